Context: an optimization exercise on an open-source flow, tuned for small area, a short achievable clock period and few clock cycles. The choices shown serve that exercise and are no tape-out recipe. Where RTL was checked, it was by simulation tests only, not by an equivalence proof against the original. The runs stand in the order in which they began. Some may have run side by side, so a run need not build on the results above it, and the first need not be the original design. Some runs may be left out. An edit can pass the tests and still lose a function that they never use. The RTL of runs 2 to 5 was laid out without a check of its function. No activity file was given, so power comes from the tool's default toggle rates.

`design/flow/run.sh`:
```
#!/bin/bash
# synth_recipe.tcl (not shown) runs the flow's synth.tcl, then flattens the netlist and writes it again
# the make line also repeats each setting of config.mk as NAME=value (left out here)
make -C /OpenROAD-flow-scripts/flow DESIGN_CONFIG=/design/flow/config.mk WORK_HOME=/design/flow/orfs CLKGATE_MAP_FILE= SYNTH_SCRIPT=/design/flow/synth_recipe.tcl finish
```
`design/flow/config.mk`:
```
export PLATFORM = sky130hd
export DESIGN_NAME = cpu
export DESIGN_NICKNAME = cpu
export VERILOG_FILES = /design/flow/design.v
export SDC_FILE = /design/flow/constraint.sdc
export NUM_CORES = 4
export LEC_CHECK = 0
export CAP_MARGIN = 20
export CORE_MARGIN = 2
export CORE_UTILIZATION = 40
export SLEW_MARGIN = 20
```
`design/flow/constraint.sdc`:
```
create_clock -name core_clock -period 10.0 [get_ports {clk}]
set_input_delay 2.0000 -clock core_clock [delete_from_list [all_inputs] [get_ports {clk}]]
set_output_delay 2.0000 -clock core_clock [all_outputs]
set_load 0.01 [all_outputs]
```
`design/flow/design.v`:
```
`timescale 1ns / 1ps
module Accum(
        input clk, rst,
        input load_ac,
        input [7:0] accm_din,
        output [7:0] accum_dout
    );
logic [7:0] accum_reg;
always_ff @(posedge clk or negedge rst) begin 
    if(~rst) 
            accum_reg <= 8'h0;
    else begin
        if(load_ac) accum_reg <= accm_din;
    end
end
assign accum_dout = accum_reg;
endmodule
`timescale 1ns / 1ps
module Alu(
    input [7:0] accum, data,
    input [2:0] opcode,
    output logic [7:0] out,
    output  zero 
    );
localparam [2:0] HLT = 3'd0, SKZ = 3'd1, ADD = 3'd2, AND = 3'd3,
                 XOR = 3'd4, LDA = 3'd5, STO = 3'd6, JMP = 3'd7;
  always_comb begin 
    case(opcode) 
        HLT : out = accum;
        SKZ : out = accum;
        ADD : out = data + accum;
        AND : out = data & accum;
        XOR : out = data ^ accum;
        LDA : out = data;
        STO : out = accum;
        JMP : out = accum;
        default : out = accum;
      endcase 
  end
  assign zero = (accum == 8'h0) ? 1 : 0 ;
endmodule
`timescale 1ns / 1ps
module Instruction_reg(
    input clk, rst,
    input load_ir,
    input [7:0] mdata_in,
    output logic [2:0] op_out,
    output logic [4:0] ir_addr
    );
    always_ff @(posedge clk or negedge rst) begin 
        if(~rst) begin 
                op_out <= 3'b0; ir_addr <= 5'b0;
        end        
        else begin
            if(load_ir) begin 
                op_out <= mdata_in[7:5] ;
                ir_addr <= mdata_in[4:0] ;
            end
        end
    end
endmodule
`timescale 1ns / 1ps
module Memory(
    input logic clk,
    input logic mem_rd, mem_wr,
    input logic [7:0] mem_din,
    input logic [4:0] mem_add,
    input logic prog_we,
    input logic [4:0] prog_addr,
    input logic [7:0] prog_data,
    input logic [4:0] dbg_addr,
    output logic [7:0] dbg_data,
    output logic [7:0] mem_dout
    );
logic [7:0] memory [31:0];
always_ff @(posedge clk) begin 
         if(prog_we) memory[prog_addr] <= prog_data;
         else if(mem_wr && !mem_rd) memory[mem_add] <= mem_din;
         if(mem_rd && !mem_wr ) mem_dout <= memory[mem_add];
         dbg_data <= memory[dbg_addr];
end
endmodule
`timescale 1ns / 1ps
module Progam_counter(
    input clk, rst,
    input load_pc, inc_pc,
    input [4:0] pc_addin,
    output logic [4:0] pc_addout
    );
logic [4:0] pc_reg;
always_ff @(posedge clk or negedge rst) begin 
    if(!rst) begin 
            pc_reg <= 5'h0;
    end
    else begin 
        if(load_pc) pc_reg <= pc_addin;
        else if(inc_pc)  pc_reg <= pc_reg + 1;
    end
end
assign pc_addout = pc_reg;
endmodule
`timescale 1ns / 1ps
module Controller(
        input [2:0] opcode,
        input zero, clk, rst, 
        output logic mem_rd, load_ir, halt, inc_pc, load_ac, load_pc, mem_wr,
        output logic [2:0] cs 
        );
localparam [2:0] HLT = 3'd0, SKZ = 3'd1, ADD = 3'd2, AND = 3'd3,
                 XOR = 3'd4, LDA = 3'd5, STO = 3'd6, JMP = 3'd7;
localparam [2:0] inst_addr = 3'd0, inst_fetch = 3'd1, inst_load = 3'd2, idle = 3'd3,
                 op_addr = 3'd4, op_fetch = 3'd5, alu_op = 3'd6, store = 3'd7;
logic [2:0] cur_st;
logic halted;
logic aluop;
assign aluop = (opcode == ADD || opcode == AND || opcode == XOR || opcode == LDA);
always_ff @(posedge clk, negedge rst) begin
    if(!rst) begin
        cur_st <= inst_addr;
        halted <= 1'b0;
    end
    else if(!halted) begin
        if(cur_st == op_addr && opcode == HLT)
            halted <= 1'b1;
        else
            cur_st <= cur_st + 1;
    end
end
assign halt = halted;
assign cs = cur_st;
always_comb begin 
    mem_rd = 0; load_ir = 0; inc_pc = 0; load_ac = 0; load_pc = 0; mem_wr = 0;
    if(!halted) begin
        case (cur_st)
            inst_addr : ;
            inst_fetch : mem_rd = 1;
            inst_load : begin mem_rd = 1; load_ir = 1; end
            idle      : begin mem_rd = 1; load_ir = 1; end
            op_addr   : if(opcode != HLT) inc_pc = 1;
            op_fetch  : if(aluop) mem_rd = 1;
            alu_op    : begin
                            if(aluop) mem_rd = 1;
                            else if(opcode == SKZ && zero) inc_pc = 1;
                            else if(opcode == JMP) load_pc = 1;
                        end
            store     : begin
                            if(aluop) begin mem_rd = 1; load_ac = 1; end
                            else if(opcode == JMP) begin inc_pc = 1; load_pc = 1; end
                            else if(opcode == STO) mem_wr = 1;
                        end
            default   : ;
        endcase
    end
end
endmodule
`timescale 1ns / 1ps
module cpu(
    input clk, rst,
    input prog_we,
    input [4:0] prog_addr,
    input [7:0] prog_data,
    input [4:0] dbg_addr,
    output halt,
    output [7:0] acc,
    output [7:0] dbg_data
    );
logic load_pc, inc_pc, load_ir, mem_rd, mem_wr, load_ac, zero, fetch;
logic [4:0] ir_addr, pc_addr, mxMem_addr;
logic [2:0] opcode , curren_state;
logic [7:0] alu_out, acc_out, mem_dout;
Progam_counter pc  (.clk(clk), .rst(rst), .load_pc(load_pc), .inc_pc(inc_pc), .pc_addin(ir_addr), .pc_addout(pc_addr));
Instruction_reg ir (.clk(clk), .rst(rst), .load_ir(load_ir), .mdata_in(mem_dout), .ir_addr (ir_addr), .op_out  (opcode));
Memory mem         (.clk(clk), .mem_rd(mem_rd), .mem_wr(mem_wr), .mem_add(mxMem_addr), .mem_din(alu_out), .mem_dout(mem_dout),
                    .prog_we(prog_we), .prog_addr(prog_addr), .prog_data(prog_data), .dbg_addr(dbg_addr), .dbg_data(dbg_data));
Accum acc_r        (.clk(clk), .rst(rst), .load_ac(load_ac), .accm_din(alu_out), .accum_dout(acc_out));
Alu   alu          (.opcode(opcode), .accum(acc_out), .data(mem_dout), .out(alu_out), .zero(zero));
Controller con     (.clk(clk), .rst(rst), .opcode(opcode), .zero(zero), .mem_rd (mem_rd), .mem_wr (mem_wr), .load_ir(load_ir), .load_ac(load_ac), 
                                                                        .load_pc(load_pc), .inc_pc (inc_pc), .halt(halt), .cs(curren_state));
assign fetch = (load_ir) ? 1'b1 : 1'b0 ;
assign mxMem_addr = (fetch) ? pc_addr : ir_addr; 
assign acc = acc_out;
endmodule
```
==> key figures, run 1 <==
Flow run
  – Max cap viols: 0

Route
  – Vias: 9891
  – Routed wire length: 44400 um
  – DR iter-0 viols: 1417
  – DRC Markers: 0
  – DRT Pass-1 Iters: 5
  – Routed vias/inst: 6.31
  – Antenna-violating nets left: 0
  – Per-cell routed wire length: 28.3 um

STA
  – RSZ-0062 raised after global routing: no
  – # setup viols final: 0
  – Max_slew headroom: 29.5%
  – Final count of pins violating max slew: 0
  – Final Hold Viols: 0
  – Crit path time final: 5.15 ns
  – Final period util: 51.5%
  – Fmax: 194 MHz
  – Final clock skew: 0.0217 ns
  – Setup Total Neg Slack: 0 ns
  – Worst slew pin tran: 1.06 ns

Worst setup path
  – Crit path required time: 10.16 ns
  – Crit path DAT: 5.32 ns
  – CP cell instances: clkdlybuf4s50_1 > nor4b_1 > nand3_2 > nor2_1 > a21oi_1 > a32oi_2 > nor2_1
  – CP Launch Type: input pin
  – Crit-path max cell delay: 0.86 ns
  – Type of the worst setup path: input pin to flip-flop
  – Worst Setup End Kind: flip-flop
  – Worst-path maximum fanout: 23
  – Worst path slowest cell: a32oi_2
  – R2R cell count: 8
  – Crit-path most repeated cell: nor2_1

CTS
  – CTS tree: yes
  – Post-CTS setup buffer count: 0
  – Worst-Skew Late Latency: 0.52 ns
  – CTS resizes: 0
  – Root Buffer: clkbuf_16
  – H-tree levels: 2
  – CTS sink count: 297
  – CTS buffer count: 34
  – # hold bufs at CTS: 0
  – Clk pin slew, worst setup/hold paths: 0.06 ns
  – Clock Path Buffers: 3

Yosys
  – Seq/Total Area, Yosys: 58.3%
  – YS warnings: 6
  – Number of flops mapped to enable cells by yosys: 264
  – Post-Syn Area: 14900 um2
  – Number of distinct library cells after synthesis: 62
  – Register bit total from synthesis: 297
  – Syn Area/Cell: 14.2 um2
  – Async SR Flop Fraction: 8.42%
  – Net count after synthesis: 1091
  – Syn Inst Count: 1055
  – Top FF cell, synth: edfxtp_1

Layout
  – Final Instance Area: 16900 um2
  – P&R area growth vs syn: 12.9%
  – Final net count: 1111
  – Most common cell after layout, fill and taps aside: edfxtp_1
  – Largest register FFs: 256
  – Diode count: 0
  – Top reg by flops: mem.memory
  – Layout cells sized above 1: 20.2%
  – Fillers: 3138
  – Most frequent cells in the layout: edfxtp_1 (264), nand2_1 (149), mux4_2 (96)

Place
  – Port Buf Inserts: 37
  – Half-perimeter wire length after placement: 29900 um
  – Area post-placement: 15700 um2
  – Gpl congestion: 0.959

Global route
  – Grt ovf: 0
  – Largest net degree at the start of global routing: 65
  – First-pass GRT wire length: 65500 um
  – Total track usage: 23.3%
  – Initial antenna violation count: 0
  – Vias in the first global route: 9546

Run status
  – Outcome: timing/DRC/antenna clean

Die
  – Core Box Area: 36700 um2
  – Chip width: 197 um
  – Die Ht: 197 um
  – Die area: 38900 um2
  – Initial core utilization: 40.7%
  – Rows: 70
  – Io pins: 38

Hold path
  – WHS Path Cells: 2
  – Worst Hold Class: flip-flop to flip-flop

Power
  – Worst vdd ir: 0.153 mV
  – PD cells: 258 nW/um2
  – Leak pwr: 5.62 nW
==> cell usage after synthesis, drive strengths merged (5+ instances only) <==
| master | count | share of area, % |
|---|---|---|
| o21ai | 32 | 1.1 |
| mux2i | 50 | 3.4 |
| and2 | 13 | 0.54 |
| mux2 | 30 | 2.3 |
| buf | 44 | 1.8 |
| nand3 | 40 | 1.3 |
| dfrtp | 25 | 4.2 |
| o22ai | 13 | 0.54 |
| a311oi | 9 | 0.69 |
| dfxtp | 8 | 1.1 |
| a211o | 6 | 0.35 |
| a211oi | 13 | 0.65 |
| nand2 | 151 | 3.8 |
| nor2b | 6 | 0.25 |
| edfxtp | 264 | 53 |
| ha | 14 | 1.2 |
| o221ai | 5 | 0.29 |
| xnor2 | 7 | 0.41 |
| nor2 | 66 | 1.7 |
| nor3 | 17 | 0.57 |
| nor4 | 6 | 0.25 |
| a21oi | 26 | 0.87 |
| nor3b | 5 | 0.25 |
| a31oi | 10 | 0.42 |
| clkbuf | 26 | 0.65 |
| o211ai | 7 | 0.35 |
| inv | 15 | 0.38 |
| mux4 | 98 | 15 |
| a21boi | 6 | 0.30 |
==> worst max-delay path, delay by kind of cell <==
family,cells,cell delay [ns]
buf+inv,1,0.53
simple gates,4,1.79
compound gates,2,0.98
==> area by class of cell <==
type | instances | area (um2) | share of cell area, %
clock buffer | 42 | 922 | 5.46
timing repair buffer | 54 | 490 | 2.91
clock inverter | 18 | 230 | 1.36
multi-input combinational | 673 | 5880 | 34.8
tap | 468 | 586 | 3.47
sequential | 297 | 8710 | 51.6
inverter | 15 | 56.3 | 0.334
==> power breakdown <==
| group | switching [mW] | internal (mW) |
|---|---|---|
| combinational | 0.903 | 0.579 |
| sequential | 0.152 | 1.45 |
| clock | 0.507 | 0.766 |
| total | 1.56 | 2.79 |
==> stage by stage <==
stage	instances	hold slack, ns	power, mW	utilization, %	setup slack [ns]
global route	1567	0.589	4.53	46.0	4.63
detailed placement	1507	0.537	3.07	42.8	4.06
floorplan	1055	0.469	2.61	-	5.37
finish	1567	0.552	4.35	46.0	4.85
CTS	1567	0.549	4.35	46.0	4.58
global placement	1507	0.517	3.06	42.8	4.23
==> per-layer routing <==
layer | global-route usage (%) | share of wire, % | vias to the layer above
met4 | 9.08 | 3.8 | 0
met2 | 35.2 | 45 | 574
met3 | 4.05 | 9.1 | 92
met5 | 0 | 0 | -
met1 | 33.6 | 42 | 5054
li1 | - | - | 4171
==> path summary, 6_finish.rpt <==
path                       slack (ns)            start            endpoint
setup / recovery                 4.85          prog_we   mem.memory[13][5]
hold / removal                   0.55  mem.mem_dout[0]       ir.ir_addr[0]
setup reg to reg                 5.81       con.halted     mem.mem_dout[2]
hold reg to reg                  0.55  mem.mem_dout[0]       ir.ir_addr[0]
max in group asynchronous        7.86              rst  acc_r.accum_reg[3]
min in group asynchronous        1.86              rst       con.cur_st[0]
==> logic make-up (layout without fill, tap and decap cells) <==
group                    Yosys count  in the layout  synth area share [%]
buffers and inverters             85            129                  2.79
AND/OR/NAND/NOR                  325            325                  9.75
multiplexers                     178            178                  20.5
XOR/XNOR                           9              9                 0.527
AO/OA/AOI/OAI                    146            146                  6.80
adder cells (fa/ha/maj)           15             15                  1.31
flip-flops                       297            297                  58.3
Testbench counts, summed over its fixed seeds: cycles 82,768.
==> run 2: changes to the inputs <==
==> design/flow/design.v (replaced) <==
`timescale 1ns / 1ps
module cpu(
    input clk, rst,
    input prog_we,
    input [4:0] prog_addr,
    input [7:0] prog_data,
    input [4:0] dbg_addr,
    output halt,
    output [7:0] acc,
    output [7:0] dbg_data
    );
localparam [2:0] HLT = 3'd0, SKZ = 3'd1, ADD = 3'd2, AND = 3'd3,
                 XOR = 3'd4, LDA = 3'd5, STO = 3'd6, JMP = 3'd7;
logic [7:0] mem [0:31];
logic [7:0] ir;
logic [4:0] pc;
logic [7:0] ac;
logic       halted;
wire [2:0] op = ir[7:5];
wire [4:0] a  = ir[4:0];
wire       zero = (ac == 8'h00);
wire [4:0] pc1 = pc + 5'd1;
wire [4:0] pc2 = pc + 5'd2;
logic [4:0] pc_next;
always_comb begin
    if (op == JMP)               pc_next = a;
    else if (op == SKZ && zero)  pc_next = pc2;
    else                         pc_next = pc1;
end
logic [4:0] fa;
always_comb begin
    if (!rst)                        fa = 5'd0;
    else if (halted || op == HLT)    fa = dbg_addr;
    else                             fa = pc_next;
end
wire [31:0] fdec = 32'd1 << fa;
wire [31:0] adec = 32'd1 << a;
logic [7:0] fdata, odata;
always_comb begin
    fdata = 8'h00;
    odata = 8'h00;
    for (int i = 0; i < 32; i++) begin
        fdata = fdata | ({8{fdec[i]}} & mem[i]);
        odata = odata | ({8{adec[i]}} & mem[i]);
    end
end
wire sto = rst && !halted && op == STO;
wire [7:0] wdata = prog_we ? prog_data : ac;
always_ff @(posedge clk) begin
    for (int i = 0; i < 32; i++)
        if (prog_we ? (prog_addr == i[4:0]) : (sto && adec[i]))
            mem[i] <= wdata;
end
always_ff @(posedge clk) begin
    if (prog_we && prog_addr == 5'd0)  ir <= prog_data;
    else if (sto && a == pc1)          ir <= ac;
    else                               ir <= fdata;
end
logic [7:0] ac_next;
always_comb begin
    case (op)
        ADD:     ac_next = ac + odata;
        AND:     ac_next = ac & odata;
        XOR:     ac_next = ac ^ odata;
        LDA:     ac_next = odata;
        default: ac_next = ac;
    endcase
end
always_ff @(posedge clk or negedge rst) begin
    if (!rst) begin
        pc     <= 5'd0;
        ac     <= 8'h00;
        halted <= 1'b0;
    end else if (!halted) begin
        if (op == HLT) halted <= 1'b1;
        else begin
            pc <= pc_next;
            ac <= ac_next;
        end
    end
end
assign halt     = halted;
assign acc      = ac;
assign dbg_data = ir;
endmodule
==> run 2 against run 1 <==
- sequential power is 15% lower
- worst hold slack improved by 0.069 ns
- sequential cell count is 19 lower
- utilization rose by 2.3 points
- via count grew 34%
- synthesized cell count grew 11%
- global-route usage rose by 21 points
- total power shrank 27%
- clock skew increased by 0.016 ns
- clock power fell by 12%
- worst setup slack got worse by 0.22 ns
- cell area down 1.0%
==> key figures, run 2 <==
Global route
  – Vias in the first global route: 12432 (+30%)
  – Largest net degree at the start of global routing: 34 (-48%)
  – Grt ovf: 0 (unchanged)
  – Total track usage: 43.9% (+21 points)
  – First-pass GRT wire length: 107000 um (+63%)
  – Initial antenna violation count: 1 (+1)

CTS
  – CTS resizes: 0 (unchanged)
  – Post-CTS setup buffer count: 0 (unchanged)
  – H-tree levels: 1 (-1)
  – Worst-Skew Late Latency: 0.60 ns (+0.08 ns)
  – # hold bufs at CTS: 0 (unchanged)
  – CTS tree: yes
  – Clock Path Buffers: 3 (unchanged)
  – CTS buffer count: 30 (-12%)
  – CTS sink count: 278 (-6.4%)
  – Root Buffer: clkbuf_16
  – Clk pin slew, worst setup/hold paths: 0.07 ns (about the same)

Yosys
  – Syn Area/Cell: 12.0 um2 (-15%)
  – Register bit total from synthesis: 278 (-6.4%)
  – Top post-synthesis cells by area: edfxtp_1 (54%), a22oi_1 (7.4%), dfrtp_1 (2.5%), nor2_1 (2.2%), nand2_1 (2.0%)
  – Post-Syn Area: 14100 um2 (-5.6%)
  – Syn Inst Count: 1174 (+11%)
  – YS warnings: 2 (-4)
  – Number of distinct library cells after synthesis: 83 (+34%)
  – Commonest cells in the netlist: edfxtp_1 (256), a22oi_1 (140), nor2_1 (83), nand2_1 (77), nand3_1 (45)
  – Top FF cell, synth: edfxtp_1
  – Post-synth top area cell: edfxtp_1
  – Seq/Total Area, Yosys: 58.1% (-0.20 points)
  – Number of flops mapped to enable cells by yosys: 256 (-3.0%)
  – Yosys top cell area share: 54.5% (+1.4 points)
  – Net count after synthesis: 1206 (+11%)
  – Async SR Flop Fraction: 5.04% (-3.4 points)
  – Cell with the most instances after synthesis: edfxtp_1

Layout
  – Largest registers: mem x256, ac x8, ir x8
  – Most common cell after layout, fill and taps aside: edfxtp_1
  – Fillers: 3148 (+0.32%)
  – Top reg by flops: mem
  – Most frequent cells in the layout: edfxtp_1 (256), a22oi_1 (140), buf_4 (85)
  – Largest register FFs: 256 (unchanged)
  – Layout cells sized above 1: 16.9% (-3.3 points)
  – P&R area growth vs syn: 18.4%
  – Final net count: 1305 (+17%)
  – Final Core Density: 48.2% (+2.3 points)

Worst setup path
  – CP Launch Type: flip-flop
  – R2r setup slk: 4.62 ns (-1.19 ns)
  – Worst Setup End Kind: flip-flop
  – Type of the worst setup path: flip-flop to flip-flop
  – Crit path required time: 10.46 ns (+0.30 ns)
  – Crit path DAT: 5.84 ns (+0.52 ns)
  – Worst-path maximum fanout: 19 (-17%)

Hold path
  – Worst Hold Class: flip-flop to flip-flop

Power
  – Clock Power Share: 35.3% (+6.1 points)
  – Switching Fraction: 31.9% (-4.0 points)
  – Logic gate share of total power: 22.0% (-12 points)
  – Power Internal: 2.17 mW (-22%)
  – Worst vdd ir: 0.127 mV (-17%)
  – Psw: 1.02 mW (-35%)
  – Seq pwr share: 42.7% (+6.0 points)
  – PD cells: 191 nW/um2 (-26%)
  – Leak pwr: 5.41 nW (-3.9%)
  – Power, Total: 3.19 mW (-27%)

Die
  – Initial core utilization: 40.7% (about the same)
  – Rows: 68 (-2.9%)
  – Die area: 36800 um2 (-5.5%)
  – Chip width: 192 um (-2.8%)
  – Io pins: 38 (unchanged)
  – Die Ht: 192 um (-2.8%)
  – Core Box Area: 34600 um2 (-5.6%)

STA
  – Final clock skew: 0.0373 ns (+0.0156 ns)
  – Final period util: 53.8% (+2.2 points)
  – RSZ-0062 raised after global routing: no
  – Worst slew pin tran: 1.25 ns (+0.196 ns)
  – Crit path time final: 5.38 ns (+0.223 ns)
  – Setup Total Neg Slack: 0 ns (unchanged)
  – Final count of pins violating max slew: 0 (unchanged)
  – Final Hold Viols: 0 (unchanged)
  – Max_slew headroom: 16.4% (-13 points)
  – # setup viols final: 0 (unchanged)
  – Fmax: 186 MHz (-4.2%)

Route
  – DRC Markers: 0 (unchanged)
  – Routed vias/inst: 7.58 (+20%)
  – Antenna-violating nets left: 0 (unchanged)
  – DRT Pass-1 Iters: 7 (+2)
  – Vias: 13276 (+34%)
  – DR iter-0 viols: 2195 (+55%)
  – Routed wire length: 80500 um (+81%)
  – Per-cell routed wire length: 46.0 um (+62%)

Run status
  – Outcome: timing/DRC/antenna clean

Flow run
  – Max cap viols: 0 (unchanged)

Place
  – Gpl congestion: 1.11 (+16%)
  – Half-perimeter wire length after placement: 55100 um (+85%)
  – Port Buf Inserts: 37 (unchanged)
==> run 2: changes by cell type in the layout (fill, tap and decap cells not counted), moves of 12 or more <==
cell,delta
nand4_1,+37
or3_1,+12
mux4_2,-96
a22oi_1,+138
nor2_2,+15
mux2i_1,-38
o32ai_1,+24
buf_4,+67
a22o_1,+18
a32oi_1,+27
a221oi_1,+18
nand2_1,-72
nor3_2,+12
==> run 2: layer usage <==
layer	up-vias	GRT usage (%)	part of all wire (%)
li1	5104	-	-
met1	6625	56.0	37
met2	1232	61.5	41
met3	313	15.0	14
met4	2	32.7	8.9
met5	-	0	0.014
==> run 2: area by class of cell <==
type | instances | area, um2 | area share (%)
clock buffer | 36 | 795 | 4.76
sequential | 278 | 8200 | 49.1
tap | 455 | 569 | 3.41
clock inverter | 17 | 178 | 1.06
inverter | 20 | 75.1 | 0.449
timing repair buffer | 122 | 1010 | 6.04
antenna | 2 | 5.00 | 0.0300
multi-input combinational | 821 | 5870 | 35.2
==> run 2: power by group through the flow <==
stage	logic (mW)	clock network (mW)	registers (mW)
final	0.703	1.12	1.36
after detailed placement	0.668	0	1.38
after global placement	0.662	0	1.38
after floorplan	0.379	0	1.37
after global routing	0.728	1.17	1.36
after CTS	0.671	1.13	1.36
==> run 2: metrics by stage <==
stage / hold slack (ns) / setup slack, ns / std cells / cell area [um2]
detailed placement: 0.607 / 4.28 / 1696 / 15700
global placement: 0.604 / 4.26 / 1696 / 15700
global route: 0.639 / 4.48 / 1749 / 16700
finish: 0.621 / 4.62 / 1751 / 16700
CTS: 0.616 / 4.75 / 1749 / 16700
floorplan: 0.531 / 5.54 / 1174 / 14100
==> run 2: worst max-delay path, stage by stage (launching register included) <==
cell      delay, ns
dfxtp_1        0.33
buf_4          0.26
nand2b_1       0.83
nor2_1         0.12
buf_4          0.25
a22o_1         0.25
a221oi_1       0.36
nand4_1        0.17
or4_1          0.75
ha_1           0.37
a21o_1         0.19
a21oi_1        0.24
o21bai_1       0.10
a21oi_1        0.26
o21bai_1       0.11
a21oi_1        0.18
xnor2_1        0.13
nor2_1         0.06
o31ai_1        0.26
==> run 2: cells by family (layout without fill, tap and decap cells) <==
logic type                 count (synthesis)  count (layout)  synth area share, %
AOI/OAI and AO/OA                        380             380                 20.8
xor gates and xnor gates                  15              15                0.931
adders and majority gates                 11              11                 1.03
buffers and inverters                     75             195                 2.10
DFF                                      278             278                 58.1
muxes                                     29              29                 2.25
other                                      0               2                    0
and+or+nand+nor                          386             386                 14.7
==> run 2: path summary, 6_finish.rpt <==
path | startpoint | cells past startpoint | to
max | ir[1] | 18 | ac[7]
min | pc[4] | 2 | pc[4]
max reg2reg | ir[1] | 18 | ac[7]
min reg2reg | pc[4] | 2 | pc[4]
max in group asynchronous | rst | 2 | ac[7]
min in group asynchronous | rst | 2 | pc[3]
==> run 3: changes to the inputs <==
--- a/design/flow/config.mk
+++ b/design/flow/config.mk
@@ -9,3 +9,4 @@
 export CORE_MARGIN = 2
 export CORE_UTILIZATION = 40
+export SETUP_SLACK_MARGIN = 5
 export SLEW_MARGIN = 20
==> run 3 against run 2 <==
- worst hold slack gained 0.0099 ns
- utilization grew 1.1 points
- worst setup slack gained 0.31 ns
- cell area grew 2.3%
- clock-buffer cell count is the same
- clock skew shrank 0.0033 ns
- register-to-register slack gained 0.40 ns
- fmax grew 6.2%
- still clean
- final cell count grew 1.5%
- clock power is essentially flat
- routed wire length grew 0.33%
- critical endpoint is now ir[4]
==> key figures, run 3 <==
STA
  – Final clock skew: 0.0340 ns (-0.00328 ns)
  – Crit path time final: 5.06 ns (-0.315 ns)
  – Max_slew headroom: 22.1% (+5.7 points)
  – Setup Total Neg Slack: 0 ns (unchanged)
  – Final period util: 50.6% (-3.1 points)
  – RSZ-0062 raised after global routing: yes
  – Fmax: 198 MHz (+6.2%)
  – Worst slew pin tran: 1.16 ns (-0.0912 ns)
  – Worst hold margin: 0.631 ns (+0.00986 ns)
  – # setup viols final: 0 (unchanged)
  – Final count of pins violating max slew: 0 (unchanged)
  – Final Hold Viols: 0 (unchanged)

Yosys
  – Syn Inst Count: 1174 (unchanged)
  – Async SR Flop Fraction: 5.04% (unchanged)
  – Number of flops mapped to enable cells by yosys: 256 (unchanged)
  – Mux cell area share after synthesis: 2.25% (unchanged)
  – Top post-synthesis cells by area: edfxtp_1 (54%), a22oi_1 (7.4%), dfrtp_1 (2.5%), nor2_1 (2.2%), nand2_1 (2.0%)
  – Post-Synth XOR/XNOR Area: 0.931% (unchanged)
  – Post-synthesis simple-gate area fraction: 14.7% (unchanged)
  – Syn Area/Cell: 12.0 um2 (unchanged)
  – Compound-gate portion of the synthesized area: 20.8% (unchanged)
  – Post-synth top area cell: edfxtp_1
  – Yosys top cell area share: 54.5% (unchanged)
  – Synth Area in Adders: 1.03% (unchanged)
  – Net count after synthesis: 1206 (unchanged)
  – Number of distinct library cells after synthesis: 83 (unchanged)
  – Cell with the most instances after synthesis: edfxtp_1
  – Top FF cell, synth: edfxtp_1
  – Register bit total from synthesis: 278 (unchanged)
  – Commonest cells in the netlist: edfxtp_1 (256), a22oi_1 (140), nor2_1 (83), nand2_1 (77), nand3_1 (45)
  – YS warnings: 2 (unchanged)
  – Seq/Total Area, Yosys: 58.1% (unchanged)
  – Post-Syn Area: 14100 um2 (unchanged)
  – Largest family of logic cells by synthesized area: compound AO/OA/AOI/OAI gates

Global route
  – Total track usage: 43.9% (about the same)
  – Initial antenna violation count: 3 (+2)
  – Grt ovf: 0 (unchanged)
  – Largest net degree at the start of global routing: 34 (unchanged)
  – Vias in the first global route: 12391 (-0.33%)
  – First-pass GRT wire length: 107000 um (about the same)
  – GRT met2 Usage: 61.7% (+0.24 points)
  – GRT met1 Usage: 56.4% (+0.37 points)
  – Global route hottest layer: met2
  – Met3 Use GR: 14.8% (-0.18 points)

Die
  – Die area: 36800 um2 (unchanged)
  – Core Box Area: 34600 um2 (unchanged)
  – Chip width: 192 um (unchanged)
  – Rows: 68 (unchanged)
  – Initial core utilization: 40.7% (unchanged)
  – Die Ht: 192 um (unchanged)
  – Io pins: 38 (unchanged)

Layout
  – Largest registers: mem x256, ac x8, ir x8
  – Largest register FFs: 256 (unchanged)
  – Final Instance Area: 17100 um2 (+2.3%)
  – P&R area growth vs syn: 21.1%
  – Most common cell after layout, fill and taps aside: edfxtp_1
  – Final Core Density: 49.3% (+1.1 points)
  – Most frequent cells in the layout: edfxtp_1 (256), a22oi_1 (140), buf_4 (107)
  – Layout cells sized above 1: 19.7% (+2.7 points)
  – Final net count: 1333 (+2.1%)
  – Top reg by flops: mem

Route
  – Routed vias/inst: 7.47 (-1.5%)
  – Routed wire length: 80800 um (+0.33%)
  – DRC Markers: 0 (unchanged)
  – DRT Pass-1 Iters: 7 (unchanged)
  – Vias: 13273 (-0.023%)
  – Antenna-violating nets left: 0 (unchanged)
  – Per-cell routed wire length: 45.4 um (-1.2%)
  – DR iter-0 viols: 2249 (+2.5%)

Flow run
  – Max cap viols: 0 (unchanged)

CTS
  – H-tree levels: 1 (unchanged)
  – Root Buffer: clkbuf_16
  – Clock Path Buffers: 3 (unchanged)
  – Clk pin slew, worst setup/hold paths: 0.07 ns (about the same)
  – CTS buffer count: 30 (unchanged)
  – CTS tree: yes
  – CTS sink count: 278 (unchanged)
  – Worst-Skew Late Latency: 0.59 ns (about the same)

Power
  – Worst vdd ir: 0.126 mV (-0.43%)
  – PD cells: 188 nW/um2 (-1.4%)
  – Power, Total: 3.21 mW (+0.82%)
  – Leak pwr: 5.59 nW (+3.5%)

Worst setup path
  – Worst-path maximum fanout: 15 (-4)
  – Type of the worst setup path: input pin to flip-flop
  – CP Launch Type: input pin
  – Crit path required time: 10.50 ns (+0.04 ns)
  – Crit path DAT: 5.56 ns (-0.28 ns)
  – Worst Setup End Kind: flip-flop

Place
  – Gpl congestion: 1.11 (unchanged)
  – Half-perimeter wire length after placement: 55100 um (unchanged)
  – Port Buf Inserts: 37 (unchanged)
  – Area post-placement: 15700 um2 (unchanged)

Hold path
  – Worst Hold Class: flip-flop to flip-flop

Run status
  – Outcome: timing/DRC/antenna clean
==> run 3: cell counts after synthesis <==
No cell type changed its count.
==> run 3: per-stage QoR <==
stage / std cells / worst slack, ns
floorplan: 1174 / 5.54
global placement: 1696 / 4.26
detailed placement: 1696 / 4.28
CTS: 1751 / 4.92
global route: 1777 / 4.93
finish: 1778 / 4.94
==> run 3: area by class of cell <==
cell class / count / area (um2)
Fill cell: 3120 / 17500
Clock buffer: 36 / 795
Multi-Input combinational cell: 821 / 5980
Timing Repair Buffer: 150 / 1280
Sequential cell: 278 / 8200
Antenna cell: 1 / 2.50
Inverter: 20 / 75.1
Tap cell: 455 / 569
Clock inverter: 17 / 178
==> run 3: routing by layer <==
layer  up-vias  wire length [um]
li1       5161                 -
met1      6631             29500
met2      1170             32900
met3       307             11400
met4         4              7010
met5         -                27
==> run 3: worst max-delay path, stage by stage <==
cell             delay, ns
clkdlybuf4s50_1       0.43
a22oi_1               0.73
nand2_1               0.50
buf_4                 0.39
nor4_4                0.93
a32oi_1               0.21
nand3_1               0.17
nor4_1                0.06
a21oi_1               0.13
==> run 3: report_power, final <==
part	internal, mW	switching, mW	leakage [nW]	total, mW
logic	0.228	0.502	2.54	0.730
registers	1.32	0.0420	2.59	1.36
clock network	0.641	0.481	0.462	1.12
total	2.19	1.03	5.59	3.21
==> run 3: cells by family after synthesis <==
family                     count (synthesis)
xor gates and xnor gates                  15
and+or+nand+nor                          386
AOI/OAI and AO/OA                        380
buffers and inverters                     75
muxes                                     29
adders and majority gates                 11
DFF                                      278
==> run 3: what timing repair did <==
action,in CTS,in global routing
buffers inserted,2,26
hold endpoints to repair,0,0
pin swaps,1,8
gates resized for setup,6,20
hold buffers,0,0
endpoints found under the setup margin,8,41
==> run 3: path summary, 6_finish.rpt <==
check	from	to	slack, ns	depth (start not counted)
worst max-delay path	dbg_addr[4]	ir[4]	4.94	9
min in group asynchronous	rst	pc[3]	1.87	2
worst max register to register	ir[2]	ac[7]	5.02	17
worst min register to register	pc[4]	pc[4]	0.63	2
max in group asynchronous	rst	ac[5]	7.70	2
worst min-delay path	pc[4]	pc[4]	0.63	2
==> run 4: changes to the inputs <==
--- a/design/flow/design.v
+++ b/design/flow/design.v
@@ -28,15 +28,18 @@
     else                         pc_next = pc1;
 end
-logic [4:0] fa;
+wire [4:0]  fa    = (halted || op == HLT) ? dbg_addr : pc_next;
+wire [31:0] fonehot = 32'd1 << fa;
+wire fwd_p = !rst && prog_we && prog_addr == 5'd0;
+wire fwd_s = !halted && op == STO && a == pc1;
+logic [31:0] fdec;
 always_comb begin
-    if (!rst)                        fa = 5'd0;
-    else if (halted || op == HLT)    fa = dbg_addr;
-    else                             fa = pc_next;
+    for (int i = 0; i < 32; i++)
+        fdec[i] = rst ? (fonehot[i] && !fwd_s) : (i == 0 && !fwd_p);
 end
-wire [31:0] fdec = 32'd1 << fa;
-wire [31:0] adec = 32'd1 << a;
+wire [4:0]  wa   = rst ? a : prog_addr;
+wire [31:0] adec = 32'd1 << wa;
 logic [7:0] fdata, odata;
 always_comb begin
-    fdata = 8'h00;
+    fdata = ({8{fwd_p}} & prog_data) | ({8{rst && fwd_s}} & ac);
     odata = 8'h00;
     for (int i = 0; i < 32; i++) begin
@@ -46,15 +49,13 @@
 end
 wire sto = rst && !halted && op == STO;
-wire [7:0] wdata = prog_we ? prog_data : ac;
+wire we  = prog_we || sto;
+wire [7:0] wdata = rst ? ac : prog_data;
 always_ff @(posedge clk) begin
     for (int i = 0; i < 32; i++)
-        if (prog_we ? (prog_addr == i[4:0]) : (sto && adec[i]))
+        if (we && adec[i])
             mem[i] <= wdata;
 end
-always_ff @(posedge clk) begin
-    if (prog_we && prog_addr == 5'd0)  ir <= prog_data;
-    else if (sto && a == pc1)          ir <= ac;
-    else                               ir <= fdata;
-end
+always_ff @(posedge clk)
+    ir <= fdata;
 logic [7:0] ac_next;
 always_comb begin
==> design/flow/flow/run.sh (new file) <==
#!/bin/bash
# Layout flow: the standard ORFS flow, with two changes:
#  - synthesis maps logic with flow/abc.script instead of ORFS's abc_speed.script
#    (same synth -nofsm -noshare, flatten and renaming as synth_recipe.tcl);
#  - optional extra environment settings from flow/env.sh (repair targets etc).
# Every tool's output is in orfs/logs/...; make's own output goes to flow_make.log.
set -euo pipefail
here=$(pwd)
# synthesis script: synth_recipe.tcl with our copy of ORFS synth.tcl
sed "s#log_cmd abc {\*}\$abc_args#set abc_args [lreplace \$abc_args 1 1 $here/flow/abc.script]\n  log_cmd abc {*}\$abc_args#" \
    "$FLOW_HOME/scripts/synth.tcl" > "$here/synth_custom.tcl"
grep -q "flow/abc.script" "$here/synth_custom.tcl"
sed "s#source \$::env(SCRIPTS_DIR)/synth.tcl#source $here/synth_custom.tcl#" synth_recipe.tcl > synth_recipe_custom.tcl
grep -q "synth_custom.tcl" synth_recipe_custom.tcl
sed "s#SYNTH_SCRIPT=[^ ]*#SYNTH_SCRIPT=$here/synth_recipe_custom.tcl#" standard.sh > standard_custom.sh
grep -q "synth_recipe_custom.tcl" standard_custom.sh
if [[ -f flow/env.sh ]]; then source flow/env.sh; fi
bash standard_custom.sh > flow_make.log 2>&1
==> design/flow/flow/abc.script (new file) <==
&get -n
&st
&dch
&nf -p -R 1000
&st
&dch
&nf -p -R 1000
&st
&dch
&nf -p -R 1000
&put
buffer -c
topo
stime -c
upsize -c
dnsize -c
==> design/flow/standard.sh (new file) <==
#!/bin/bash
# synth_recipe.tcl (not shown) runs the flow's synth.tcl, then flattens the netlist and writes it again
# the make line also repeats each setting of config.mk as NAME=value (left out here)
make -C /OpenROAD-flow-scripts/flow DESIGN_CONFIG=/design/flow/config.mk WORK_HOME=/design/flow/orfs CLKGATE_MAP_FILE= SYNTH_SCRIPT=/design/flow/synth_recipe.tcl "${@:-finish}"
--- a/design/flow/config.mk
+++ b/design/flow/config.mk
@@ -9,4 +9,3 @@
 export CORE_MARGIN = 2
 export CORE_UTILIZATION = 40
-export SETUP_SLACK_MARGIN = 5
 export SLEW_MARGIN = 20
removed: design/flow/run.sh
==> run 4 against run 3 <==
- register-to-register slack lost 0.33 ns
- combinational power is 54% lower
- final cell count decreased by 17%
- sequential cell count is the same
- cell area down 11%
- total power down 11%
- die area is 9.8% lower
- routed wire length shrank 11%
- first-iteration DRC count grew 27%
- critical path type unchanged
==> key figures, run 4 <==
Worst setup path
  – Crit-path max cell delay: 1.12 ns (+0.19 ns)
  – Crit path required time: 10.43 ns (-0.07 ns)
  – Worst-path maximum fanout: 32 (+17)
  – Worst path slowest cell: a221oi_1
  – Worst Setup End Kind: flip-flop
  – Type of the worst setup path: input pin to flip-flop
  – R2r setup slk: 4.69 ns (-0.33 ns)
  – Crit path DAT: 7.14 ns (+1.58 ns)
  – CP cell instances: clkdlybuf4s50_1 > mux2_2 > nor2_1 > buf_4 > a221oi_1 > nand3_1 > nor2_1 > nand4_1 > ha_1 > a221o_1 > a211oi_1 > a21oi_1
  – Crit-path most repeated cell: nor2_1
  – CP Launch Type: input pin

Route
  – Met2 WL: 29800 um (-9.5%)
  – DR top layer: met5
  – Routed wire length: 72200 um (-11%)
  – M1 WL: 25400 um (-14%)
  – Vias: 11321 (-15%)
  – DRT Pass-1 Iters: 10 (+3)
  – DR iter-0 viols: 2858 (+27%)
  – Per-cell routed wire length: 49.0 um (+7.9%)
  – DR WL met3: 10700 um (-6.2%)
  – Antenna-violating nets left: 0 (unchanged)
  – DRC Markers: 0 (unchanged)
  – Routed vias/inst: 7.69 (+3.0%)

Global route
  – Initial antenna violation count: 8 (+5)
  – Vias in the first global route: 10648 (-14%)
  – Total track usage: 43.3% (-0.62 points)
  – First-pass GRT wire length: 95500 um (-11%)
  – Grt ovf: 0 (unchanged)
  – Largest net degree at the start of global routing: 33 (-2.9%)

Yosys
  – Syn Inst Count: 929 (-21%)
  – Post-synth top area cell: edfxtp_1
  – Post-Syn Area: 12700 um2 (-10%)
  – Number of flops mapped to enable cells by yosys: 256 (unchanged)
  – Syn Area/Cell: 13.7 um2 (+14%)
  – Top FF cell, synth: edfxtp_1
  – Commonest cells in the netlist: edfxtp_1 (256), nand2_1 (93), a222oi_1 (71), a221oi_1 (56), nor2_1 (55)
  – Async SR Flop Fraction: 5.04% (unchanged)
  – Register bit total from synthesis: 278 (unchanged)
  – Number of distinct library cells after synthesis: 57 (-31%)
  – Seq/Total Area, Yosys: 64.5% (+6.4 points)
  – Top post-synthesis cells by area: edfxtp_1 (61%), a222oi_1 (5.6%), a221oi_1 (3.9%), a22o_1 (3.3%), dfrtp_1 (2.8%)
  – Yosys top cell area share: 60.5% (+6.0 points)
  – Net count after synthesis: 962 (-20%)
  – YS warnings: 2 (unchanged)
  – Cell with the most instances after synthesis: edfxtp_1

Place
  – Half-perimeter wire length after placement: 51400 um (-6.7%)
  – Gpl congestion: 1.14 (+2.7%)
  – Place WS: 2.97 ns (-1.31 ns)
  – Port Buf Inserts: 37 (unchanged)

Layout
  – Final net count: 1080 (-19%)
  – Largest registers: mem x256, ac x8, ir x8
  – Diode count: 0 (-1)
  – Top reg by flops: mem
  – Final Core Density: 48.6% (-0.75 points)
  – Layout cells sized above 1: 19.3% (-0.41 points)
  – Most common cell after layout, fill and taps aside: edfxtp_1
  – P&R area growth vs syn: 20.1%
  – Largest register FFs: 256 (unchanged)
  – Fillers: 2759 (-12%)
  – Most frequent cells in the layout: edfxtp_1 (256), nand2_1 (93), a222oi_1 (71), buf_4 (71), a221oi_1 (56)

STA
  – PnR worst setup slack: 3.29 ns (-1.65 ns)
  – Setup Total Neg Slack: 0 ns (unchanged)
  – Final Hold Viols: 0 (unchanged)
  – Worst hold margin: 0.590 ns (-0.0414 ns)
  – Final clock skew: 0.0175 ns (-0.0166 ns)
  – # setup viols final: 0 (unchanged)
  – Fmax: 149 MHz (-25%)
  – Worst slew pin tran: 1.32 ns (+0.160 ns)
  – Max_slew headroom: 11.8% (-10 points)
  – Final count of pins violating max slew: 0 (unchanged)
  – Final period util: 67.1% (+16 points)
  – Crit path time final: 6.71 ns (+1.65 ns)
  – RSZ-0062 raised after global routing: no

CTS
  – CTS tree: yes
  – # hold bufs at CTS: 0 (unchanged)
  – Worst-Skew Late Latency: 0.57 ns (-0.02 ns)
  – Post-CTS setup buffer count: 0 (-2)
  – Clock Path Buffers: 3 (unchanged)
  – H-tree levels: 1 (unchanged)
  – CTS sink count: 278 (unchanged)
  – CTS buffer count: 31 (+3.3%)
  – Clk pin slew, worst setup/hold paths: 0.06 ns (about the same)
  – CTS resizes: 0 (-6)
  – Root Buffer: clkbuf_16

Die
  – Io pins: 38 (unchanged)
  – Rows: 65 (-4.4%)
  – Chip width: 182 um (-5.0%)
  – Die Ht: 182 um (-5.0%)
  – Initial core utilization: 40.5% (-0.29 points)
  – Die area: 33200 um2 (-9.8%)
  – Core Box Area: 31400 um2 (-9.3%)

Flow run
  – Max cap viols: 0 (unchanged)

Power
  – Leak pwr: 5.18 nW (-7.4%)
  – Worst vdd ir: 0.131 mV (+3.5%)
  – PD cells: 188 nW/um2 (+0.17%)

Run status
  – Outcome: timing/DRC/antenna clean

Hold path
  – Worst Hold Class: flip-flop to flip-flop
==> run 4: cell types whose count changed after synthesis, moves of 27 or more <==
| cell | before | now |
|---|---|---|
| a22o_1 | 18 | 48 |
| a222oi_1 | 2 | 71 |
| nor2_1 | 83 | 55 |
| a32oi_1 | 27 | 0 |
| o32ai_1 | 31 | 0 |
| a22oi_1 | 140 | 42 |
| clkbuf_1 | 42 | 9 |
| a221oi_1 | 20 | 56 |
==> run 4: final cells by class <==
cell class	count	area [um2]	share of cell area, %
inverters	7	26.3	0.172
repair buffers	108	898	5.89
clock buffers	35	801	5.25
clock inverters	21	272	1.78
multi-input cells	621	4550	29.8
flip-flops and latches	278	8200	53.8
well taps	402	503	3.30
==> run 4: critical path: cells and delay by family <==
| family | cells | cell delay [ns] |
|---|---|---|
| compound gates | 4 | 1.70 |
| fa+ha+maj | 1 | 0.42 |
| buf+inv | 2 | 0.87 |
| mux | 1 | 0.80 |
| simple gates | 4 | 1.33 |
==> run 4: layer usage <==
metal	up-vias	GRT usage [%]
li1	4227	-
met1	5563	54.5
met2	1213	62.3
met3	310	16.3
met4	8	28.7
met5	-	1.19
==> run 4: worst paths after layout <==
check | end | from | cells after the start
setup / recovery | ac[7] | prog_addr[4] | 12
hold / removal | pc[4] | pc[4] | 2
setup reg to reg | ac[7] | ir[4] | 11
hold reg to reg | pc[4] | pc[4] | 2
max in group asynchronous | ac[7] | rst | 2
min in group asynchronous | pc[3] | rst | 2
==> run 4: metrics by stage <==
stage | cell area [um2] | power [mW] | instances
2_1_floorplan | 12700 | 1.51 | 929
3_3_place_gp | 14100 | 1.66 | 1415
3_5_place_dp | 14200 | 1.66 | 1416
4_1_cts | 15200 | 2.86 | 1472
5_1_grt | 15200 | 2.94 | 1472
6_report | 15200 | 2.87 | 1472
==> run 4: where the power goes <==
group | switching (mW) | total (mW) | internal, mW
Sequential | 0.0295 | 1.33 | 1.30
Clock | 0.503 | 1.21 | 0.711
Combinational | 0.233 | 0.333 | 0.0998
==> run 4: cell families (layout without fill, tap and decap cells) <==
logic type / after synthesis / count (layout) / share of synthesized area [%]
multiplexers: 14 / 14 / 1.19
adder cells (fa/ha/maj): 12 / 12 / 1.24
flip-flops: 278 / 278 / 64.5
buffers and inverters: 30 / 171 / 1.34
AND/OR/NAND/NOR: 312 / 312 / 12.5
AO/OA/AOI/OAI: 269 / 269 / 18.2
XOR/XNOR: 14 / 14 / 0.965
==> run 5: changes to the inputs <==
==> design/flow/flow/env.sh (new file) <==
export SETUP_SLACK_MARGIN=6.5; export TNS_END_PERCENT=20
==> run 5 against run 4 <==
- still clean on timing, DRC and antenna
- total power up 3.2%
- first-iteration DRC count up 2.3%
- worst hold slack worse by 0.0025 ns
- fmax up 25%
- clock-buffer cell count down 4
- area after synthesis unchanged
- synthesized cell count unchanged
- register-to-register slack better by 1.2 ns
- sequential power about the same
- routed wire length down 1.1%
- worst setup slack better by 1.3 ns
- cell area up 18%
- largest cell class unchanged
==> key figures, run 5 <==
Run status
  – Outcome: timing/DRC/antenna clean

Hold path
  – Worst Hold Class: flip-flop to flip-flop
  – Hold Startpoint: pc[1]

STA
  – Setup Total Neg Slack: 0 ns (unchanged)
  – Worst slew pin tran: 1.03 ns (-0.290 ns)
  – Final count of pins violating max slew: 0 (unchanged)
  – # setup viols final: 0 (unchanged)
  – Fmax: 186 MHz (+25%)
  – Final clock skew: 0.0174 ns (-0.0000158 ns)
  – RSZ-0062 raised after global routing: yes
  – Crit path time final: 5.36 ns (-1.35 ns)
  – Max_slew headroom: 31.0% (+19 points)
  – Final Hold Viols: 0 (unchanged)
  – Final period util: 53.6% (-13 points)

Yosys
  – Async SR Flop Fraction: 5.04% (unchanged)
  – Post-Syn Area: 12700 um2 (unchanged)
  – Yosys top cell area share: 60.5% (unchanged)
  – Number of flops mapped to enable cells by yosys: 256 (unchanged)
  – Cell with the most instances after synthesis: edfxtp_1
  – Number of distinct library cells after synthesis: 57 (unchanged)
  – Post-synth top area cell: edfxtp_1
  – Syn Area/Cell: 13.7 um2 (unchanged)
  – Seq/Total Area, Yosys: 64.5% (unchanged)
  – Net count after synthesis: 962 (unchanged)
  – Top post-synthesis cells by area: edfxtp_1 (61%), a222oi_1 (5.6%), a221oi_1 (3.9%), a22o_1 (3.3%), dfrtp_1 (2.8%)
  – YS warnings: 2 (unchanged)
  – Register bit total from synthesis: 278 (unchanged)
  – Syn Inst Count: 929 (unchanged)
  – Commonest cells in the netlist: edfxtp_1 (256), nand2_1 (93), a222oi_1 (71), a221oi_1 (56), nor2_1 (55)
  – Top FF cell, synth: edfxtp_1

CTS
  – CTS tree: yes
  – Clk pin slew, worst setup/hold paths: 0.07 ns (about the same)
  – CTS sink count: 278 (unchanged)
  – Worst-Skew Late Latency: 0.60 ns (+0.03 ns)
  – Root Buffer: clkbuf_16
  – Clock Path Buffers: 3 (unchanged)
  – # hold bufs at CTS: 0 (unchanged)
  – CTS buffer count: 30 (-3.2%)
  – H-tree levels: 1 (unchanged)

Flow run
  – Max cap viols: 0 (unchanged)

Route
  – DRT Pass-1 Iters: 10 (unchanged)
  – DRC Markers: 0 (unchanged)
  – Vias: 12296 (+8.6%)
  – Routed wire length: 71400 um (-1.1%)
  – DR iter-0 viols: 2924 (+2.3%)
  – Per-cell routed wire length: 43.4 um (-11%)
  – Routed vias/inst: 7.48 (-2.8%)
  – Antenna-violating nets left: 0 (unchanged)

Layout
  – Final net count: 1251 (+16%)
  – Most frequent cells in the layout: edfxtp_1 (256), buf_4 (177), a222oi_1 (71)
  – P&R area growth vs syn: 41.9%
  – Layout cells sized above 1: 41.0% (+22 points)
  – Most common cell after layout, fill and taps aside: edfxtp_1
  – Largest register FFs: 256 (unchanged)
  – Largest registers: mem x256, ac x8, ir x8
  – Top reg by flops: mem
  – Final cell count without fillers: 1644 (+12%)
  – Final Instance Area: 18000 um2 (+18%)

Worst setup path
  – Crit-path max cell delay: 0.66 ns (-0.46 ns)
  – Crit path DAT: 5.81 ns (-1.33 ns)
  – CP Launch Type: input pin
  – R2r setup slk: 5.88 ns (+1.19 ns)
  – Crit. Startpoint: rst
  – RR Startpoint: ir[3]
  – CP cell instances: buf_16 > buf_16 > buf_4 > a21oi_4 > buf_4 > nor2_2 > nand2_2 > nor2_4 > a222oi_1 > nand4_1 > or4_4 > ha_1 > a21o_1 > o21ai_1 > a21oi_1 > a211oi_1 > a21oi_1
  – Worst Setup End Kind: flip-flop
  – Worst-path maximum fanout: 8 (-75%)
  – Type of the worst setup path: input pin to flip-flop
  – Worst path slowest cell: a222oi_1
  – Crit path required time: 10.45 ns (+0.02 ns)

Place
  – Gpl congestion: 1.05 (-7.8%)
  – Area post-placement: 14300 um2 (+1.1%)
  – Half-perimeter wire length after placement: 46900 um (-8.8%)
  – Cells after DPL: 1410 (-0.42%)
  – Port Buf Inserts: 37 (unchanged)

Die
  – Core Box Area: 31400 um2 (unchanged)
  – Rows: 65 (unchanged)
  – Io pins: 38 (unchanged)
  – Die area: 33200 um2 (unchanged)
  – Initial core utilization: 40.5% (unchanged)
  – Chip width: 182 um (unchanged)
  – Die Ht: 182 um (unchanged)

Power
  – Switching Fraction: 27.7% (+1.1 points)
  – PD cells: 165 nW/um2 (-13%)
  – Leak pwr: 6.41 nW (+24%)
  – Power Internal: 2.14 mW (+1.6%)
  – Logic gate share of total power: 16.4% (+4.8 points)
  – Psw: 822 uW (+7.5%)
  – Clock Power Share: 38.9% (-3.3 points)
  – Worst vdd ir: 0.139 mV (+6.6%)
  – Seq pwr share: 44.7% (-1.5 points)

Global route
  – Initial antenna violation count: 3 (-5)
  – Total track usage: 41.9% (-1.5 points)
  – First-pass GRT wire length: 94300 um (-1.2%)
  – Grt ovf: 0 (unchanged)
  – Vias in the first global route: 11226 (+5.4%)
  – Largest net degree at the start of global routing: 33 (unchanged)
## run 5: cell counts after synthesis
Identical to the previous run, type by type.
## run 5: area by class of cell
class | count | area [um2]
Antenna cell | 2 | 5.00
Inverter | 7 | 30.0
Multi-Input combinational cell | 625 | 5670
Clock buffer | 31 | 754
Fill cell | 2480 | 13400
Tap cell | 402 | 503
Timing Repair Buffer | 276 | 2620
Clock inverter | 23 | 243
Sequential cell | 278 | 8210
## run 5: cell families after synthesis
kind of cell | count (synthesis) | synth area share (%)
and+or+nand+nor | 312 | 12.5
AOI/OAI and AO/OA | 269 | 18.2
DFF | 278 | 64.5
adders and majority gates | 12 | 1.24
muxes | 14 | 1.19
buffers and inverters | 30 | 1.34
xor gates and xnor gates | 14 | 0.965
## run 5: repair_timing
action / in CTS / in global routing
endpoints found under the hold margin: 0 / 0
gates resized for setup: 230 / 49
setup buffers: 122 / 49
setup endpoints to repair: 289 / 157
pin swaps: 90 / 61
cloned: 7 / 0
## run 5: power groups by stage
stage	logic, mW	clock network (mW)	registers [mW]
after floorplan	0.200	0	1.34
after global placement	0.331	0	1.35
after detailed placement	0.331	0	1.35
after CTS	0.428	1.15	1.33
after global routing	0.501	1.20	1.33
final	0.488	1.15	1.33
## run 5: path summary, 6_finish.rpt
path                       endpoint  cells past startpoint
min in group asynchronous     ac[1]                      1
max in group asynchronous     pc[0]                      5
max reg2reg                   ac[7]                     12
min                           pc[1]                      2
min reg2reg                   pc[1]                      2
max                           ac[7]                     17
## run 5: layer usage
| layer | up-vias | wire [um] | track usage (%) |
|---|---|---|---|
| li1 | 4592 | - | - |
| met1 | 6035 | 26400 | 56.6 |
| met2 | 1337 | 27700 | 56.6 |
| met3 | 330 | 12100 | 18.8 |
| met4 | 2 | 5160 | 21.0 |
| met5 | - | 11 | 0 |
## run 5: through the flow
stage	hold WS, ns	power, mW	worst slack (ns)	utilization [%]
4_1_cts	0.584	2.90	4.81	55.4
2_1_floorplan	0.471	1.54	4.70	-
3_5_place_dp	0.556	1.68	2.83	45.6
5_1_grt	0.620	3.03	4.55	57.4
6_report	0.587	2.97	4.64	57.4
3_3_place_gp	0.538	1.68	2.92	45.5
## run 5: critical path, delay by kind of cell
| family | cells | cell delay, ns |
|---|---|---|
| AO/OA/AOI/OAI | 7 | 1.52 |
| adder cells (fa/ha/maj) | 1 | 0.36 |
| buffers and inverters | 4 | 0.54 |
| AND/OR/NAND/NOR | 5 | 1.39 |
==> run 6: changes to the inputs <==
--- a/design/flow/design.v
+++ b/design/flow/design.v
@@ -37,6 +37,6 @@
         fdec[i] = rst ? (fonehot[i] && !fwd_s) : (i == 0 && !fwd_p);
 end
-wire [4:0]  wa   = rst ? a : prog_addr;
-wire [31:0] adec = 32'd1 << wa;
+wire [31:0] adec = 32'd1 << a;
+wire [31:0] pdec = 32'd1 << prog_addr;
 logic [7:0] fdata, odata;
 always_comb begin
@@ -49,9 +49,8 @@
 end
 wire sto = rst && !halted && op == STO;
-wire we  = prog_we || sto;
 wire [7:0] wdata = rst ? ac : prog_data;
 always_ff @(posedge clk) begin
     for (int i = 0; i < 32; i++)
-        if (we && adec[i])
+        if ((prog_we && pdec[i]) || (sto && adec[i]))
             mem[i] <= wdata;
 end
==> design/flow/flow/env.sh (replaced) <==
export SETUP_SLACK_MARGIN=6
export BUFFER_PORTS_ARGS="-buffer_cell sky130_fd_sc_hd__buf_2"
==> run 6 against run 5 <==
- still clean on timing, DRC and antenna
- clock power shrank 6%
- worst hold slack got worse by 0.052 ns
- sequential power is essentially flat
- area after synthesis increased by 2.3%
- final cell count decreased by 3.2%
- synthesized cell count up 5.3%
- register-to-register slack is essentially flat
- critical path type is now flip-flop to flip-flop
- largest power group unchanged
==> key figures, run 6 <==
CTS
  – H-tree levels: 1 (unchanged)
  – CTS buffer count: 29 (-3.3%)
  – CTS tree: yes
  – Worst-Skew Late Latency: 0.59 ns (about the same)
  – Root Buffer: clkbuf_16
  – # hold bufs at CTS: 0 (unchanged)
  – Clock Path Buffers: 3 (unchanged)
  – CTS sink count: 278 (unchanged)
  – Clk pin slew, worst setup/hold paths: 0.07 ns (about the same)

Die
  – Chip width: 184 um (+1.1%)
  – Die area: 33900 um2 (+2.2%)
  – Rows: 65 (unchanged)
  – Initial core utilization: 40.8% (+0.39 points)
  – Die Ht: 184 um (+1.1%)
  – Io pins: 38 (unchanged)
  – Core Box Area: 31800 um2 (+1.3%)

STA
  – Final period util: 41.1% (-13 points)
  – Worst slew pin tran: 1.11 ns (+0.0747 ns)
  – RSZ-0062 raised after global routing: yes
  – # setup viols final: 0 (unchanged)
  – Final clock skew: 0.0352 ns (+0.0177 ns)
  – PnR worst setup slack: 5.89 ns (+1.26 ns)
  – Final Hold Viols: 0 (unchanged)
  – Fmax: 243 MHz (+31%)
  – Final count of pins violating max slew: 0 (unchanged)
  – Setup Total Neg Slack: 0 ns (unchanged)
  – Max_slew headroom: 26.2% (-4.8 points)
  – Crit path time final: 4.11 ns (-1.26 ns)

Yosys
  – Net count after synthesis: 1010 (+5.0%)
  – Top FF cell, synth: edfxtp_1
  – Yosys top cell area share: 59.2% (-1.3 points)
  – Register bit total from synthesis: 278 (unchanged)
  – Syn Area/Cell: 13.3 um2 (-2.9%)
  – Post-Syn Area: 13000 um2 (+2.3%)
  – Cell with the most instances after synthesis: edfxtp_1
  – Async SR Flop Fraction: 5.04% (unchanged)
  – Number of flops mapped to enable cells by yosys: 256 (unchanged)
  – Syn Inst Count: 978 (+5.3%)
  – Commonest cells in the netlist: edfxtp_1 (256), nand2_1 (87), a22oi_1 (86), a222oi_1 (78), nor2_1 (49)
  – Number of distinct library cells after synthesis: 69 (+21%)
  – Top post-synthesis cells by area: edfxtp_1 (59%), a222oi_1 (6.0%), a22oi_1 (5.0%), dfrtp_1 (2.7%), nand2_1 (2.5%)
  – Post-synth top area cell: edfxtp_1
  – Seq/Total Area, Yosys: 63.1% (-1.4 points)
  – YS warnings: 2 (unchanged)

Hold path
  – Worst Hold Class: flip-flop to flip-flop
  – WHS Path Cells: 2 (unchanged)

Layout
  – Area of the multi-input gates: 4840 um2 (-15%)
  – P&R area growth vs syn: 22.3%
  – Fillers: 2761 (+11%)
  – Final net count: 1167 (-6.7%)
  – Most frequent cells in the layout: edfxtp_1 (256), buf_4 (109), a22oi_1 (85)
  – Top reg by flops: mem
  – Register area: 8210 um2 (about the same)
  – Largest registers: mem x256, ac x8, ir x8
  – Layout cells sized above 1: 26.6% (-14 points)
  – Most common cell after layout, fill and taps aside: edfxtp_1
  – Largest register FFs: 256 (unchanged)

Route
  – Routed vias/inst: 7.43 (-0.63%)
  – Routed wire length: 67600 um (-5.3%)
  – Vias: 11825 (-3.8%)
  – DRT Pass-1 Iters: 13 (+3)
  – Antenna-violating nets left: 0 (unchanged)
  – Per-cell routed wire length: 42.5 um (-2.1%)
  – DR iter-0 viols: 2879 (-1.5%)
  – DRC Markers: 0 (unchanged)

Power
  – Logic gate share of total power: 13.8% (-2.6 points)
  – Worst vdd ir: 0.139 mV (+0.13%)
  – Clock Power Share: 38.9% (about the same)
  – Seq pwr share: 47.3% (+2.6 points)
  – Power Internal: 2.04 mW (-5.0%)
  – Psw: 740 uW (-10%)
  – Switching Fraction: 26.6% (-1.1 points)
  – PD cells: 175 nW/um2 (+6.3%)
  – Leak pwr: 5.40 nW (-16%)

Worst setup path
  – R2r setup slk: 5.89 ns (about the same)
  – Crit path required time: 10.44 ns (about the same)
  – Crit path DAT: 4.55 ns (-1.26 ns)
  – R2R cell count: 22 (+10)
  – CP Launch Type: flip-flop
  – Type of the worst setup path: flip-flop to flip-flop
  – Worst-path maximum fanout: 14 (+6)
  – Worst Setup End Kind: flip-flop

Global route
  – Grt ovf: 0 (unchanged)
  – Largest net degree at the start of global routing: 37 (+12%)
  – Total track usage: 39.4% (-2.5 points)
  – Initial antenna violation count: 0 (-3)
  – First-pass GRT wire length: 90100 um (-4.4%)
  – Vias in the first global route: 10882 (-3.1%)

Place
  – Place WS: 5.11 ns (+2.29 ns)
  – Half-perimeter wire length after placement: 46400 um (-0.93%)
  – Gpl congestion: 1.14 (+8.6%)
  – Port Buf Inserts: 37 (unchanged)

Flow run
  – Max cap viols: 0 (unchanged)

Run status
  – Outcome: timing/DRC/antenna clean
## run 6: cell count changes in the layout (fill, tap and decap cells not counted), sizes merged, moves of 16 or more
cell | previous run | this run
nor3 | 58 | 36
buf | 242 | 157
inv | 7 | 29
a22oi | 42 | 86
o22ai | 0 | 16
a22o | 48 | 19
a221oi | 58 | 30
o32ai | 0 | 16
clkdlybuf4s50 | 24 | 0
## run 6: layout make-up
type | count | share of cell area, %
sequential | 278 | 51.7
tap | 435 | 3.43
clock inverter | 12 | 0.930
antenna | 1 | 0.0158
timing repair buffer | 160 | 7.83
inverter | 29 | 0.764
clock buffer | 39 | 4.81
multi-input combinational | 637 | 30.5
## run 6: timing repair
item | 4_1_cts | 5_1_grt
endpoints found under the setup margin | 15 | 11
gates cloned | 0 | 3
setup buffers | 13 | 30
gates resized for setup | 45 | 30
pin swaps | 11 | 26
## run 6: power groups by stage
stage / Sequential [mW] / Combinational [mW] / Clock (mW)
after detailed placement: 1.34 / 0.296 / 0
after floorplan: 1.33 / 0.174 / 0
after global routing: 1.31 / 0.395 / 1.12
final: 1.31 / 0.384 / 1.08
after CTS: 1.31 / 0.325 / 1.08
after global placement: 1.34 / 0.295 / 0
## run 6: metal layers
metal | wire [um] | global-route usage (%) | share of wire, % | up-vias
li1 | - | - | - | 4492
met4 | 6460 | 27.3 | 9.5 | 0
met3 | 10800 | 16.9 | 16 | 369
met5 | 0 | 0 | 0 | -
met1 | 23600 | 49.3 | 35 | 5720
met2 | 26800 | 54.7 | 40 | 1244
## run 6: cell families (layout without fill, tap and decap cells)
family                     Yosys count  count (layout)  share of synthesized area [%]
muxes                                2               2                          0.164
and+or+nand+nor                    307             307                           13.5
adders and majority gates           11              11                           1.12
buffers and inverters               63             240                           2.09
xor gates and xnor gates            12              12                          0.809
AOI/OAI and AO/OA                  305             305                           19.2
other                                0               1                              0
DFF                                278             278                           63.1
## run 6: worst max-delay path, stage by stage, from the launching register on
cell and delay (ns):
dfxtp_4 0.37, buf_12 0.16, clkinv_8 0.08, buf_12 0.12, buf_4 0.11, nor4_2 0.03, buf_4 0.22, a222oi_1 0.42
and4_1 0.27, nand4_1 0.29, ha_2 0.31, inv_1 0.07, fa_2 0.21, nor2b_1 0.05, o21ai_1 0.12, nand2b_1 0.09
a21o_1 0.19, a21o_1 0.18, o21ai_1 0.11, a21oi_1 0.06, a221oi_2 0.18, nand2_1 0.07, mux2_2 0.25
## run 6: per-stage QoR
step                      util (%)  area, um2  std cells  total power [mW]  hold WS (ns)
after floorplan                  -      13000        978              1.50         0.446
after CTS                     48.6      15500       1556              2.71         0.536
after global routing          49.9      15900       1590              2.83         0.558
after detailed placement      44.8      14200       1492              1.64         0.521
after global placement        44.7      14200       1490              1.63         0.552
final                         49.9      15900       1591              2.78         0.535
## run 6: final timing paths
path | from | to
setup reg to reg | ir[4] | ac[6]
setup / recovery | ir[4] | ac[6]
hold reg to reg | mem[12][0] | ir[0]
min in group asynchronous | rst | pc[0]
hold / removal | mem[12][0] | ir[0]
max in group asynchronous | rst | ac[5]
Testbench counts for the RTL of run 6, summed over its fixed seeds: cycles 15,794.
==> run 7: changes to the inputs <==
--- a/design/flow/design.v
+++ b/design/flow/design.v
@@ -22,4 +22,11 @@
 wire [4:0] pc1 = pc + 5'd1;
 wire [4:0] pc2 = pc + 5'd2;
+function automatic [31:0] dec32(input [4:0] x, input en);
+    logic [3:0] lo;
+    logic [7:0] hi;
+    for (int j = 0; j < 4; j++) lo[j] = (x[1:0] == j[1:0]);
+    for (int k = 0; k < 8; k++) hi[k] = en && (x[4:2] == k[2:0]);
+    for (int i = 0; i < 32; i++) dec32[i] = lo[i % 4] && hi[i / 4];
+endfunction
 logic [4:0] pc_next;
 always_comb begin
@@ -28,18 +35,14 @@
     else                         pc_next = pc1;
 end
-wire [4:0]  fa    = (halted || op == HLT) ? dbg_addr : pc_next;
-wire [31:0] fonehot = 32'd1 << fa;
+wire [4:0] fsel = (halted || op == HLT) ? dbg_addr : pc_next;
+wire [4:0] fa   = fsel & {5{rst}};
 wire fwd_p = !rst && prog_we && prog_addr == 5'd0;
-wire fwd_s = !halted && op == STO && a == pc1;
-logic [31:0] fdec;
-always_comb begin
-    for (int i = 0; i < 32; i++)
-        fdec[i] = rst ? (fonehot[i] && !fwd_s) : (i == 0 && !fwd_p);
-end
-wire [31:0] adec = 32'd1 << a;
-wire [31:0] pdec = 32'd1 << prog_addr;
+wire fwd_s = rst && !halted && op == STO && a == pc1;
+wire [31:0] fdec = dec32(fa, !(fwd_p || fwd_s));
+wire [31:0] adec = dec32(a, 1'b1);
+wire [31:0] pdec = dec32(prog_addr, prog_we);
 logic [7:0] fdata, odata;
 always_comb begin
-    fdata = ({8{fwd_p}} & prog_data) | ({8{rst && fwd_s}} & ac);
+    fdata = ({8{fwd_p}} & prog_data) | ({8{fwd_s}} & ac);
     odata = 8'h00;
     for (int i = 0; i < 32; i++) begin
@@ -52,15 +55,28 @@
 always_ff @(posedge clk) begin
     for (int i = 0; i < 32; i++)
-        if ((prog_we && pdec[i]) || (sto && adec[i]))
+        if (pdec[i] || (sto && adec[i]))
             mem[i] <= wdata;
 end
 always_ff @(posedge clk)
     ir <= fdata;
+logic [7:0] g, p, cg, cp, sum;
+always_comb begin
+    g = ac & odata;
+    p = ac ^ odata;
+    cg = g;
+    cp = p;
+    for (int s = 1; s < 8; s = s * 2)
+        for (int i = 7; i >= s; i--) begin
+            cg[i] = cg[i] | (cp[i] & cg[i - s]);
+            cp[i] = cp[i] & cp[i - s];
+        end
+    sum = p ^ {cg[6:0], 1'b0};
+end
 logic [7:0] ac_next;
 always_comb begin
     case (op)
-        ADD:     ac_next = ac + odata;
-        AND:     ac_next = ac & odata;
-        XOR:     ac_next = ac ^ odata;
+        ADD:     ac_next = sum;
+        AND:     ac_next = g;
+        XOR:     ac_next = p;
         LDA:     ac_next = odata;
         default: ac_next = ac;
==> design/flow/flow/env.sh (replaced) <==
export SETUP_SLACK_MARGIN=6
export BUFFER_PORTS_ARGS="-buffer_cell sky130_fd_sc_hd__buf_2"
export CTS_BUF_LIST=sky130_fd_sc_hd__clkbuf_8
export CTS_CLUSTER_SIZE=30
export CTS_CLUSTER_DIAMETER=60
==> run 7 against run 6 <==
- critical path type unchanged
- still clean
- area after synthesis is 3.1% lower
- critical path depth is 6 lower
- worst hold slack worse by 0.00066 ns
- largest cell class unchanged
- die area is 3.1% lower
- combinational power is 13% higher
- non-clock buffer count is 2 higher
==> key figures, run 7 <==
Run status
  – Outcome: timing/DRC/antenna clean

CTS
  – Root Buffer: clkbuf_8
  – CTS sink count: 278 (unchanged)
  – CTS tree: yes
  – Clk pin slew, worst setup/hold paths: 0.11 ns (+0.04 ns)
  – H-tree levels: 1 (unchanged)
  – CTS buffer count: 27 (-6.9%)
  – Worst-Skew Late Latency: 0.62 ns (+0.03 ns)
  – Clock Path Buffers: 3 (unchanged)

Yosys
  – Synth Area in Adders: 1.15% (+0.036 points)
  – Top post-synthesis cells by area: edfxtp_1 (61%), a222oi_1 (5.3%), a22oi_1 (5.0%), a22o_1 (2.8%), dfrtp_1 (2.8%)
  – Syn Inst Count: 920 (-5.9%)
  – Number of distinct library cells after synthesis: 59 (-14%)
  – Register bit total from synthesis: 278 (unchanged)
  – Net count after synthesis: 952 (-5.7%)
  – Yosys top cell area share: 61.1% (+1.9 points)
  – Post-synthesis simple-gate area fraction: 10.6% (-2.9 points)
  – Post-Synth XOR/XNOR Area: 0.627% (-0.18 points)
  – Largest family of logic cells by synthesized area: compound AO/OA/AOI/OAI gates
  – Async SR Flop Fraction: 5.04% (unchanged)
  – Number of flops mapped to enable cells by yosys: 256 (unchanged)
  – Seq/Total Area, Yosys: 65.2% (+2.0 points)
  – Commonest cells in the netlist: edfxtp_1 (256), nor2_1 (88), a22oi_1 (83), a222oi_1 (66), nand2_1 (59)
  – Post-Syn Area: 12600 um2 (-3.1%)
  – YS warnings: 2 (unchanged)
  – Syn Area/Cell: 13.7 um2 (+3.0%)
  – Mux cell area share after synthesis: 0.448% (+0.28 points)
  – Cell with the most instances after synthesis: edfxtp_1
  – Top FF cell, synth: edfxtp_1
  – Compound-gate portion of the synthesized area: 21.1% (+1.9 points)
  – Post-synth top area cell: edfxtp_1

Worst setup path
  – Type of the worst setup path: flip-flop to flip-flop
  – R2R cell count: 16 (-27%)
  – Crit path required time: 10.53 ns (+0.09 ns)
  – Crit path DAT: 4.53 ns (-0.02 ns)
  – R2r setup slk: 6.00 ns (+0.11 ns)
  – RR Startpoint: ir[2]
  – CP Launch Type: flip-flop
  – Worst Setup End Kind: flip-flop
  – RR Endpoint: ac[7]
  – Worst-path maximum fanout: 8 (-6)

STA
  – Crit path time final: 4.00 ns (-0.111 ns)
  – Max_slew headroom: 21.2% (-4.9 points)
  – Worst hold margin: 0.535 ns (-0.000656 ns)
  – Final Hold Viols: 0 (unchanged)
  – Final count of pins violating max slew: 0 (unchanged)
  – Fmax: 250 MHz (+2.8%)
  – Worst slew pin tran: 1.18 ns (+0.0741 ns)
  – Setup Total Neg Slack: 0 ns (unchanged)
  – # setup viols final: 0 (unchanged)
  – Final clock skew: 0.0253 ns (-0.00987 ns)
  – Final period util: 40.0% (-1.1 points)
  – RSZ-0062 raised after global routing: yes

Hold path
  – WHS Path Cells: 2 (unchanged)
  – Hold Startpoint: mem[1][2]
  – Worst Hold Class: flip-flop to flip-flop
  – Hold worst-path end: ir[2]

Place
  – Area post-placement: 14000 um2 (-1.8%)
  – Gpl congestion: 0.988 (-14%)
  – Half-perimeter wire length after placement: 45000 um (-3.2%)
  – Cells after DPL: 1404 (-5.9%)
  – Port Buf Inserts: 37 (unchanged)

Die
  – Initial core utilization: 40.9% (+0.068 points)
  – Rows: 64 (-1.5%)
  – Core Box Area: 30700 um2 (-3.3%)
  – Io pins: 38 (unchanged)
  – Chip width: 181 um (-1.5%)
  – Die area: 32900 um2 (-3.1%)
  – Die Ht: 181 um (-1.5%)

Route
  – Per-cell routed wire length: 45.7 um (+7.6%)
  – Routed wire length: 68700 um (+1.5%)
  – Antenna-violating nets left: 0 (unchanged)
  – DR iter-0 viols: 2669 (-7.3%)
  – Routed vias/inst: 7.61 (+2.4%)
  – Vias: 11429 (-3.3%)
  – DRT Pass-1 Iters: 10 (-3)
  – DRC Markers: 0 (unchanged)

Layout
  – P&R area growth vs syn: 22.3% (about the same)
  – Final cell count without fillers: 1501 (-5.7%)
  – Final net count: 1116 (-4.4%)
  – Final Core Density: 50.0% (+0.10 points)
  – Top reg by flops: mem
  – Most common cell after layout, fill and taps aside: edfxtp_1
  – Largest registers: mem x256, ac x8, ir x8
  – Most frequent cells in the layout: edfxtp_1 (256), buf_4 (108), a22oi_1 (83)
  – Layout cells sized above 1: 28.1% (+1.5 points)
  – Largest register FFs: 256 (unchanged)
  – Final Instance Area: 15400 um2 (-3.1%)

Global route
  – Initial antenna violation count: 1 (+1)
  – Grt ovf: 0 (unchanged)
  – Vias in the first global route: 10576 (-2.8%)
  – First-pass GRT wire length: 90700 um (+0.65%)
  – Total track usage: 41.0% (+1.7 points)
  – Largest net degree at the start of global routing: 37 (unchanged)

Power
  – Leak pwr: 5.11 nW (-5.2%)
  – Worst vdd ir: 0.125 mV (-10%)
  – PD cells: 171 nW/um2 (-2.2%)

Flow run
  – Max cap viols: 0 (unchanged)
## run 7: where the power goes
group / internal (mW) / switching (mW)
clock network: 0.389 / 0.483
logic: 0.149 / 0.285
registers: 1.29 / 0.0321
## run 7: per-stage QoR
| stage | total power, mW | setup slack [ns] |
|---|---|---|
| 2_1_floorplan | 1.53 | 5.90 |
| 3_3_place_gp | 1.70 | 3.95 |
| 3_5_place_dp | 1.70 | 3.88 |
| 4_1_cts | 2.60 | 5.99 |
| 5_1_grt | 2.69 | 5.95 |
| 6_report | 2.63 | 6.00 |
## run 7: cell families after synthesis
logic type,after synthesis
flip-flops,278
AO/OA/AOI/OAI,315
buffers and inverters,32
adder cells (fa/ha/maj),11
AND/OR/NAND/NOR,270
XOR/XNOR,9
multiplexers,5
## run 7: worst max-delay path: stages, from the launching register on
cell	delay [ns]
dfxtp_4	0.41
or3_4	0.48
nor2_2	0.80
a222oi_1	0.15
nand3_1	0.18
or4_4	0.24
ha_4	0.22
a21o_1	0.16
a21o_1	0.16
and2_4	0.13
o21a_1	0.19
o21a_1	0.20
o21ai_1	0.11
nand2b_1	0.08
a21oi_1	0.12
o21ai_1	0.08
a41oi_1	0.19
## run 7: area by class of cell
cell class,instances,area (um2)
clock inverters,22,314
diodes,1,2.50
flip-flops and latches,278,8220
well taps,396,495
fillers,2669,15400
repair buffers,162,1230
multi-input cells,611,4740
inverters,4,15.0
clock buffers,27,372
## run 7: what timing repair did
action | CTS | global route
hold buffers | 0 | 0
resized for setup | 52 | 35
pin swaps | 22 | 20
gates cloned | 1 | 1
setup buffers | 32 | 13
setup endpoints to repair | 48 | 10
## run 7: routing by layer
layer	wire length [um]	vias up	GRT usage, %
met3	10200	274	15.7
li1	-	4325	-
met4	5400	2	25.9
met2	27600	1133	57.0
met5	29	-	0
met1	25400	5695	53.8
## run 7: worst max path at each step
stage / endpoint / slack, ns / cells after the start / startpoint
finish: ac[7] / 6.00 / 16 / ir[2]
global route: ac[7] / 5.95 / 19 / ir[3]
CTS: ir[0] / 5.99 / 15 / rst
detailed placement: ir[0] / 3.88 / 13 / rst
global placement: ir[0] / 3.95 / 13 / rst
floorplan: ir[3] / 5.90 / 10 / rst
Testbench counts for the RTL of run 7, summed over its fixed seeds: cycles 15,794.
==> run 8: changes to the inputs <==
--- a/design/flow/design.v
+++ b/design/flow/design.v
@@ -35,21 +35,27 @@
     else                         pc_next = pc1;
 end
-wire [4:0] fsel = (halted || op == HLT) ? dbg_addr : pc_next;
-wire [4:0] fa   = fsel & {5{rst}};
-wire fwd_p = !rst && prog_we && prog_addr == 5'd0;
-wire fwd_s = rst && !halted && op == STO && a == pc1;
-wire [31:0] fdec = dec32(fa, !(fwd_p || fwd_s));
+wire [4:0] fa = (halted || op == HLT) ? dbg_addr : pc_next;
+wire fwd_s = !halted && op == STO && a == pc1;
 wire [31:0] adec = dec32(a, 1'b1);
 wire [31:0] pdec = dec32(prog_addr, prog_we);
-logic [7:0] fdata, odata;
-always_comb begin
-    fdata = ({8{fwd_p}} & prog_data) | ({8{fwd_s}} & ac);
-    odata = 8'h00;
-    for (int i = 0; i < 32; i++) begin
-        fdata = fdata | ({8{fdec[i]}} & mem[i]);
-        odata = odata | ({8{adec[i]}} & mem[i]);
+function automatic [7:0] rd32(input [4:0] x, input en, input [255:0] m);
+    logic [3:0] lo;
+    logic [7:0] hi;
+    logic [7:0] grp;
+    for (int j = 0; j < 4; j++) lo[j] = (x[1:0] == j[1:0]);
+    for (int k = 0; k < 8; k++) hi[k] = en && (x[4:2] == k[2:0]);
+    rd32 = 8'h00;
+    for (int k = 0; k < 8; k++) begin
+        grp = 8'h00;
+        for (int j = 0; j < 4; j++) grp = grp | ({8{lo[j]}} & m[8 * (4 * k + j) +: 8]);
+        rd32 = rd32 | ({8{hi[k]}} & grp);
     end
-end
-wire sto = rst && !halted && op == STO;
+endfunction
+logic [255:0] mflat;
+always_comb
+    for (int i = 0; i < 32; i++) mflat[8 * i +: 8] = mem[i];
+wire [7:0] fdata = rd32(fa, !fwd_s, mflat) | ({8{fwd_s}} & ac);
+wire [7:0] odata = rd32(a, 1'b1, mflat);
+wire sto = !halted && op == STO;
 wire [7:0] wdata = rst ? ac : prog_data;
 always_ff @(posedge clk) begin
@@ -58,6 +64,8 @@
             mem[i] <= wdata;
 end
-always_ff @(posedge clk)
-    ir <= fdata;
+localparam [7:0] IR_RESET = {AND, 5'd0};
+always_ff @(posedge clk or negedge rst)
+    if (!rst) ir <= IR_RESET;
+    else      ir <= fdata;
 logic [7:0] g, p, cg, cp, sum;
 always_comb begin
@@ -85,5 +93,5 @@
 always_ff @(posedge clk or negedge rst) begin
     if (!rst) begin
-        pc     <= 5'd0;
+        pc     <= 5'd31;
         ac     <= 8'h00;
         halted <= 1'b0;
==> design/flow/flow/env.sh (replaced) <==
export SETUP_SLACK_MARGIN=6.5
export BUFFER_PORTS_ARGS="-buffer_cell sky130_fd_sc_hd__buf_2"
--- a/design/flow/config.mk
+++ b/design/flow/config.mk
@@ -8,4 +8,7 @@
 export CAP_MARGIN = 20
 export CORE_MARGIN = 2
-export CORE_UTILIZATION = 40
+export CORE_UTILIZATION = 60
+export CTS_CLUSTER_DIAMETER = 60
+export CTS_CLUSTER_SIZE = 30
+export PLACE_DENSITY = 0.75
 export SLEW_MARGIN = 20
==> run 8 against run 7 <==
- worst hold slack worse by 0.049 ns
- critical path depth did not move
- clock power down 1%
- cell area shrank 0.84%
- clock skew decreased by 0.0028 ns
- clock-buffer cell count decreased by 4
- critical path type unchanged
- first-iteration DRC count decreased by 24%
- die area decreased by 30%
- non-clock buffer count shrank 65
- routed wire length down 35%
- combinational power grew 37%
- synthesized cell count increased by 12%
- critical endpoint unchanged
==> key figures, run 8 <==
Power
  – PD cells: 181 nW/um2 (+5.9%)
  – Leak pwr: 5.12 nW (about the same)
  – Worst vdd ir: 0.137 mV (+9.6%)

CTS
  – Root Buffer: clkbuf_16
  – Clock Path Buffers: 3 (unchanged)
  – Worst-Skew Late Latency: 0.54 ns (-0.08 ns)
  – # hold bufs at CTS: 0 (unchanged)
  – H-tree levels: 1 (unchanged)
  – Clk pin slew, worst setup/hold paths: 0.08 ns (-0.03 ns)
  – CTS sink count: 278 (unchanged)
  – CTS buffer count: 21 (-22%)
  – CTS tree: yes

Worst setup path
  – Worst path slowest cell: dfrtp_2
  – Crit path required time: 10.44 ns (-0.09 ns)
  – Type of the worst setup path: flip-flop to flip-flop
  – Kind of cell adding the most delay to the critical path: compound AO/OA/AOI/OAI gates
  – Worst-path maximum fanout: 17 (+9)
  – CP Launch Type: flip-flop
  – Crit-path max cell delay: 0.50 ns (-0.30 ns)
  – CP Buf/Inv Count: 3 (+3)
  – CP cell instances: nor2_4 > buf_12 > buf_12 > bufbuf_16 > a22oi_1 > nand2_1 > a211oi_1 > nand3_1 > ha_4 > a21oi_1 > nor2b_1 > o21ai_1 > nand2b_1 > a21oi_1 > o21ai_1 > a41oi_2
  – Worst Setup End Kind: flip-flop
  – Crit path DAT: 4.00 ns (-0.53 ns)

Yosys
  – Async SR Flop Fraction: 7.91% (+2.9 points)
  – YS warnings: 2 (unchanged)
  – Post-Syn Area: 13100 um2 (+4.3%)
  – Post-synth top area cell: edfxtp_1
  – Seq/Total Area, Yosys: 62.8% (-2.3 points)
  – Number of flops mapped to enable cells by yosys: 256 (unchanged)
  – Yosys top cell area share: 58.6% (-2.5 points)
  – Cell with the most instances after synthesis: edfxtp_1
  – Register bit total from synthesis: 278 (unchanged)
  – Syn Area/Cell: 12.7 um2 (-7.0%)
  – Top FF cell, synth: edfxtp_1
  – Top post-synthesis cells by area: edfxtp_1 (59%), a22oi_1 (14%), nand2_1 (3.2%), dfrtp_1 (2.9%), o22ai_1 (1.9%)
  – Syn Inst Count: 1032 (+12%)
  – Commonest cells in the netlist: edfxtp_1 (256), a22oi_1 (249), nand2_1 (112), a21oi_1 (49)
  – Number of distinct library cells after synthesis: 56 (-5.1%)
  – Net count after synthesis: 1064 (+12%)

Layout
  – P&R area growth vs syn: 16.2%
  – Largest register FFs: 256 (unchanged)
  – Fillers: 1424 (-47%)
  – Largest registers: mem x256, ac x8, ir x8
  – Layout cells sized above 1: 21.0% (-7.1 points)
  – Final net count: 1105 (-0.99%)
  – Top reg by flops: mem
  – Register area: 8250 um2 (+0.43%)
  – Final Core Density: 70.6% (+21 points)
  – Area of the multi-input gates: 4930 um2 (+4.2%)
  – Most frequent cells in the layout: edfxtp_1 (256), a22oi_1 (242), nand2_1 (108)
  – Diode count: 0 (-1)
  – Most common cell after layout, fill and taps aside: edfxtp_1

STA
  – Final period util: 35.6% (-4.4 points)
  – Crit path time final: 3.56 ns (-0.437 ns)
  – Worst hold margin: 0.486 ns (-0.0489 ns)
  – Final Hold Viols: 0 (unchanged)
  – Worst slew pin tran: 1.18 ns (+0.00313 ns)
  – PnR worst setup slack: 6.44 ns (+0.437 ns)
  – Final clock skew: 0.0225 ns (-0.00282 ns)
  – Max_slew headroom: 21.0% (-0.21 points)
  – RSZ-0062 raised after global routing: yes
  – # setup viols final: 0 (unchanged)
  – Fmax: 281 MHz (+12%)
  – Setup Total Neg Slack: 0 ns (unchanged)
  – Final count of pins violating max slew: 0 (unchanged)

Hold path
  – Worst Hold Class: flip-flop to flip-flop

Global route
  – Total track usage: 36.2% (-4.9 points)
  – Vias in the first global route: 9916 (-6.2%)
  – Grt ovf: 0 (unchanged)
  – Largest net degree at the start of global routing: 65 (+76%)
  – Initial antenna violation count: 0 (-1)
  – First-pass GRT wire length: 63100 um (-30%)

Die
  – Chip width: 152 um (-16%)
  – Die area: 23100 um2 (-30%)
  – Rows: 54 (-16%)
  – Core Box Area: 21600 um2 (-30%)
  – Initial core utilization: 60.7% (+20 points)
  – Io pins: 38 (unchanged)
  – Die Ht: 152 um (-16%)

Run status
  – Outcome: timing/DRC/antenna clean

Route
  – Per-cell routed wire length: 32.8 um (-28%)
  – Routed vias/inst: 7.69 (+0.93%)
  – DR iter-0 viols: 2032 (-24%)
  – DRT Pass-1 Iters: 7 (-3)
  – Vias: 10506 (-8.1%)
  – DRC Markers: 0 (unchanged)
  – Antenna-violating nets left: 0 (unchanged)
  – Routed wire length: 44900 um (-35%)

Place
  – Half-perimeter wire length after placement: 25300 um (-44%)
  – Gpl congestion: 0.954 (-3.5%)
  – Place WS: 5.25 ns (+1.37 ns)
  – Port Buf Inserts: 37 (unchanged)

Flow run
  – Max cap viols: 0 (unchanged)
==> run 8: changes by cell type after synthesis, moves of 15 or more <==
cell	delta
nand4_1	-28
nor2_1	-71
nand2_1	+53
a22oi_1	+166
clkbuf_1	+17
a221oi_1	-29
o22ai_1	+38
a222oi_1	-65
buf_2	+15
o32ai_1	-32
a22o_1	-16
a21oi_1	+39
nand3_1	-21
==> run 8: path summary, 6_finish.rpt <==
| path | start | endpoint | slack (ns) | cells past startpoint |
|---|---|---|---|---|
| hold reg to reg | pc[4] | pc[4] | 0.49 | 2 |
| max in group asynchronous | rst | ac[2] | 7.87 | 1 |
| setup / recovery | ir[1] | ac[7] | 6.44 | 16 |
| setup reg to reg | ir[1] | ac[7] | 6.44 | 16 |
| hold / removal | pc[4] | pc[4] | 0.49 | 2 |
| min in group asynchronous | rst | ir[4] | 1.56 | 1 |
==> run 8: logic make-up after synthesis <==
kind of cell	Yosys count	share of synthesized area, %
compound gates	440	24.6
flops	278	62.8
simple gates	196	6.84
buf+inv	85	2.93
xor+xnor	12	0.801
fa+ha+maj	11	1.11
mux	10	0.848
==> run 8: power by group <==
group	leakage, nW	switching, mW	internal [mW]	total [mW]
clock	0.326	0.452	0.411	0.863
sequential	2.44	0.0225	1.29	1.31
combinational	2.35	0.370	0.223	0.593
==> run 8: worst min-delay path, delay by kind of cell (launching register included) <==
family,cells,cell delay (ns)
simple gates,2,0.10
flops,1,0.39
==> run 8: metrics by stage <==
stage               std cells  power (mW)  instance area, um2
finish                   1367        2.76               15300
global route             1367        2.82               15300
CTS                      1343        2.68               14800
detailed placement       1289        1.77               13500
global placement         1289        1.76               13500
floorplan                1032        1.61               13100
==> run 8: what timing repair did <==
action	4_1_cts	5_1_grt
pin swaps	16	25
resized for setup	75	37
gates cloned	5	6
buffers inserted	12	17
endpoints found under the setup margin	15	10
==> run 8: per-layer routing <==
metal	GRT usage, %	wire, um	vias to the layer above
li1	-	-	4313
met1	49.2	15300	5026
met2	54.5	19600	954
met3	9.04	6980	213
met4	18.6	3030	0
met5	0	0	-
==> run 8: final cells by class <==
cell class | count | share of cell area [%]
Clock inverter | 14 | 0.943
Sequential cell | 278 | 54.1
Clock buffer | 23 | 3.49
Tap cell | 280 | 2.30
Multi-Input combinational cell | 669 | 32.3
Timing Repair Buffer | 97 | 6.68
Inverter | 6 | 0.148
Testbench counts for the RTL of run 8, summed over its fixed seeds: cycles 15,986.
==> run 9: changes to the inputs <==
--- a/design/flow/design.v
+++ b/design/flow/design.v
@@ -36,13 +36,14 @@
 end
 wire [4:0] fa = (halted || op == HLT) ? dbg_addr : pc_next;
-wire fwd_s = !halted && op == STO && a == pc1;
+wire fwd_p = !rst && prog_we && prog_addr == 5'd0;
+wire fwd_s = rst && !halted && op == STO && a == pc1;
 wire [31:0] adec = dec32(a, 1'b1);
 wire [31:0] pdec = dec32(prog_addr, prog_we);
-function automatic [7:0] rd32(input [4:0] x, input en, input [255:0] m);
+function automatic [7:0] rd32(input [4:0] x, input en, input run, input [255:0] m);
     logic [3:0] lo;
     logic [7:0] hi;
     logic [7:0] grp;
-    for (int j = 0; j < 4; j++) lo[j] = (x[1:0] == j[1:0]);
-    for (int k = 0; k < 8; k++) hi[k] = en && (x[4:2] == k[2:0]);
+    for (int j = 0; j < 4; j++) lo[j] = run ? (x[1:0] == j[1:0]) : (j == 0);
+    for (int k = 0; k < 8; k++) hi[k] = en && (run ? (x[4:2] == k[2:0]) : (k == 0));
     rd32 = 8'h00;
     for (int k = 0; k < 8; k++) begin
@@ -55,7 +56,8 @@
 always_comb
     for (int i = 0; i < 32; i++) mflat[8 * i +: 8] = mem[i];
-wire [7:0] fdata = rd32(fa, !fwd_s, mflat) | ({8{fwd_s}} & ac);
-wire [7:0] odata = rd32(a, 1'b1, mflat);
-wire sto = !halted && op == STO;
+wire [7:0] fdata = rd32(fa, !(fwd_p || fwd_s), rst, mflat) |
+                   ({8{fwd_p}} & prog_data) | ({8{fwd_s}} & ac);
+wire [7:0] odata = rd32(a, 1'b1, 1'b1, mflat);
+wire sto = rst && !halted && op == STO;
 wire [7:0] wdata = rst ? ac : prog_data;
 always_ff @(posedge clk) begin
@@ -64,8 +66,6 @@
             mem[i] <= wdata;
 end
-localparam [7:0] IR_RESET = {AND, 5'd0};
-always_ff @(posedge clk or negedge rst)
-    if (!rst) ir <= IR_RESET;
-    else      ir <= fdata;
+always_ff @(posedge clk)
+    ir <= fdata;
 logic [7:0] g, p, cg, cp, sum;
 always_comb begin
@@ -93,5 +93,5 @@
 always_ff @(posedge clk or negedge rst) begin
     if (!rst) begin
-        pc     <= 5'd31;
+        pc     <= 5'd0;
         ac     <= 8'h00;
         halted <= 1'b0;
==> run 9 against run 8 <==
- area after synthesis up 0.51%
- cell area up 1.7%
- sequential power about the same
- clock power rose by 2.8%
==> key figures, run 9 <==
Worst setup path
  – Worst Setup End Kind: flip-flop
  – Crit path required time: 10.44 ns (about the same)
  – CP Launch Type: flip-flop
  – Crit. Startpoint: ir[4]
  – CP Buf/Inv Count: 0 (-3)
  – Worst-path maximum fanout: 17 (unchanged)
  – R2r setup slk: 6.39 ns (-0.05 ns)
  – RR Startpoint: ir[4]
  – Kind of cell adding the most delay to the critical path: compound AO/OA/AOI/OAI gates
  – Crit-path max cell delay: 0.67 ns (+0.17 ns)
  – R2R cell count: 16 (unchanged)
  – Worst path slowest cell: dfxtp_2
  – Crit path DAT: 4.05 ns (+0.05 ns)
  – RR Endpoint: ac[7]
  – Type of the worst setup path: flip-flop to flip-flop
  – CP cell instances: nand3_1 > a21oi_1 > nor4_2 > nand3_2 > ha_4 > a21o_1 > a21o_1 > and2_4 > o21a_1 > o21ai_2 > nand2b_1 > a21oi_2 > a21oi_1 > o21ai_1 > nand3_1 > o21ai_1

Layout
  – Area of the multi-input gates: 5310 um2 (+7.7%)
  – Register area: 8210 um2 (-0.52%)
  – Largest register FFs: 256 (unchanged)
  – Final cell count without fillers: 1376 (+0.66%)
  – Most frequent cells in the layout: edfxtp_1 (256), a22oi_1 (134), nand2_1 (83)
  – Largest registers: mem x256, ac x8, ir x8
  – Top reg by flops: mem
  – Fillers: 1435 (+0.77%)
  – Most common cell after layout, fill and taps aside: edfxtp_1
  – Diode count: 0 (unchanged)
  – Layout cells sized above 1: 24.2% (+3.2 points)
  – P&R area growth vs syn: 17.6%
  – Final net count: 1115 (+0.90%)

Hold path
  – Hold Startpoint: pc[4]
  – Worst Hold Class: flip-flop to flip-flop
  – WHS Path Cells: 2 (unchanged)
  – Hold worst-path end: pc[4]

CTS
  – Worst-Skew Late Latency: 0.54 ns (about the same)
  – CTS sink count: 278 (unchanged)
  – Clk pin slew, worst setup/hold paths: 0.09 ns (about the same)
  – CTS buffer count: 20 (-4.8%)
  – H-tree levels: 1 (unchanged)
  – CTS tree: yes
  – Root Buffer: clkbuf_16
  – Clock Path Buffers: 3 (unchanged)

Yosys
  – Seq/Total Area, Yosys: 62.1% (-0.69 points)
  – Syn Inst Count: 1042 (+0.97%)
  – Top FF cell, synth: edfxtp_1
  – Top post-synthesis cells by area: edfxtp_1 (58%), a22oi_1 (7.9%), a22o_1 (3.8%), a221oi_1 (3.7%), a21oi_1 (2.8%)
  – Post-Syn Area: 13200 um2 (+0.51%)
  – Net count after synthesis: 1074 (+0.94%)
  – YS warnings: 2 (unchanged)
  – Register bit total from synthesis: 278 (unchanged)
  – Yosys top cell area share: 58.3% (-0.30 points)
  – Number of flops mapped to enable cells by yosys: 256 (unchanged)
  – Async SR Flop Fraction: 5.04% (-2.9 points)
  – Commonest cells in the netlist: edfxtp_1 (256), a22oi_1 (139), nand2_1 (85), a21oi_1 (75), a22o_1 (57)
  – Post-synth top area cell: edfxtp_1
  – Number of distinct library cells after synthesis: 62 (+11%)
  – Cell with the most instances after synthesis: edfxtp_1
  – Syn Area/Cell: 12.7 um2 (-0.45%)

Place
  – Port Buf Inserts: 37 (unchanged)
  – Cells after DPL: 1301 (+0.93%)
  – Half-perimeter wire length after placement: 26800 um (+5.8%)
  – Gpl congestion: 1.01 (+5.8%)

Route
  – DRC Markers: 0 (unchanged)
  – Per-cell routed wire length: 33.3 um (+1.5%)
  – Routed wire length: 45800 um (+2.2%)
  – Antenna-violating nets left: 0 (unchanged)
  – DRT Pass-1 Iters: 7 (unchanged)
  – Routed vias/inst: 7.90 (+2.8%)
  – DR iter-0 viols: 2032 (unchanged)
  – Vias: 10872 (+3.5%)

Flow run
  – Max cap viols: 0 (unchanged)

STA
  – Crit path time final: 3.61 ns (+0.0460 ns)
  – Worst hold margin: 0.552 ns (+0.0661 ns)
  – Worst slew pin tran: 1.08 ns (-0.0999 ns)
  – Fmax: 277 MHz (-1.3%)
  – Max_slew headroom: 27.7% (+6.7 points)
  – Final clock skew: 0.0367 ns (+0.0142 ns)
  – Final period util: 36.1% (+0.46 points)
  – RSZ-0062 raised after global routing: yes
  – Setup Total Neg Slack: 0 ns (unchanged)
  – Final Hold Viols: 0 (unchanged)
  – # setup viols final: 0 (unchanged)
  – Final count of pins violating max slew: 0 (unchanged)

Die
  – Initial core utilization: 60.8% (+0.12 points)
  – Chip width: 152 um (+0.25%)
  – Die area: 23200 um2 (+0.50%)
  – Rows: 54 (unchanged)
  – Core Box Area: 21700 um2 (+0.31%)
  – Die Ht: 152 um (+0.25%)
  – Io pins: 38 (unchanged)

Power
  – PD cells: 176 nW/um2 (-3.0%)
  – Leak pwr: 5.24 nW (+2.3%)
  – Worst vdd ir: 0.150 mV (+8.9%)

Global route
  – Initial antenna violation count: 0 (unchanged)
  – Largest net degree at the start of global routing: 65 (unchanged)
  – Total track usage: 37.7% (+1.5 points)
  – Grt ovf: 0 (unchanged)
  – First-pass GRT wire length: 66200 um (+4.9%)
  – Vias in the first global route: 9941 (+0.25%)

Run status
  – Outcome: timing/DRC/antenna clean
[run 9: report_power, final]
part           switching, mW  internal (mW)  total [mW]
sequential            0.0299           1.29        1.32
clock                  0.467          0.420       0.887
combinational          0.331          0.190       0.521
[run 9: timing repair]
action / CTS / global route
setup endpoints to repair: 292 / 145
gates resized for setup: 76 / 57
cloned: 5 / 4
hold buffers: 0 / 0
hold endpoints to repair: 0 / 0
pin swaps: 13 / 15
buffers inserted: 20 / 11
[run 9: kinds of logic (layout without fill, tap and decap cells)]
kind of cell,after synthesis,count (layout),share of synthesized area [%]
compound gates,458,459,25.5
xor+xnor,9,9,0.598
fa+ha+maj,11,11,1.10
buf+inv,85,137,2.83
flops,278,278,62.1
mux,5,5,0.427
simple gates,196,197,7.41
[run 9: area by class of cell]
cell class                      instances  area share [%]
Clock inverter                         14            1.17
Timing Repair Buffer                   94            5.82
Multi-Input combinational cell        681            34.2
Sequential cell                       278            52.9
Inverter                                8           0.194
Tap cell                              280            2.26
Clock buffer                           21            3.39
[run 9: worst register-to-register path: stages (launching register included)]
cell and delay, ns:
dfxtp_2 0.67, nand3_1 0.49, a21oi_1 0.44, nor4_2 0.07
nand3_2 0.18, ha_4 0.24, a21o_1 0.17, a21o_1 0.20
and2_4 0.16, o21a_1 0.20, o21ai_2 0.15, nand2b_1 0.09
a21oi_2 0.15, a21oi_1 0.08, o21ai_1 0.08, nand3_1 0.08
o21ai_1 0.07
[run 9: how the worst max path moves through the flow]
stage	slack [ns]	endpoint	cells past startpoint
floorplan	6.21	mem[0][2]	4
global placement	4.94	ir[5]	10
detailed placement	4.85	ir[5]	10
CTS	6.45	ac[7]	20
global route	6.28	ac[7]	20
finish	6.39	ac[7]	16
[run 9: metal layers]
layer	share of wire, %	up-vias	wire length (um)	global-route usage, %
met5	0	-	0	0
li1	-	4416	-	-
met2	44	1036	20000	56.5
met1	36	5259	16400	55.6
met3	15	161	7000	7.85
met4	5.2	0	2400	12.9
[run 9: through the flow]
stage                     total power, mW  instance area (um2)  setup slack [ns]  utilization [%]
after floorplan                      1.58                13300              6.21                -
after global placement               1.73                13700              4.94             63.0
after detailed placement             1.73                13700              4.85             63.0
after CTS                            2.65                15000              6.45             69.2
after global routing                 2.78                15500              6.28             71.5
final                                2.73                15500              6.39             71.5
Testbench counts for the RTL of run 9, summed over its fixed seeds: cycles 15,794.
==> run 10: changes to the inputs <==
==> design/flow/design.v (replaced) <==
`timescale 1ns / 1ps
module Alu(
    input  [2:0] op,
    input  [7:0] ac,
    input  [7:0] d,
    output logic [7:0] out
    );
localparam [2:0] ADD = 3'd2, AND = 3'd3, XOR = 3'd4, LDA = 3'd5;
always_comb begin
    case (op)
        ADD:     out = ac + d;
        AND:     out = ac & d;
        XOR:     out = ac ^ d;
        LDA:     out = d;
        default: out = ac;
    endcase
end
endmodule
`timescale 1ns / 1ps
module cpu(
    input clk, rst,
    input prog_we,
    input [4:0] prog_addr,
    input [7:0] prog_data,
    input [4:0] dbg_addr,
    output halt,
    output [7:0] acc,
    output [7:0] dbg_data
    );
localparam [2:0] HLT = 3'd0, SKZ = 3'd1, ADD = 3'd2, AND = 3'd3,
                 XOR = 3'd4, LDA = 3'd5, STO = 3'd6, JMP = 3'd7;
logic [7:0] mem [0:31];
logic [7:0] ir;
logic [4:0] pc;
logic [7:0] ac;
logic       halted;
wire [2:0] op = ir[7:5];
wire [4:0] a  = ir[4:0];
wire       zero = (ac == 8'h00);
wire [4:0] pc1 = pc + 5'd1;
wire [4:0] pc2 = pc + 5'd2;
function automatic [31:0] dec32(input [4:0] x, input en);
    logic [3:0] lo;
    logic [7:0] hi;
    for (int j = 0; j < 4; j++) lo[j] = (x[1:0] == j[1:0]);
    for (int k = 0; k < 8; k++) hi[k] = en && (x[4:2] == k[2:0]);
    for (int i = 0; i < 32; i++) dec32[i] = lo[i % 4] && hi[i / 4];
endfunction
logic [4:0] pc_next;
always_comb begin
    if (op == JMP)               pc_next = a;
    else if (op == SKZ && zero)  pc_next = pc2;
    else                         pc_next = pc1;
end
wire [4:0] fa = (halted || op == HLT) ? dbg_addr : pc_next;
wire fwd_s = !halted && op == STO && a == pc1;
wire [31:0] adec = dec32(a, 1'b1);
wire [31:0] pdec = dec32(prog_addr, prog_we);
function automatic [7:0] rd32(input [4:0] x, input en, input [255:0] m);
    logic [3:0] lo;
    logic [7:0] hi;
    logic [7:0] col;
    for (int j = 0; j < 4; j++) lo[j] = en && (x[1:0] == j[1:0]);
    for (int k = 0; k < 8; k++) hi[k] = (x[4:2] == k[2:0]);
    rd32 = 8'h00;
    for (int j = 0; j < 4; j++) begin
        col = 8'h00;
        for (int k = 0; k < 8; k++) col = col | ({8{hi[k]}} & m[8 * (4 * k + j) +: 8]);
        rd32 = rd32 | ({8{lo[j]}} & col);
    end
endfunction
logic [255:0] mflat;
always_comb
    for (int i = 0; i < 32; i++) mflat[8 * i +: 8] = mem[i];
wire [7:0] fdata = rd32(fa, !fwd_s, mflat) | ({8{fwd_s}} & ac);
wire [7:0] odata = rd32(a, 1'b1, mflat);
wire sto = !halted && op == STO;
wire [7:0] wdata = rst ? ac : prog_data;
always_ff @(posedge clk) begin
    for (int i = 0; i < 32; i++)
        if (pdec[i] || (sto && adec[i]))
            mem[i] <= wdata;
end
localparam [7:0] IR_RESET = {AND, 5'd0};
always_ff @(posedge clk or negedge rst)
    if (!rst) ir <= IR_RESET;
    else      ir <= fdata;
wire [7:0] ac_next;
Alu alu (.op(op), .ac(ac), .d(odata), .out(ac_next));
always_ff @(posedge clk or negedge rst) begin
    if (!rst) begin
        pc     <= 5'd31;
        ac     <= 8'h00;
        halted <= 1'b0;
    end else if (!halted) begin
        if (op == HLT) halted <= 1'b1;
        else begin
            pc <= pc_next;
            ac <= ac_next;
        end
    end
end
assign halt     = halted;
assign acc      = ac;
assign dbg_data = ir;
endmodule
==> design/flow/flow/run.sh (replaced) <==
#!/bin/bash
# Layout flow: the standard ORFS flow, with these changes:
#  - synthesis keeps module Alu separate until logic mapping; the Alu is mapped
#    with ORFS's abc_speed.script and the rest with flow/abc.script (same
#    synth -nofsm -noshare, flatten and renaming as synth_recipe.tcl, which
#    flattens the Alu back into the top before writing the netlist);
#  - extra environment settings from flow/env.sh (repair targets etc).
# Every tool's output is in orfs/logs/...; make's own output goes to flow_make.log.
set -euo pipefail
here=$(pwd)
sed "s#log_cmd abc {\*}\$abc_args#set abc_args_area [lreplace \$abc_args 1 1 $here/flow/abc.script]\n  set abc_args_fast [lreplace \$abc_args 1 1 \$::env(SCRIPTS_DIR)/abc_speed.script]\n  log_cmd abc {*}\$abc_args_area \$::env(DESIGN_NAME)\n  log_cmd abc {*}\$abc_args_fast Alu#" \
    "$FLOW_HOME/scripts/synth.tcl" > "$here/synth_custom.tcl"
grep -q "flow/abc.script" "$here/synth_custom.tcl"
sed "s#source \$::env(SCRIPTS_DIR)/synth.tcl#source $here/synth_custom.tcl#" synth_recipe.tcl > synth_recipe_custom.tcl
grep -q "synth_custom.tcl" synth_recipe_custom.tcl
sed "s#SYNTH_SCRIPT=[^ ]*#SYNTH_SCRIPT=$here/synth_recipe_custom.tcl#" standard.sh > standard_custom.sh
grep -q "synth_recipe_custom.tcl" standard_custom.sh
export SYNTH_KEEP_MODULES=Alu
if [[ -f flow/env.sh ]]; then source flow/env.sh; fi
bash standard_custom.sh > flow_make.log 2>&1
==> run 10 against run 9 <==
- clock power fell by 1%
- sequential cell count did not move
- worst setup slack improved by 0.12 ns
- critical endpoint is now ir[5]
- total power fell by 2.3%
- sequential power barely moved
- clock-buffer cell count did not move
- global-route usage fell by 2.1 points
- largest cell class unchanged
- fmax rose by 3.6%
- routed wire length fell by 11%
- via count fell by 5.7%
- die area fell by 1.5%
==> key figures, run 10 <==
Run status
  – Outcome: timing/DRC/antenna clean

CTS
  – Clk pin slew, worst setup/hold paths: 0.08 ns (about the same)
  – CTS buffer count: 21 (+5.0%)
  – # hold bufs at CTS: 0 (unchanged)
  – Clock Path Buffers: 3 (unchanged)
  – Root Buffer: clkbuf_16
  – CTS tree: yes
  – H-tree levels: 1 (unchanged)
  – Worst-Skew Late Latency: 0.54 ns (about the same)
  – CTS sink count: 278 (unchanged)

Layout
  – Final cell count without fillers: 1310 (-4.8%)
  – Diode count: 0 (unchanged)
  – Top reg by flops: mem
  – Fillers: 1450 (+1.0%)
  – Layout cells sized above 1: 20.8% (-3.4 points)
  – Largest registers: mem x256, ac x8, ir x8
  – P&R area growth vs syn: 12.5%
  – Most frequent cells in the layout: edfxtp_1 (256), nand2_1 (98), a22oi_1 (92)
  – Most common cell after layout, fill and taps aside: edfxtp_1
  – Register area: 8260 um2 (+0.64%)
  – Final net count: 1053 (-5.6%)
  – Largest register FFs: 256 (unchanged)
  – Area of the multi-input gates: 4660 um2 (-12%)

STA
  – Fmax: 287 MHz (+3.6%)
  – Crit path time final: 3.48 ns (-0.125 ns)
  – Final clock skew: 0.0249 ns (-0.0119 ns)
  – Worst slew pin tran: 1.29 ns (+0.203 ns)
  – RSZ-0062 raised after global routing: yes
  – # setup viols final: 0 (unchanged)
  – Max_slew headroom: 13.9% (-14 points)
  – Final count of pins violating max slew: 0 (unchanged)
  – Final Hold Viols: 0 (unchanged)
  – Final period util: 34.8% (-1.2 points)
  – PnR worst setup slack: 6.52 ns (+0.125 ns)
  – Setup Total Neg Slack: 0 ns (unchanged)

Yosys
  – Number of distinct library cells after synthesis: 66 (+6.5%)
  – Seq/Total Area, Yosys: 63.5% (+1.3 points)
  – Yosys top cell area share: 59.2% (+0.90 points)
  – Register bit total from synthesis: 278 (unchanged)
  – Commonest cells in the netlist: edfxtp_1 (256), nand2_1 (101), a22oi_1 (99), a222oi_1 (69), nand3_1 (53)
  – YS warnings: 3 (+1)
  – Top FF cell, synth: edfxtp_1
  – Async SR Flop Fraction: 7.91% (+2.9 points)
  – Number of flops mapped to enable cells by yosys: 256 (unchanged)
  – Cell with the most instances after synthesis: edfxtp_1
  – Post-Syn Area: 13000 um2 (-1.5%)
  – Post-synth top area cell: edfxtp_1
  – Syn Area/Cell: 13.2 um2 (+4.0%)
  – Top post-synthesis cells by area: edfxtp_1 (59%), a22oi_1 (5.7%), a222oi_1 (5.3%), nand2_1 (2.9%), dfrtp_1 (2.9%)
  – Syn Inst Count: 987 (-5.3%)
  – Net count after synthesis: 1019 (-5.1%)

Route
  – Vias: 10254 (-5.7%)
  – DR WL met3: 6790 um (-2.9%)
  – DRT Pass-1 Iters: 12 (+5)
  – DR top layer: met4
  – Per-cell routed wire length: 31.1 um (-6.6%)
  – M1 WL: 13900 um (-15%)
  – Antenna-violating nets left: 0 (unchanged)
  – Met2 WL: 17500 um (-13%)
  – DRC Markers: 0 (unchanged)
  – Routed vias/inst: 7.83 (-0.93%)
  – Routed wire length: 40800 um (-11%)
  – DR iter-0 viols: 2198 (+8.2%)

Power
  – Leak pwr: 4.62 nW (-12%)
  – PD cells: 182 nW/um2 (+3.7%)
  – Worst vdd ir: 0.179 mV (+19%)

Worst setup path
  – Worst Setup End Kind: flip-flop
  – Crit path DAT: 3.95 ns (-0.10 ns)
  – Type of the worst setup path: input pin to flip-flop
  – CP Launch Type: input pin
  – Crit path required time: 10.47 ns (+0.03 ns)
  – Worst-path maximum fanout: 32 (+15)
  – R2R cell count: 12 (-4)

Global route
  – Grt ovf: 0 (unchanged)
  – Total track usage: 35.6% (-2.1 points)
  – Largest net degree at the start of global routing: 33 (-49%)
  – Initial antenna violation count: 0 (unchanged)
  – First-pass GRT wire length: 59000 um (-11%)
  – Vias in the first global route: 9659 (-2.8%)

Hold path
  – Worst Hold Class: flip-flop to flip-flop
  – WHS Path Cells: 2 (unchanged)

Die
  – Chip width: 151 um (-0.75%)
  – Die Ht: 151 um (-0.75%)
  – Io pins: 38 (unchanged)
  – Core Box Area: 21200 um2 (-2.5%)
  – Initial core utilization: 61.4% (+0.58 points)
  – Die area: 22800 um2 (-1.5%)
  – Rows: 53 (-1.9%)

Place
  – Gpl congestion: 1.00 (-0.49%)
  – Half-perimeter wire length after placement: 23900 um (-11%)
  – Port Buf Inserts: 37 (unchanged)
  – Cells after DPL: 1244 (-4.4%)
  – Place WS: 5.58 ns (+0.721 ns)

Flow run
  – Max cap viols: 0 (unchanged)
-- run 10: cell types whose count changed in the layout (fill, tap and decap cells not counted), sizes merged, moves of 8 or more --
cell    before  now
a222oi       9   69
dfxtp        8    0
nand2       88  102
a22o        57   28
o22ai       51   34
a221oi      59   28
a21oi       80   33
a31oi        5   18
a211o        8    0
a22oi      139   99
mux2i        0    8
nand3       19   54
nor3        21    8
-- run 10: critical path, cell delays in order --
cell and delay [ns]:
buf_2 0.08, a21o_2 0.19, nand3_1 0.14, nor2_2 0.11, buf_4 0.45, a222oi_1 0.23
a31oi_1 0.51, a21oi_1 0.09, nand3_1 0.12
-- run 10: logic make-up after synthesis --
group | synth area share (%)
XOR/XNOR | 0.876
AND/OR/NAND/NOR | 9.03
flip-flops | 63.5
multiplexers | 1.31
buffers and inverters | 2.71
AO/OA/AOI/OAI | 21.5
adder cells (fa/ha/maj) | 1.12
-- run 10: cell type report --
class | count | share of cell area [%]
timing repair buffer | 86 | 4.20
clock inverter | 16 | 1.27
inverter | 2 | 0.0771
multi-input combinational | 631 | 31.9
tap | 275 | 2.35
clock buffer | 21 | 3.60
timing repair inverter | 1 | 0.0343
sequential | 278 | 56.6
-- run 10: power breakdown --
group,internal (mW),switching [mW],total (mW)
combinational,0.176,0.307,0.483
sequential,1.29,0.0210,1.31
clock,0.418,0.456,0.874
-- run 10: through the flow --
stage / instance area [um2] / util, % / hold slack (ns) / power [mW]
floorplan: 13000 / - / 0.465 / 1.60
global placement: 13400 / 63.2 / 0.481 / 1.73
detailed placement: 13400 / 63.2 / 0.483 / 1.73
CTS: 14300 / 67.8 / 0.496 / 2.61
global route: 14600 / 69.1 / 0.510 / 2.73
finish: 14600 / 69.1 / 0.496 / 2.66
-- run 10: path summary, 6_finish.rpt --
| kind | from | end | slack (ns) |
|---|---|---|---|
| worst max-delay path | dbg_addr[2] | ir[5] | 6.52 |
| worst min-delay path | pc[3] | pc[3] | 0.50 |
| worst max register to register | ir[6] | ir[5] | 6.55 |
| worst min register to register | pc[3] | pc[3] | 0.50 |
| max in group asynchronous | rst | ir[4] | 7.91 |
| min in group asynchronous | rst | ir[7] | 1.54 |
-- run 10: repair_timing --
| item | CTS | global route |
|---|---|---|
| pin swaps | 6 | 24 |
| resized for setup | 33 | 35 |
| setup endpoints to repair | 20 | 29 |
| cloned | 1 | 0 |
| setup buffers | 18 | 9 |
-- run 10: modules after synthesis, one instance, submodules excluded --
module	copies in the design	cells	cell area, um2	flops+latches
Alu	1	107	683	0
cpu	1	880	12300	278
-- run 10: metal layers --
| layer | global-route usage, % | vias to the layer above |
|---|---|---|
| met2 | 51.6 | 1009 |
| met3 | 11.9 | 206 |
| met1 | 47.7 | 4838 |
| li1 | - | 4201 |
| met4 | 19.3 | 0 |
| met5 | 0 | - |
Testbench counts for the RTL of run 10, summed over its fixed seeds: cycles 15,986.
==> run 11: changes to the inputs <==
==> design/flow/flow/env.sh (replaced) <==
export SETUP_SLACK_MARGIN=6.6
export BUFFER_PORTS_ARGS="-buffer_cell sky130_fd_sc_hd__buf_2"
==> run 11 against run 10 <==
- worst hold slack gained 0.0095 ns
- sequential share of layout area decreased by 0.81 points
- fmax decreased by 0.78%
- die area unchanged
- final cell count rose by 0.92%
- worst setup slack got worse by 0.027 ns
- clock-buffer cell count is 2 lower
- register-to-register slack lost 0.06 ns
- total power shrank 2.5%
- critical endpoint is now ac[6]
- largest cell class unchanged
- largest power group unchanged
==> key figures, run 11 <==
STA
  – Crit path time final: 3.51 ns (+0.0274 ns)
  – Final count of pins violating max slew: 0 (unchanged)
  – Max_slew headroom: 21.1% (+7.1 points)
  – Final Hold Viols: 0 (unchanged)
  – Setup Total Neg Slack: 0 ns (unchanged)
  – # setup viols final: 0 (unchanged)
  – Final clock skew: 0.0243 ns (-0.000521 ns)
  – RSZ-0062 raised after global routing: yes
  – Fmax: 285 MHz (-0.78%)
  – Final period util: 35.1% (+0.27 points)
  – Worst slew pin tran: 1.18 ns (-0.107 ns)

Place
  – Port Buf Inserts: 37 (unchanged)
  – Half-perimeter wire length after placement: 24200 um (+1.2%)
  – Gpl congestion: 0.990 (-1.5%)

Yosys
  – Number of distinct library cells after synthesis: 66 (unchanged)
  – Top post-synthesis cells by area: edfxtp_1 (59%), a22oi_1 (5.7%), a222oi_1 (5.3%), nand2_1 (2.9%), dfrtp_1 (2.9%)
  – Register bit total from synthesis: 278 (unchanged)
  – Post-synth top area cell: edfxtp_1
  – Yosys top cell area share: 59.2% (unchanged)
  – Net count after synthesis: 1019 (unchanged)
  – Post-Syn Area: 13000 um2 (unchanged)
  – Commonest cells in the netlist: edfxtp_1 (256), nand2_1 (101), a22oi_1 (99), a222oi_1 (69), nand3_1 (53)
  – Syn Inst Count: 987 (unchanged)
  – Top FF cell, synth: edfxtp_1
  – YS warnings: 3 (unchanged)
  – Syn Area/Cell: 13.2 um2 (unchanged)
  – Number of flops mapped to enable cells by yosys: 256 (unchanged)
  – Seq/Total Area, Yosys: 63.5% (unchanged)
  – Async SR Flop Fraction: 7.91% (unchanged)
  – Cell with the most instances after synthesis: edfxtp_1

Route
  – Vias: 10499 (+2.4%)
  – Routed wire length: 41800 um (+2.5%)
  – Per-cell routed wire length: 31.6 um (+1.6%)
  – Routed vias/inst: 7.94 (+1.5%)
  – DRT Pass-1 Iters: 9 (-3)
  – DR iter-0 viols: 2680 (+22%)
  – DRC Markers: 0 (unchanged)
  – Antenna-violating nets left: 0 (unchanged)

CTS
  – # hold bufs at CTS: 0 (unchanged)
  – CTS sink count: 278 (unchanged)
  – Clock Path Buffers: 3 (unchanged)
  – CTS buffer count: 18 (-14%)
  – Clk pin slew, worst setup/hold paths: 0.10 ns (+0.02 ns)
  – Root Buffer: clkbuf_16
  – Worst-Skew Late Latency: 0.53 ns (about the same)
  – CTS tree: yes
  – H-tree levels: 1 (unchanged)

Layout
  – Largest registers: mem x256, ac x8, ir x8
  – Final net count: 1068 (+1.4%)
  – Most frequent cells in the layout: edfxtp_1 (256), nand2_1 (96), a22oi_1 (90)
  – Most common cell after layout, fill and taps aside: edfxtp_1
  – Top reg by flops: mem
  – Largest register FFs: 256 (unchanged)
  – Layout cells sized above 1: 23.8% (+3.0 points)
  – Fillers: 1393 (-3.9%)
  – P&R area growth vs syn: 14.2%
  – Area of the multi-input gates: 4810 um2 (+3.1%)
  – Register area: 8270 um2 (about the same)
  – Diode count: 0 (unchanged)

Global route
  – Grt ovf: 0 (unchanged)
  – First-pass GRT wire length: 59400 um (+0.76%)
  – Initial antenna violation count: 0 (unchanged)
  – Largest net degree at the start of global routing: 33 (unchanged)
  – Total track usage: 35.8% (+0.21 points)
  – Vias in the first global route: 9659 (unchanged)

Die
  – Chip width: 151 um (unchanged)
  – Die Ht: 151 um (unchanged)
  – Core Box Area: 21200 um2 (unchanged)
  – Die area: 22800 um2 (unchanged)
  – Rows: 53 (unchanged)
  – Io pins: 38 (unchanged)
  – Initial core utilization: 61.4% (unchanged)

Run status
  – Outcome: timing/DRC/antenna clean

Worst setup path
  – Type of the worst setup path: flip-flop to flip-flop
  – Crit path required time: 10.42 ns (-0.05 ns)
  – Worst-path maximum fanout: 9 (-72%)
  – CP Launch Type: flip-flop
  – Crit path DAT: 3.93 ns (-0.02 ns)
  – Worst Setup End Kind: flip-flop

Power
  – Logic gate share of total power: 19.9% (+1.8 points)
  – Switching Fraction: 29.1% (-0.36 points)
  – Leak pwr: 4.69 nW (+1.4%)
  – Worst vdd ir: 0.133 mV (-26%)
  – Power, Total: 2.60 mW (-2.5%)
  – PD cells: 175 nW/um2 (-4.0%)
  – Psw: 755 uW (-3.7%)
  – Seq pwr share: 50.1% (+1.0 points)
  – Clock Power Share: 29.9% (-2.9 points)
  – Power Internal: 1.84 mW (-2.0%)

Hold path
  – Worst Hold Class: flip-flop to flip-flop

Flow run
  – Max cap viols: 0 (unchanged)
-- run 11: cell counts after synthesis --
Identical to the previous run, type by type.
-- run 11: through the flow --
| step | util, % | instance area (um2) | hold WS [ns] | instances | setup WS (ns) |
|---|---|---|---|---|---|
| 3_5_place_dp | 63.1 | 13400 | 0.488 | 1242 | 5.66 |
| 3_3_place_gp | 63.1 | 13400 | 0.483 | 1242 | 5.77 |
| 6_report | 70.1 | 14800 | 0.506 | 1322 | 6.49 |
| 2_1_floorplan | - | 13000 | 0.465 | 987 | 6.60 |
| 4_1_cts | 67.7 | 14300 | 0.501 | 1295 | 6.56 |
| 5_1_grt | 70.1 | 14800 | 0.535 | 1322 | 6.30 |
-- run 11: final cells by class --
cell class	instances	share of cell area, %
clock buffer	19	3.21
sequential	278	55.7
timing repair inverter	1	0.0337
timing repair buffer	103	5.42
multi-input combinational	632	32.4
inverter	2	0.0759
clock inverter	12	0.785
tap	275	2.32
-- run 11: cells by family (layout without fill, tap and decap cells) --
family / Yosys count / count (layout) / share of synthesized area, %
adders and majority gates: 11 / 11 / 1.12
muxes: 16 / 16 / 1.31
DFF: 278 / 278 / 63.5
and+or+nand+nor: 234 / 235 / 9.03
AOI/OAI and AO/OA: 357 / 357 / 21.5
buffers and inverters: 78 / 137 / 2.71
xor gates and xnor gates: 13 / 13 / 0.876
-- run 11: what timing repair did --
item,4_1_cts,5_1_grt
gates resized for setup,53,58
pin swaps,15,43
endpoints found under the setup margin,53,89
setup buffers,21,23
gates cloned,1,2
-- run 11: power by group through the flow --
stage / clock (mW) / sequential, mW / combinational, mW
CTS: 0.778 / 1.30 / 0.442
global placement: 0 / 1.34 / 0.385
floorplan: 0 / 1.32 / 0.275
global route: 0.819 / 1.30 / 0.537
detailed placement: 0 / 1.34 / 0.389
finish: 0.778 / 1.30 / 0.517
-- run 11: critical path: stages (launching register included) --
cell and delay, ns:
dfrtp_2 0.45, buf_6 0.14, and3b_2 0.22, buf_12 0.16, buf_8 0.16, a222oi_1 0.38, nand3_1 0.18, a22oi_1 0.41
nand2_1 0.25, ha_1 0.38, mux2i_1 0.15, o21ai_0 0.11, a21oi_1 0.20, o21ai_1 0.09, nand2_1 0.06, nand2_1 0.05
-- run 11: worst paths after layout --
path	startpoint	endpoint	slack [ns]	cells past startpoint
worst max-delay path	ir[2]	ac[6]	6.49	15
worst min-delay path	pc[1]	pc[1]	0.51	2
worst min register to register	pc[1]	pc[1]	0.51	2
max in group asynchronous	rst	ir[7]	7.91	1
worst max register to register	ir[2]	ac[6]	6.49	15
min in group asynchronous	rst	ir[0]	1.53	1
-- run 11: per-module statistics from Yosys, one instance, submodules excluded --
module	times used	cells
Alu	1	107
cpu	1	880
-- run 11: routing by layer --
layer	vias to the layer above	part of all wire [%]	GRT usage, %
met2	1101	43	52.8
met1	4930	35	50.3
met4	0	5.9	17.6
met5	-	0	0.682
met3	232	17	8.64
li1	4236	-	-

afterwards: timing with drivers on the ports:
In the flow no input, the clock included, has a driving cell. The finished layouts below were timed again as built, in two steps. Step 1 assumes that a clkbuf_16 drives the clock port and a buf_2 every other input. Step 2 adds t to the input delays and takes it off the output delays; t is the mean of the earliest and latest rising clock arrival at the registers after step 1. Input paths then give back, and output paths get back, about the clock's delay inside the block. a / b / c = no drivers / after step 1 / after step 2; a / b = the first two.
| run | t (ns) | slack for setup (ns) | worst hold slack (ns) | latest minus earliest clock arrival (ns) |
|---|---|---|---|---|
| run 1 | 0.565 | 4.846 / 4.879 / 4.314 | 0.552 / 0.552 / 0.552 | 0.022 / 0.022 |
| run 2 | 0.632 | 4.622 / 4.622 / 4.034 | 0.621 / 0.621 / 0.621 | 0.037 / 0.038 |
| run 3 | 0.632 | 4.937 / 4.964 / 4.332 | 0.631 / 0.631 / 0.631 | 0.037 / 0.036 |
| run 4 | 0.619 | 3.288 / 3.318 / 2.699 | 0.590 / 0.590 / 0.590 | 0.019 / 0.018 |
| run 5 | 0.641 | 4.635 / 4.600 / 3.959 | 0.587 / 0.587 / 0.587 | 0.018 / 0.017 |
| run 6 | 0.625 | 5.891 / 5.891 / 5.438 | 0.535 / 0.535 / 0.535 | 0.036 / 0.035 |
| run 7 | 0.654 | 6.002 / 5.915 / 5.261 | 0.535 / 0.535 / 0.535 | 0.030 / 0.030 |
| run 8 | 0.573 | 6.439 / 6.439 / 5.931 | 0.486 / 0.486 / 0.486 | 0.026 / 0.026 |
| run 9 | 0.571 | 6.393 / 6.393 / 5.846 | 0.552 / 0.552 / 0.552 | 0.038 / 0.037 |
| run 10 | 0.571 | 6.518 / 6.496 / 5.971 | 0.496 / 0.496 / 0.496 | 0.029 / 0.028 |
| run 11 | 0.568 | 6.490 / 6.490 / 6.058 | 0.506 / 0.506 / 0.506 | 0.024 / 0.024 |
After both steps setup and hold are still met in every run listed. The setup slack of run 7, which loses most, moves by -0.087 ns with the drivers and by -0.741 ns with both steps.
